Source: an optimization exercise on an open RTL-to-GDS flow (aim: small area). Production flows keep margins and buffers that such runs may drop.
In this exercise RTL edits were held to simulation tests only and were not proved equivalent to the original.
The runs stand in the order in which they began. Some may have run side by side, so a run need not build on the results above it, and the first need not be the original design.
The series may have gaps, and a smaller design here may also do less where the tests do not look.
No activity file was given, so power comes from the tool's default toggle rates.

File: design/flow/run.sh
#!/bin/bash
# synth_recipe.tcl (not shown) runs the flow's synth.tcl, then flattens the netlist and writes it again
# the make line also repeats each setting of config.mk as NAME=value (left out here)
make -C /OpenROAD-flow-scripts/flow DESIGN_CONFIG=/design/flow/config.mk WORK_HOME=/design/flow/orfs CLKGATE_MAP_FILE= SYNTH_SCRIPT=/design/flow/synth_recipe.tcl finish
File: design/flow/config.mk
export PLATFORM = sky130hd
export DESIGN_NAME = pwm_top
export DESIGN_NICKNAME = pwm_top
export VERILOG_FILES = /design/flow/design.v
export SDC_FILE = /design/flow/constraint.sdc
export NUM_CORES = 4
export LEC_CHECK = 0
export CAP_MARGIN = 20
export CORE_MARGIN = 2
export CORE_UTILIZATION = 45
export SLEW_MARGIN = 20
File: design/flow/constraint.sdc
create_clock -name core_clock -period 10.0 [get_ports {clk_psc_i}]
set_input_delay 2.0000 -clock core_clock [delete_from_list [all_inputs] [get_ports {clk_psc_i}]]
set_output_delay 2.0000 -clock core_clock [all_outputs]
set_load 0.01 [all_outputs]
File: design/flow/design.v
module pwm_prescaler #(
    parameter integer PSC_WIDTH = 16
)(
    input  wire                 clk_psc_i,        
    input  wire                 rst_n_i,          
    input  wire                 cen_i,            
    input  wire [PSC_WIDTH-1:0] psc_preload_i,    
    output reg                  ck_cnt_o         
);
    reg [PSC_WIDTH-1:0] psc_counter_reg;
    reg [PSC_WIDTH-1:0] psc_shadow_reg;
    reg                  uev_o;             
    always @(posedge clk_psc_i or negedge rst_n_i) begin
        if (!rst_n_i) begin
            psc_shadow_reg <= {PSC_WIDTH{1'b0}};
            uev_o          <= 1'b0;
        end else begin
            if (psc_counter_reg >= psc_shadow_reg && cen_i) begin
                psc_shadow_reg <= psc_preload_i;
                uev_o          <= 1'b1;
            end else begin
                uev_o          <= 1'b0;
            end
        end
    end
    always @(posedge clk_psc_i or negedge rst_n_i) begin
        if (!rst_n_i) begin
            psc_counter_reg <= {PSC_WIDTH{1'b0}};
            ck_cnt_o        <= 1'b0;
        end else if (!cen_i) begin
            psc_counter_reg <= {PSC_WIDTH{1'b0}};
            ck_cnt_o        <= 1'b0;
        end else if (psc_preload_i == {PSC_WIDTH{1'b0}}) begin
            ck_cnt_o        <= 1'b1;
            psc_counter_reg <= {PSC_WIDTH{1'b0}};
        end else begin
            if (psc_counter_reg >= psc_shadow_reg) begin
                psc_counter_reg <= {PSC_WIDTH{1'b0}};
                ck_cnt_o        <= 1'b1;
            end else begin
                psc_counter_reg <= psc_counter_reg + 1'b1;
                ck_cnt_o        <= 1'b0;
            end
        end
    end
endmodule
module pwm_counter #(
    parameter integer CNT_WIDTH = 16
)(
    input  wire                 clk_psc_i,        
    input  wire                 rst_n_i,          
    input  wire                 ck_cnt_i,         
    input  wire                 cnt_en_i,         
    input  wire [CNT_WIDTH-1:0] arr_preload_i,    
    output reg  [CNT_WIDTH-1:0] cnt_o,            
    output reg                  overflow_o        
);
    reg [CNT_WIDTH-1:0] arr_shadow_reg;
    always @(posedge clk_psc_i or negedge rst_n_i) begin
        if (!rst_n_i) begin
            arr_shadow_reg <= {CNT_WIDTH{1'b0}};
        end else begin
            if (!cnt_en_i || overflow_o)
                arr_shadow_reg <= arr_preload_i;
        end
    end
    always @(posedge clk_psc_i or negedge rst_n_i) begin
        if (!rst_n_i) begin
            cnt_o       <= {CNT_WIDTH{1'b0}};
            overflow_o  <= 1'b0;
        end else if (!cnt_en_i) begin
            cnt_o       <= {CNT_WIDTH{1'b0}};
            overflow_o  <= 1'b0;
        end else if (ck_cnt_i) begin
            if (cnt_o >= arr_shadow_reg) begin
                cnt_o       <= {CNT_WIDTH{1'b0}};
                overflow_o  <= 1'b1;
            end else begin
                cnt_o       <= cnt_o + 1'b1;
                overflow_o  <= 1'b0;
            end
        end else begin
            overflow_o <= 1'b0;
        end
    end
endmodule
module pwm_comparator #(
    parameter integer WIDTH = 16
)(
    input  wire                     clk_psc_i,         
    input  wire                     rst_n_i,           
    input  wire [WIDTH-1:0]     cnt_i,             
    input  wire [WIDTH-1:0]     cmp_start_i,       
    input  wire [WIDTH-1:0]     cmp_end_i,         
    input  wire update_event_i,
    output reg                      cnt_eq_cmp_start_o,  
    output reg                      cnt_gt_cmp_start_o,  
    output reg                      cnt_eq_cmp_end_o,    
    output reg                      cnt_gt_cmp_end_o     
);
    reg [WIDTH-1:0] cmp_start_reg, cmp_end_reg;
    always @(posedge clk_psc_i or negedge rst_n_i) begin
        if (!rst_n_i) begin
            cmp_start_reg <= 0;
            cmp_end_reg   <= 0;
        end else begin
            if(update_event_i) begin
                cmp_start_reg <= cmp_start_i;
                cmp_end_reg   <= cmp_end_i;
            end
            else begin
                cmp_start_reg <= cmp_start_reg;
                cmp_end_reg   <= cmp_end_reg;
            end
        end
    end
    always @(posedge clk_psc_i or negedge rst_n_i) begin
        if (!rst_n_i) begin
            cnt_eq_cmp_start_o <= 1'b0;
            cnt_gt_cmp_start_o <= 1'b0;
            cnt_eq_cmp_end_o   <= 1'b0;
            cnt_gt_cmp_end_o   <= 1'b0;
        end else begin
            cnt_eq_cmp_start_o <= (cnt_i == cmp_start_reg);
            cnt_gt_cmp_start_o <= (cnt_i >  cmp_start_reg);
            cnt_eq_cmp_end_o   <= (cnt_i == cmp_end_reg);
            cnt_gt_cmp_end_o   <= (cnt_i >  cmp_end_reg);
        end
    end
endmodule
module pwm_oc_refgen (
    input  wire clk_psc_i,           
    input  wire rst_n_i,             
    input  wire cmp_start_eq_i,      
    input  wire cmp_start_gt_i,      
    input  wire cmp_end_eq_i,        
    input  wire cmp_end_gt_i,        
    input  wire mode_i,              
    output reg  oc_a_ref_o,          
    output reg  oc_b_ref_o           
);
    always @(posedge clk_psc_i or negedge rst_n_i) begin
        if (!rst_n_i) begin
            oc_a_ref_o <= 1'b0;
            oc_b_ref_o <= 1'b0;
        end 
        else begin
            if (mode_i) begin
                if (cmp_start_eq_i) begin
                    oc_a_ref_o <= 1'b1;
                    oc_b_ref_o <= 1'b0;
                end 
                else if (cmp_end_eq_i) begin
                    oc_a_ref_o <= 1'b0;
                    oc_b_ref_o <= 1'b1;
                end
            end
            else begin
                if (cmp_start_eq_i)
                    oc_a_ref_o <= 1'b0;
                else if (cmp_start_gt_i)
                    oc_a_ref_o <= oc_a_ref_o;  
                else
                    oc_a_ref_o <= 1'b1;
                if (cmp_end_eq_i)
                    oc_b_ref_o <= 1'b0;
                else if (cmp_end_gt_i)
                    oc_b_ref_o <= oc_b_ref_o;  
                else
                    oc_b_ref_o <= 1'b1;
            end
        end
    end
endmodule
module pwm_oc_deadtime #(
    parameter integer WIDTH = 8
)(
    input  wire              clk_psc_i,        
    input  wire              rst_n_i,          
    input  wire              update_event_i,   
    input  wire              pwm_in_i,         
    input  wire [WIDTH-1:0]  dtg_preload_i,    
    output wire              pwm_high_o,       
    output wire              pwm_low_o         
);
    reg [WIDTH-1:0] dtg_shadow_r;
    always @(posedge clk_psc_i or negedge rst_n_i) begin
        if (!rst_n_i)
            dtg_shadow_r <= {WIDTH{1'b0}};
        else if (update_event_i)
            dtg_shadow_r <= dtg_preload_i;
    end
    reg [WIDTH-1:0] dt_counter_r;
    reg              pwm_in_dly_r;
    always @(posedge clk_psc_i or negedge rst_n_i) begin
        if (!rst_n_i) begin
            dt_counter_r <= {WIDTH{1'b0}};
            pwm_in_dly_r <= 1'b0;
        end 
        else begin
            if (pwm_in_dly_r != pwm_in_i) begin
                if (dt_counter_r < dtg_shadow_r)
                    dt_counter_r <= dt_counter_r + 1'b1;
                else begin
                    dt_counter_r <= {WIDTH{1'b0}};
                    pwm_in_dly_r <= pwm_in_i;  
                end
            end 
            else begin
                dt_counter_r <= {WIDTH{1'b0}};
            end
        end
    end
    assign pwm_high_o =  pwm_in_dly_r &  pwm_in_i;   
    assign pwm_low_o  = ~(pwm_in_dly_r |  pwm_in_i);  
endmodule
module pwm_oc #(
    parameter integer DEADTIME_WIDTH = 8
)(
    input  wire clk_psc_i,            
    input  wire rst_n_i,              
    input  wire cmp_start_eq_i,       
    input  wire cmp_start_gt_i,       
    input  wire cmp_end_eq_i,         
    input  wire cmp_end_gt_i,         
    input  wire oc_mode_i,            
    input  wire dtg_src_sel_i,        
    input  wire update_event_i,       
    input  wire [DEADTIME_WIDTH-1:0] dtg_preload_i,  
    input  wire [1:0] oc_main_sel_i,  
    input  wire [1:0] oc_comp_sel_i,  
    input  wire oc_main_pol_i,        
    input  wire oc_comp_pol_i,        
    output wire oc_main_o,            
    output wire oc_comp_o             
);
    wire oc_ref_a_int;
    wire oc_ref_b_int;
    wire dtg_input_int;
    wire oc_main_dt_int;
    wire oc_comp_dt_int;
    pwm_oc_refgen u_oc_ref (
        .clk_psc_i       (clk_psc_i),
        .rst_n_i         (rst_n_i),
        .cmp_start_eq_i  (cmp_start_eq_i),
        .cmp_start_gt_i  (cmp_start_gt_i),
        .cmp_end_eq_i    (cmp_end_eq_i),
        .cmp_end_gt_i    (cmp_end_gt_i),
        .mode_i          (oc_mode_i),
        .oc_a_ref_o      (oc_ref_a_int),
        .oc_b_ref_o      (oc_ref_b_int)
    );
    assign dtg_input_int = (dtg_src_sel_i) ? oc_ref_a_int : oc_ref_b_int;
    pwm_oc_deadtime #(
        .WIDTH(DEADTIME_WIDTH)
    ) u_deadtime (
        .clk_psc_i    (clk_psc_i),
        .rst_n_i      (rst_n_i),
        .update_event_i(update_event_i),
        .pwm_in_i     (dtg_input_int),
        .dtg_preload_i(dtg_preload_i),
        .pwm_high_o   (oc_main_dt_int),
        .pwm_low_o    (oc_comp_dt_int)
    );
    reg oc_main_mux_int;
    reg oc_comp_mux_int;
    always @(*) begin
        case (oc_main_sel_i)
            2'b00: oc_main_mux_int = 1'b0;
            2'b01: oc_main_mux_int = oc_ref_a_int;
            2'b10: oc_main_mux_int = dtg_input_int;
            2'b11: oc_main_mux_int = oc_main_dt_int;
            default: oc_main_mux_int = 1'b0;
        endcase
        case (oc_comp_sel_i)
            2'b00: oc_comp_mux_int = 1'b0;
            2'b01: oc_comp_mux_int = oc_ref_b_int;
            2'b10: oc_comp_mux_int = dtg_input_int;
            2'b11: oc_comp_mux_int = oc_comp_dt_int;
            default: oc_comp_mux_int = 1'b0;
        endcase
    end
    assign oc_main_o = (oc_main_pol_i) ? ~oc_main_mux_int : oc_main_mux_int;
    assign oc_comp_o = (oc_comp_pol_i) ? ~oc_comp_mux_int : oc_comp_mux_int;
endmodule
module pwm_core #(
    parameter integer WIDTH = 16
)(
    input  wire                 clk_psc_i,
    input  wire                 rst_n_i,
    input  wire                 cnt_en_w,
    input  wire [WIDTH-1:0]     psc_preload_w,
    input  wire [WIDTH-1:0]     arr_preload_w,
    input  wire [WIDTH-1:0]     cmp_ch1_start_w,
    input  wire [WIDTH-1:0]     cmp_ch1_end_w,
    input  wire [WIDTH-1:0]     cmp_ch2_start_w,
    input  wire [WIDTH-1:0]     cmp_ch2_end_w,
    input  wire [7:0]           dtg_ch1_w,
    input  wire [7:0]           dtg_ch2_w,
    input  wire [WIDTH-1:0]     cfg_reg_ch1,
    input  wire [WIDTH-1:0]     cfg_reg_ch2,
    output wire                 pwm_ch1_a_o,
    output wire                 pwm_ch1_b_o,
    output wire                 pwm_ch2_a_o,
    output wire                 pwm_ch2_b_o
);
    wire ck_cnt_w;
    wire [WIDTH-1:0] cnt_val_w;
    wire overflow_w;
    pwm_prescaler #(
        .PSC_WIDTH(WIDTH)
    ) u_pwm_prescaler (
        .clk_psc_i(clk_psc_i),
        .rst_n_i(rst_n_i),
        .cen_i(cnt_en_w),
        .psc_preload_i(psc_preload_w),
        .ck_cnt_o(ck_cnt_w)
    );
    pwm_counter #(
        .CNT_WIDTH(WIDTH)
    ) u_pwm_counter (
        .clk_psc_i(clk_psc_i),
        .rst_n_i(rst_n_i),
        .ck_cnt_i(ck_cnt_w),
        .cnt_en_i(cnt_en_w),
        .arr_preload_i(arr_preload_w),
        .cnt_o(cnt_val_w),
        .overflow_o(overflow_w)
    );
    wire cnt_eq_cmp_ch1_start_w;
    wire cnt_gt_cmp_ch1_start_w;
    wire cnt_eq_cmp_ch1_end_w;
    wire cnt_gt_cmp_ch1_end_w;
    pwm_comparator #(.WIDTH(WIDTH)) u_pwm_comparator_ch1 (
        .clk_psc_i(clk_psc_i),
        .rst_n_i(rst_n_i),
        .update_event_i(overflow_w),
        .cnt_i(cnt_val_w),
        .cmp_start_i(cmp_ch1_start_w),
        .cmp_end_i(cmp_ch1_end_w),
        .cnt_eq_cmp_start_o(cnt_eq_cmp_ch1_start_w),
        .cnt_gt_cmp_start_o(cnt_gt_cmp_ch1_start_w),
        .cnt_eq_cmp_end_o(cnt_eq_cmp_ch1_end_w),
        .cnt_gt_cmp_end_o(cnt_gt_cmp_ch1_end_w)
    );
    wire oc_main_ch1_o;
    wire oc_comp_ch1_o;
    pwm_oc #(.DEADTIME_WIDTH(8)) u_pwm_oc_ch1 (
        .clk_psc_i(clk_psc_i),
        .rst_n_i(rst_n_i),
        .cmp_start_eq_i(cnt_eq_cmp_ch1_start_w),
        .cmp_start_gt_i(cnt_gt_cmp_ch1_start_w),
        .cmp_end_eq_i(cnt_eq_cmp_ch1_end_w),
        .cmp_end_gt_i(cnt_gt_cmp_ch1_end_w),
        .oc_mode_i(cfg_reg_ch1[0]),
        .dtg_src_sel_i(cfg_reg_ch1[1]),
        .update_event_i(overflow_w),
        .dtg_preload_i(dtg_ch1_w),
        .oc_main_sel_i(cfg_reg_ch1[3:2]),
        .oc_comp_sel_i(cfg_reg_ch1[5:4]),
        .oc_main_pol_i(cfg_reg_ch1[6]),
        .oc_comp_pol_i(cfg_reg_ch1[7]),
        .oc_main_o(oc_main_ch1_o),
        .oc_comp_o(oc_comp_ch1_o)
    );
    assign pwm_ch1_a_o = oc_main_ch1_o;
    assign pwm_ch1_b_o = oc_comp_ch1_o;
    wire cnt_eq_cmp_ch2_start_w;
    wire cnt_gt_cmp_ch2_start_w;
    wire cnt_eq_cmp_ch2_end_w;
    wire cnt_gt_cmp_ch2_end_w;
    pwm_comparator #(.WIDTH(16)) u_pwm_comparator_ch2 (
        .clk_psc_i(clk_psc_i),
        .rst_n_i(rst_n_i),
        .update_event_i(overflow_w),
        .cnt_i(cnt_val_w),
        .cmp_start_i(cmp_ch2_start_w),
        .cmp_end_i(cmp_ch2_end_w),
        .cnt_eq_cmp_start_o(cnt_eq_cmp_ch2_start_w),
        .cnt_gt_cmp_start_o(cnt_gt_cmp_ch2_start_w),
        .cnt_eq_cmp_end_o(cnt_eq_cmp_ch2_end_w),
        .cnt_gt_cmp_end_o(cnt_gt_cmp_ch2_end_w)
    );
    wire oc_main_ch2_o;
    wire oc_comp_ch2_o;
    pwm_oc #(.DEADTIME_WIDTH(8)) u_pwm_oc_ch2 (
        .clk_psc_i(clk_psc_i),
        .rst_n_i(rst_n_i),
        .cmp_start_eq_i(cnt_eq_cmp_ch2_start_w),
        .cmp_start_gt_i(cnt_gt_cmp_ch2_start_w),
        .cmp_end_eq_i(cnt_eq_cmp_ch2_end_w),
        .cmp_end_gt_i(cnt_gt_cmp_ch2_end_w),
        .oc_mode_i(cfg_reg_ch2[0]),
        .dtg_src_sel_i(cfg_reg_ch2[1]),
        .update_event_i(overflow_w),
        .dtg_preload_i(dtg_ch2_w),
        .oc_main_sel_i(cfg_reg_ch2[3:2]),
        .oc_comp_sel_i(cfg_reg_ch2[5:4]),
        .oc_main_pol_i(cfg_reg_ch2[6]),
        .oc_comp_pol_i(cfg_reg_ch2[7]),
        .oc_main_o(oc_main_ch2_o),
        .oc_comp_o(oc_comp_ch2_o)
    );
    assign pwm_ch2_a_o = oc_main_ch2_o;
    assign pwm_ch2_b_o = oc_comp_ch2_o;
endmodule
module pwm_register #(
    parameter integer WIDTH = 16
)(
    input  wire              clk_psc_i,
    input  wire              rst_n_i,
    input  wire              wr_en_i,
    input  wire              rd_en_i,
    input  wire [7:0]        addr_i,
    input  wire [WIDTH-1:0]  wr_data_i,
    output reg  [WIDTH-1:0]  rd_data_o,
    output reg               cen_1_o,
    output reg  [WIDTH-1:0]  arr_preload_1_o,
    output reg  [WIDTH-1:0]  psc_preload_1_o,
    output reg  [WIDTH-1:0]  cmp_ch1_start_o, cmp_ch1_end_o, cfg_reg_ch1,
    output reg  [7:0]        dtg_ch1_o,
    output reg  [WIDTH-1:0]  cmp_ch2_start_o, cmp_ch2_end_o, cfg_reg_ch2,
    output reg  [7:0]        dtg_ch2_o,
    output reg               cen_2_o,
    output reg  [WIDTH-1:0]  arr_preload_2_o,
    output reg  [WIDTH-1:0]  psc_preload_2_o,
    output reg  [WIDTH-1:0]  cmp_ch3_start_o, cmp_ch3_end_o, cfg_reg_ch3,
    output reg  [7:0]        dtg_ch3_o,
    output reg  [WIDTH-1:0]  cmp_ch4_start_o, cmp_ch4_end_o, cfg_reg_ch4,
    output reg  [7:0]        dtg_ch4_o,
    output reg               cen_3_o,
    output reg  [WIDTH-1:0]  arr_preload_3_o,
    output reg  [WIDTH-1:0]  psc_preload_3_o,
    output reg  [WIDTH-1:0]  cmp_ch5_start_o, cmp_ch5_end_o, cfg_reg_ch5,
    output reg  [7:0]        dtg_ch5_o,
    output reg  [WIDTH-1:0]  cmp_ch6_start_o, cmp_ch6_end_o, cfg_reg_ch6,
    output reg  [7:0]        dtg_ch6_o,
    output reg               cen_4_o,
    output reg  [WIDTH-1:0]  arr_preload_4_o,
    output reg  [WIDTH-1:0]  psc_preload_4_o,
    output reg  [WIDTH-1:0]  cmp_ch7_start_o, cmp_ch7_end_o, cfg_reg_ch7,
    output reg  [7:0]        dtg_ch7_o,
    output reg  [WIDTH-1:0]  cmp_ch8_start_o, cmp_ch8_end_o, cfg_reg_ch8,
    output reg  [7:0]        dtg_ch8_o
);
    always @(posedge clk_psc_i or negedge rst_n_i) begin
        if (!rst_n_i) begin
            cen_1_o <= 1'b0;
            cen_2_o <= 1'b0;
            cen_3_o <= 1'b0;
            cen_4_o <= 1'b0;
            arr_preload_1_o <= {WIDTH{1'b1}};
            arr_preload_2_o <= {WIDTH{1'b1}};
            arr_preload_3_o <= {WIDTH{1'b1}};
            arr_preload_4_o <= {WIDTH{1'b1}};
            psc_preload_1_o <= {WIDTH{1'b0}};
            psc_preload_2_o <= {WIDTH{1'b0}};
            psc_preload_3_o <= {WIDTH{1'b0}};
            psc_preload_4_o <= {WIDTH{1'b0}};
            cmp_ch1_start_o <= {WIDTH{1'b0}}; cmp_ch1_end_o <= {WIDTH{1'b0}}; cfg_reg_ch1 <= {WIDTH{1'b0}}; dtg_ch1_o <= 8'd1;
            cmp_ch2_start_o <= {WIDTH{1'b0}}; cmp_ch2_end_o <= {WIDTH{1'b0}}; cfg_reg_ch2 <= {WIDTH{1'b0}}; dtg_ch2_o <= 8'd1;
            cmp_ch3_start_o <= {WIDTH{1'b0}}; cmp_ch3_end_o <= {WIDTH{1'b0}}; cfg_reg_ch3 <= {WIDTH{1'b0}}; dtg_ch3_o <= 8'd1;
            cmp_ch4_start_o <= {WIDTH{1'b0}}; cmp_ch4_end_o <= {WIDTH{1'b0}}; cfg_reg_ch4 <= {WIDTH{1'b0}}; dtg_ch4_o <= 8'd1;
            cmp_ch5_start_o <= {WIDTH{1'b0}}; cmp_ch5_end_o <= {WIDTH{1'b0}}; cfg_reg_ch5 <= {WIDTH{1'b0}}; dtg_ch5_o <= 8'd1;
            cmp_ch6_start_o <= {WIDTH{1'b0}}; cmp_ch6_end_o <= {WIDTH{1'b0}}; cfg_reg_ch6 <= {WIDTH{1'b0}}; dtg_ch6_o <= 8'd1;
            cmp_ch7_start_o <= {WIDTH{1'b0}}; cmp_ch7_end_o <= {WIDTH{1'b0}}; cfg_reg_ch7 <= {WIDTH{1'b0}}; dtg_ch7_o <= 8'd1;
            cmp_ch8_start_o <= {WIDTH{1'b0}}; cmp_ch8_end_o <= {WIDTH{1'b0}}; cfg_reg_ch8 <= {WIDTH{1'b0}}; dtg_ch8_o <= 8'd1;
        end else if (wr_en_i) begin
            case (addr_i)
                8'd0: {cen_4_o, cen_3_o, cen_2_o, cen_1_o} <= wr_data_i[3:0];
                8'd1: psc_preload_1_o <= wr_data_i; 
                8'd2: arr_preload_1_o <= wr_data_i;
                8'd3: psc_preload_2_o <= wr_data_i; 
                8'd4: arr_preload_2_o <= wr_data_i;
                8'd5: psc_preload_3_o <= wr_data_i; 
                8'd6: arr_preload_3_o <= wr_data_i;
                8'd7: psc_preload_4_o <= wr_data_i;
                8'd8: arr_preload_4_o <= wr_data_i;
                8'd10: cmp_ch1_start_o <= wr_data_i; 
                8'd11: cmp_ch1_end_o <= wr_data_i;
                8'd12: dtg_ch1_o <= wr_data_i[7:0];
				8'd13: cfg_reg_ch1 <= wr_data_i;
                8'd14: cmp_ch2_start_o <= wr_data_i;
				8'd15: cmp_ch2_end_o <= wr_data_i;
                8'd16: dtg_ch2_o <= wr_data_i[7:0];
				8'd17: cfg_reg_ch2 <= wr_data_i;
                8'd18: cmp_ch3_start_o <= wr_data_i;
				8'd19: cmp_ch3_end_o <= wr_data_i;
                8'd20: dtg_ch3_o <= wr_data_i[7:0];
				8'd21: cfg_reg_ch3 <= wr_data_i;
                8'd22: cmp_ch4_start_o <= wr_data_i;
				8'd23: cmp_ch4_end_o <= wr_data_i;
                8'd24: dtg_ch4_o <= wr_data_i[7:0];
				8'd25: cfg_reg_ch4 <= wr_data_i;
                8'd26: cmp_ch5_start_o <= wr_data_i;
				8'd27: cmp_ch5_end_o <= wr_data_i;
                8'd28: dtg_ch5_o <= wr_data_i[7:0];
				8'd29: cfg_reg_ch5 <= wr_data_i;
                8'd30: cmp_ch6_start_o <= wr_data_i;
				8'd31: cmp_ch6_end_o <= wr_data_i;
                8'd32: dtg_ch6_o <= wr_data_i[7:0];
				8'd33: cfg_reg_ch6 <= wr_data_i;
                8'd34: cmp_ch7_start_o <= wr_data_i;
				8'd35: cmp_ch7_end_o <= wr_data_i;
                8'd36: dtg_ch7_o <= wr_data_i[7:0];
				8'd37: cfg_reg_ch7 <= wr_data_i;
                8'd38: cmp_ch8_start_o <= wr_data_i;
				8'd39: cmp_ch8_end_o <= wr_data_i;
                8'd40: dtg_ch8_o <= wr_data_i[7:0];
				8'd41: cfg_reg_ch8 <= wr_data_i;
                default: ; 
            endcase
        end
    end
    always @(*) begin
        if (rd_en_i) begin
            case (addr_i)
                8'd0: rd_data_o = {{(WIDTH-4){1'b0}}, cen_4_o, cen_3_o, cen_2_o, cen_1_o};
                8'd1: rd_data_o = psc_preload_1_o;
				8'd2: rd_data_o = arr_preload_1_o;
                8'd3: rd_data_o = psc_preload_2_o;
				8'd4: rd_data_o = arr_preload_2_o;
                8'd5: rd_data_o = psc_preload_3_o;
				8'd6: rd_data_o = arr_preload_3_o;
                8'd7: rd_data_o = psc_preload_4_o;
				8'd8: rd_data_o = arr_preload_4_o;
                8'd10: rd_data_o = cmp_ch1_start_o;
				8'd11: rd_data_o = cmp_ch1_end_o;
                8'd12: rd_data_o = {{(WIDTH-8){1'b0}}, dtg_ch1_o};
				8'd13: rd_data_o = cfg_reg_ch1;
                8'd14: rd_data_o = cmp_ch2_start_o;
				8'd15: rd_data_o = cmp_ch2_end_o;
                8'd16: rd_data_o = {{(WIDTH-8){1'b0}}, dtg_ch2_o};
				8'd17: rd_data_o = cfg_reg_ch2;
                8'd18: rd_data_o = cmp_ch3_start_o;
				8'd19: rd_data_o = cmp_ch3_end_o;
                8'd20: rd_data_o = {{(WIDTH-8){1'b0}}, dtg_ch3_o};
				8'd21: rd_data_o = cfg_reg_ch3;
                8'd22: rd_data_o = cmp_ch4_start_o;
				8'd23: rd_data_o = cmp_ch4_end_o;
                8'd24: rd_data_o = {{(WIDTH-8){1'b0}}, dtg_ch4_o};
				8'd25: rd_data_o = cfg_reg_ch4;
                8'd26: rd_data_o = cmp_ch5_start_o;
				8'd27: rd_data_o = cmp_ch5_end_o;
                8'd28: rd_data_o = {{(WIDTH-8){1'b0}}, dtg_ch5_o};
				8'd29: rd_data_o = cfg_reg_ch5;
                8'd30: rd_data_o = cmp_ch6_start_o;
				8'd31: rd_data_o = cmp_ch6_end_o;
                8'd32: rd_data_o = {{(WIDTH-8){1'b0}}, dtg_ch6_o};
				8'd33: rd_data_o = cfg_reg_ch6;
                8'd34: rd_data_o = cmp_ch7_start_o;
				8'd35: rd_data_o = cmp_ch7_end_o;
                8'd36: rd_data_o = {{(WIDTH-8){1'b0}}, dtg_ch7_o};
				8'd37: rd_data_o = cfg_reg_ch7;
                8'd38: rd_data_o = cmp_ch8_start_o;
				8'd39: rd_data_o = cmp_ch8_end_o;
                8'd40: rd_data_o = {{(WIDTH-8){1'b0}}, dtg_ch8_o};
				8'd41: rd_data_o = cfg_reg_ch8;
                default: rd_data_o = {WIDTH{1'b0}};
            endcase
        end else begin
            rd_data_o = {WIDTH{1'b0}};
        end
    end
endmodule
module pwm_top #(
    parameter integer WIDTH = 16
)(
    input  wire              clk_psc_i,      
    input  wire              rst_n_i,        
    input  wire [7:0]        addr_i,
    input  wire [15:0]       wdata_i,
    output wire [15:0]       rdata_o,
    input  wire              wr_en_i,
    input  wire              rd_en_i,
    output wire              pwm_ch1_a_o, pwm_ch1_b_o,
    output wire              pwm_ch2_a_o, pwm_ch2_b_o,
    output wire              pwm_ch3_a_o, pwm_ch3_b_o,
    output wire              pwm_ch4_a_o, pwm_ch4_b_o,
    output wire              pwm_ch5_a_o, pwm_ch5_b_o,
    output wire              pwm_ch6_a_o, pwm_ch6_b_o,
    output wire              pwm_ch7_a_o, pwm_ch7_b_o,
    output wire              pwm_ch8_a_o, pwm_ch8_b_o
);
    wire                cnt_en_1_w;
    wire [WIDTH-1:0]    psc_preload_1_w;
    wire [WIDTH-1:0]    arr_preload_1_w;
    wire [WIDTH-1:0]    cfg_reg_ch1;
    wire [WIDTH-1:0]    cmp_ch1_start_w, cmp_ch1_end_w;
    wire [7:0]          dtg_ch1_w;
    wire [WIDTH-1:0]    cfg_reg_ch2;
    wire [WIDTH-1:0]    cmp_ch2_start_w, cmp_ch2_end_w;
    wire [7:0]          dtg_ch2_w;
    wire                cnt_en_2_w;
    wire [WIDTH-1:0]    psc_preload_2_w;
    wire [WIDTH-1:0]    arr_preload_2_w;
    wire [WIDTH-1:0]    cfg_reg_ch3;
    wire [WIDTH-1:0]    cmp_ch3_start_w, cmp_ch3_end_w;
    wire [7:0]          dtg_ch3_w;
    wire [WIDTH-1:0]    cfg_reg_ch4;
    wire [WIDTH-1:0]    cmp_ch4_start_w, cmp_ch4_end_w;
    wire [7:0]          dtg_ch4_w;
    wire                cnt_en_3_w;
    wire [WIDTH-1:0]    psc_preload_3_w;
    wire [WIDTH-1:0]    arr_preload_3_w;
    wire [WIDTH-1:0]    cfg_reg_ch5;
    wire [WIDTH-1:0]    cmp_ch5_start_w, cmp_ch5_end_w;
    wire [7:0]          dtg_ch5_w;
    wire [WIDTH-1:0]    cfg_reg_ch6;
    wire [WIDTH-1:0]    cmp_ch6_start_w, cmp_ch6_end_w;
    wire [7:0]          dtg_ch6_w;
    wire                cnt_en_4_w;
    wire [WIDTH-1:0]    psc_preload_4_w;
    wire [WIDTH-1:0]    arr_preload_4_w;
    wire [WIDTH-1:0]    cfg_reg_ch7;
    wire [WIDTH-1:0]    cmp_ch7_start_w, cmp_ch7_end_w;
    wire [7:0]          dtg_ch7_w;
    wire [WIDTH-1:0]    cfg_reg_ch8;
    wire [WIDTH-1:0]    cmp_ch8_start_w, cmp_ch8_end_w;
    wire [7:0]          dtg_ch8_w;
    pwm_register #(
        .WIDTH(WIDTH)
    ) u_pwm_register (
        .clk_psc_i(clk_psc_i),
        .rst_n_i(rst_n_i),
        .wr_en_i(wr_en_i),
        .rd_en_i(rd_en_i),
        .addr_i(addr_i),
        .wr_data_i(wdata_i),
        .rd_data_o(rdata_o),
        .cen_1_o(cnt_en_1_w),
        .arr_preload_1_o(arr_preload_1_w),
        .psc_preload_1_o(psc_preload_1_w),
        .cmp_ch1_start_o(cmp_ch1_start_w),
        .cmp_ch1_end_o(cmp_ch1_end_w),
        .cfg_reg_ch1(cfg_reg_ch1),
        .dtg_ch1_o(dtg_ch1_w),
        .cmp_ch2_start_o(cmp_ch2_start_w),
        .cmp_ch2_end_o(cmp_ch2_end_w),
        .cfg_reg_ch2(cfg_reg_ch2),
        .dtg_ch2_o(dtg_ch2_w),
        .cen_2_o(cnt_en_2_w),
        .arr_preload_2_o(arr_preload_2_w),
        .psc_preload_2_o(psc_preload_2_w),
        .cmp_ch3_start_o(cmp_ch3_start_w),
        .cmp_ch3_end_o(cmp_ch3_end_w),
        .cfg_reg_ch3(cfg_reg_ch3),
        .dtg_ch3_o(dtg_ch3_w),
        .cmp_ch4_start_o(cmp_ch4_start_w),
        .cmp_ch4_end_o(cmp_ch4_end_w),
        .cfg_reg_ch4(cfg_reg_ch4),
        .dtg_ch4_o(dtg_ch4_w),
        .cen_3_o(cnt_en_3_w),
        .arr_preload_3_o(arr_preload_3_w),
        .psc_preload_3_o(psc_preload_3_w),
        .cmp_ch5_start_o(cmp_ch5_start_w),
        .cmp_ch5_end_o(cmp_ch5_end_w),
        .cfg_reg_ch5(cfg_reg_ch5),
        .dtg_ch5_o(dtg_ch5_w),
        .cmp_ch6_start_o(cmp_ch6_start_w),
        .cmp_ch6_end_o(cmp_ch6_end_w),
        .cfg_reg_ch6(cfg_reg_ch6),
        .dtg_ch6_o(dtg_ch6_w),
        .cen_4_o(cnt_en_4_w),
        .arr_preload_4_o(arr_preload_4_w),
        .psc_preload_4_o(psc_preload_4_w),
        .cmp_ch7_start_o(cmp_ch7_start_w),
        .cmp_ch7_end_o(cmp_ch7_end_w),
        .cfg_reg_ch7(cfg_reg_ch7),
        .dtg_ch7_o(dtg_ch7_w),
        .cmp_ch8_start_o(cmp_ch8_start_w),
        .cmp_ch8_end_o(cmp_ch8_end_w),
        .cfg_reg_ch8(cfg_reg_ch8),
        .dtg_ch8_o(dtg_ch8_w)
    );
    pwm_core u_pwm_core_1 (
        .clk_psc_i       (clk_psc_i),
        .rst_n_i         (rst_n_i),
        .cnt_en_w        (cnt_en_1_w),
        .psc_preload_w   (psc_preload_1_w),
        .arr_preload_w   (arr_preload_1_w),
        .cmp_ch1_start_w (cmp_ch1_start_w),
        .cmp_ch1_end_w   (cmp_ch1_end_w),
        .cmp_ch2_start_w (cmp_ch2_start_w),
        .cmp_ch2_end_w   (cmp_ch2_end_w),
        .dtg_ch1_w       (dtg_ch1_w),
        .dtg_ch2_w       (dtg_ch2_w),
        .cfg_reg_ch1     (cfg_reg_ch1),
        .cfg_reg_ch2     (cfg_reg_ch2),
        .pwm_ch1_a_o     (pwm_ch1_a_o),
        .pwm_ch1_b_o     (pwm_ch1_b_o),
        .pwm_ch2_a_o     (pwm_ch2_a_o),
        .pwm_ch2_b_o     (pwm_ch2_b_o)
    );
    pwm_core u_pwm_core_2 (
        .clk_psc_i       (clk_psc_i),
        .rst_n_i         (rst_n_i),
        .cnt_en_w        (cnt_en_2_w),
        .psc_preload_w   (psc_preload_2_w),
        .arr_preload_w   (arr_preload_2_w),
        .cmp_ch1_start_w (cmp_ch3_start_w),
        .cmp_ch1_end_w   (cmp_ch3_end_w),
        .cmp_ch2_start_w (cmp_ch4_start_w),
        .cmp_ch2_end_w   (cmp_ch4_end_w),
        .dtg_ch1_w       (dtg_ch3_w),
        .dtg_ch2_w       (dtg_ch4_w),
        .cfg_reg_ch1     (cfg_reg_ch3),
        .cfg_reg_ch2     (cfg_reg_ch4),
        .pwm_ch1_a_o     (pwm_ch3_a_o),
        .pwm_ch1_b_o     (pwm_ch3_b_o),
        .pwm_ch2_a_o     (pwm_ch4_a_o),
        .pwm_ch2_b_o     (pwm_ch4_b_o)
    );
    pwm_core u_pwm_core_3 (
        .clk_psc_i       (clk_psc_i),
        .rst_n_i         (rst_n_i),
        .cnt_en_w        (cnt_en_3_w),
        .psc_preload_w   (psc_preload_3_w),
        .arr_preload_w   (arr_preload_3_w),
        .cmp_ch1_start_w (cmp_ch5_start_w),
        .cmp_ch1_end_w   (cmp_ch5_end_w),
        .cmp_ch2_start_w (cmp_ch6_start_w),
        .cmp_ch2_end_w   (cmp_ch6_end_w),
        .dtg_ch1_w       (dtg_ch5_w),
        .dtg_ch2_w       (dtg_ch6_w),
        .cfg_reg_ch1     (cfg_reg_ch5),
        .cfg_reg_ch2     (cfg_reg_ch6),
        .pwm_ch1_a_o     (pwm_ch5_a_o),
        .pwm_ch1_b_o     (pwm_ch5_b_o),
        .pwm_ch2_a_o     (pwm_ch6_a_o),
        .pwm_ch2_b_o     (pwm_ch6_b_o)
    );
    pwm_core u_pwm_core_4 (
        .clk_psc_i       (clk_psc_i),
        .rst_n_i         (rst_n_i),
        .cnt_en_w        (cnt_en_4_w),
        .psc_preload_w   (psc_preload_4_w),
        .arr_preload_w   (arr_preload_4_w),
        .cmp_ch1_start_w (cmp_ch7_start_w),
        .cmp_ch1_end_w   (cmp_ch7_end_w),
        .cmp_ch2_start_w (cmp_ch8_start_w),
        .cmp_ch2_end_w   (cmp_ch8_end_w),
        .dtg_ch1_w       (dtg_ch7_w),
        .dtg_ch2_w       (dtg_ch8_w),
        .cfg_reg_ch1     (cfg_reg_ch7),
        .cfg_reg_ch2     (cfg_reg_ch8),
        .pwm_ch1_a_o     (pwm_ch7_a_o),
        .pwm_ch1_b_o     (pwm_ch7_b_o),
        .pwm_ch2_a_o     (pwm_ch8_a_o),
        .pwm_ch2_b_o     (pwm_ch8_b_o)
    );
endmodule
==> results.sh, run 1 <==
export IMPL_synth_ff_type="sky130_fd_sc_hd__dfrtp_1"
export IMPL_setup_viol_count_final=0
export IMPL_worstSetupStartpointType="input port"
export IMPL_top_signal_layer_used="met5"
export IMPL_fmax_mhz=115.9
export IMPL_buffer_ports_inserted=59
export IMPL_drt_drc_violations_left=0
export IMPL_cp_slowest_cell="sky130_fd_sc_hd__a2111oi_0"
export IMPL_wl_per_cell_um=29.05
export IMPL_worst_r2r_setup_slack_ns=6.76
export IMPL_post_place_cells=7964
export IMPL_die_area_mm2=0.1496
export IMPL_initial_antenna_violation_count=18
export IMPL_insertion_delay_ns=0.79
export IMPL_min_delay_path_class="register to register"
export IMPL_cts_resized_gates=0
export IMPL_detail_route_vias_per_cell=5.993
export IMPL_synth_seq_cells=1284
export IMPL_finalInstanceArea_mm2=0.07318
export IMPL_share_of_synthesized_area_occupied_by_flip_flops_and_latches_pct=48.86
export IMPL_p_leak_nw=33.72
export IMPL_dpl_cell_area_mm2=0.06825
export IMPL_setup_worst_path_class="input port to primary output"
export IMPL_grt_max_degree=186
export IMPL_cts_hold_buf=0
export IMPL_cp_data_required_time_ns=8.00
export IMPL_max_cap_violations=0
export IMPL_ir_drop_mv=0.1483
export IMPL_post_cts_setup_buffer_count=0
export IMPL_clock_power_share_pct=46.1
export IMPL_fin_crit_sh_pct=86.31
export IMPL_reg2regPathDepth=9
export IMPL_drt_initial_drc_count=4654
export IMPL_power_share_sequential_pct=47.6
export IMPL_area_growth_syn_to_layout_pct=10.95
export IMPL_number_of_global_route_vias_before_repair=47673
export IMPL_rsz0062_at_grt="no"
export IMPL_final_max_slew_viol_count=0
export IMPL_post_route_cells_drive_above_1_share_pct=18.50
export IMPL_routabilityCongestion=1.025
export IMPL_global_router_s_overall_resource_usage_pct=31.86
export IMPL_r2r_start="u_pwm_core_3.u_pwm_counter.cnt_o[0]$_DFFE_PN0P_"
export IMPL_tns_ns=0
export IMPL_synthArstFlopShare_pct=100.0
export IMPL_postSynthNetCount=6719
export IMPL_routed_wl_um=239200
export IMPL_rr_endpoint="u_pwm_core_3.u_pwm_counter.cnt_o[9]$_DFFE_PN0P_"
export IMPL_power_share_combinational_pct=6.3
export IMPL_run_status="finished clean"
export IMPL_ant_nets=0
export IMPL_post_cts_clock_slew_at_the_launch_and_capture_registers_of_the_worst_setup_and_hold_paths_ns=0.06
export IMPL_cts_max_level=4
export IMPL_number_of_flops_mapped_to_enable_cells_by_yosys=0
export IMPL_layoutNonFillerInstCount=8236
export IMPL_start_util_pct=45.31
export IMPL_worst_setup_path_endpoint="rdata_o[15]"
export IMPL_finalCriticalPeriod_ns=8.631
export IMPL_grt_pass1_wl_um=347800
export IMPL_route_met3_wl_um=16160
export IMPL_num_nets_final=6713
export IMPL_crit_chain="buf_2 > buf_4 > nand2b_1 > nor3_1 > a2111oi_0 > o21ai_0 > a2111oi_0 > a41oi_1 > clkdlybuf4s50_1"
export IMPL_crit_fanout=39
export IMPL_worst_hold_path_num_cells=1
export IMPL_num_fill_cells=13132
export IMPL_cp_end_kind="primary output"
export IMPL_cts_num_sinks=1284
export IMPL_clock_buffer_count_from_cts=145
export IMPL_cts_buffer_depth=3
export IMPL_ports=60
export IMPL_max_slew_margin_pct=20.84
export IMPL_core_area_mm2=0.1456
export IMPL_global_route_overflow=0
export IMPL_drt_met1_wl_um=106900
export IMPL_maximum_cell_stage_delay_along_the_critical_path_ns=1.01
export IMPL_crit_path_frequent_cell="sky130_fd_sc_hd__a2111oi_0"
export IMPL_total_power_mw=11.80
export IMPL_die_w_um=386.8
export IMPL_postSynthAreaPerCell_um2=10.63
export IMPL_dieHeight_um=386.8
export IMPL_utilization_pct=50.27
export IMPL_post_dp_hpwl_um=173300
export IMPL_detailroute_via_count=49359
export IMPL_finalHoldViolCount=0
export IMPL_sw_share_pct=25.70
export IMPL_drt_pass1_iter_count=6
export IMPL_p_per_area_mw_per_mm2=161.3
export IMPL_clock_tree_root_cell="sky130_fd_sc_hd__clkbuf_16"
export IMPL_crit_path_from="addr_i[2]"
export IMPL_tritoncts="done"
export IMPL_synth_cell_area_mm2=0.06595
export IMPL_worst_ep_arrival_time_ns=6.63
export IMPL_netlist_instances=6203
export IMPL_synth_warning_count=7
export IMPL_cellInternalPower_mw=8.768
export IMPL_skew_ns=0.02874
export IMPL_met2_wire_length_um=105900
export IMPL_psw_mw=3.033
export IMPL_tightest_slew_ns=1.157
export IMPL_num_rows=140
export IMPL_yosysUniqueCellTypes=77
==> metrics by stage <==
stage / setup slack [ns] / hold WS, ns
6_report: 1.369 / 0.5028
5_1_grt: 1.462 / 0.5168
4_1_cts: 1.643 / 0.5017
3_5_place_dp: 1.654 / 0.4869
3_3_place_gp: 1.675 / 0.4818
2_1_floorplan: 4.288 / 0.4590
==> routing by layer <==
layer | GRT usage [%] | up-vias
met1 | 45.57 | 25419
met4 | 12.11 | 10
li1 | - | 21868
met3 | 5.421 | 373
met5 | 0 | -
met2 | 48.35 | 1689
==> power groups by stage <==
stage	Clock, mW	Combinational (mW)	Sequential, mW
after CTS	5.52	0.741	5.61
final	5.44	0.744	5.62
after detailed placement	0	0.737	5.70
after floorplan	0	0.406	5.53
after global placement	0	0.724	5.70
after global routing	5.74	0.806	5.62
==> how the worst min path moves through the flow <==
stage                     slack (ns)                                                         from                                                           to
after floorplan                 0.46                      u_pwm_register.dtg_ch1_o[2]$_DFFE_PN0P_                                                     register
after global placement          0.48                   u_pwm_register.cfg_reg_ch3[13]$_DFFE_PN0P_                   u_pwm_register.cfg_reg_ch3[13]$_DFFE_PN0P_
after detailed placement        0.49                   u_pwm_register.cfg_reg_ch3[13]$_DFFE_PN0P_                   u_pwm_register.cfg_reg_ch3[13]$_DFFE_PN0P_
after CTS                       0.50                   u_pwm_register.cfg_reg_ch3[13]$_DFFE_PN0P_                   u_pwm_register.cfg_reg_ch3[13]$_DFFE_PN0P_
after global routing            0.52  u_pwm_core_2.u_pwm_prescaler.psc_shadow_reg[12]$_DFFE_PN0P_  u_pwm_core_2.u_pwm_prescaler.psc_shadow_reg[12]$_DFFE_PN0P_
final                           0.50                   u_pwm_register.cfg_reg_ch3[13]$_DFFE_PN0P_                   u_pwm_register.cfg_reg_ch3[13]$_DFFE_PN0P_
==> area by class of cell <==
cell class | instances | area (um^2) | share of cell area, %
antenna | 4 | 10.01 | 0.01368
clock buffer | 219 | 4257 | 5.817
clock inverter | 46 | 594.3 | 0.8122
inverter | 509 | 1911 | 2.611
multi-input combinational | 4116 | 30540 | 41.73
sequential | 1284 | 32240 | 44.05
tap | 1917 | 2399 | 3.278
timing repair buffer | 141 | 1230 | 1.681
==> cells in the mapped netlist (all sizes together) (9+ instances only) <==
| library cell | number | share of area (%) |
|---|---|---|
| a31oi | 29 | 0.28 |
| o22ai | 30 | 0.28 |
| nand2b | 61 | 0.58 |
| o311ai | 30 | 0.40 |
| a211oi | 17 | 0.19 |
| and4 | 11 | 0.15 |
| and3 | 51 | 0.48 |
| o21ai | 528 | 4.0 |
| mux2i | 73 | 1.1 |
| buf | 111 | 0.94 |
| a22oi | 94 | 1.1 |
| a32oi | 10 | 0.13 |
| nor2b | 67 | 0.64 |
| nor3 | 52 | 0.39 |
| a21o | 78 | 0.89 |
| a22o | 26 | 0.35 |
| dfstp | 72 | 2.9 |
| nor4 | 35 | 0.35 |
| nand2 | 602 | 3.5 |
| xnor2 | 41 | 0.54 |
| xor2 | 83 | 1.1 |
| nand4 | 85 | 0.81 |
| a41oi | 17 | 0.23 |
| clkbuf | 183 | 1.0 |
| nor2 | 301 | 1.8 |
| dfrtp | 1212 | 46 |
| a21oi | 215 | 1.6 |
| o211ai | 33 | 0.38 |
| mux2 | 694 | 12 |
| o22a | 10 | 0.13 |
| and2 | 11 | 0.10 |
| ha | 488 | 9.3 |
| o21a | 26 | 0.30 |
| or2 | 16 | 0.15 |
| a221oi | 25 | 0.33 |
| nand3 | 181 | 1.4 |
| a222oi | 9 | 0.14 |
| inv | 509 | 2.9 |
| o31ai | 13 | 0.15 |
| a2111oi | 11 | 0.15 |
==> placed cells by master, fill, tap and decap left out, types with 13 or more instances in the layout <==
| cell type | n |
|---|---|
| sky130_fd_sc_hd__a31oi_1 | 29 |
| sky130_fd_sc_hd__clkbuf_1 | 39 |
| sky130_fd_sc_hd__a211oi_1 | 17 |
| sky130_fd_sc_hd__xor2_1 | 83 |
| sky130_fd_sc_hd__mux2_2 | 691 |
| sky130_fd_sc_hd__a41oi_1 | 17 |
| sky130_fd_sc_hd__nand4_1 | 85 |
| sky130_fd_sc_hd__clkdlybuf4s50_1 | 38 |
| sky130_fd_sc_hd__o22ai_1 | 30 |
| sky130_fd_sc_hd__a21oi_1 | 214 |
| sky130_fd_sc_hd__mux2i_1 | 73 |
| sky130_fd_sc_hd__a21o_1 | 78 |
| sky130_fd_sc_hd__nor2_1 | 284 |
| sky130_fd_sc_hd__o211ai_1 | 33 |
| sky130_fd_sc_hd__clkinv_2 | 18 |
| sky130_fd_sc_hd__nand2_1 | 582 |
| sky130_fd_sc_hd__xnor2_1 | 41 |
| sky130_fd_sc_hd__and3_1 | 51 |
| sky130_fd_sc_hd__nand2_2 | 20 |
| sky130_fd_sc_hd__buf_4 | 84 |
| sky130_fd_sc_hd__clkbuf_8 | 35 |
| sky130_fd_sc_hd__ha_1 | 488 |
| sky130_fd_sc_hd__a22o_1 | 26 |
| sky130_fd_sc_hd__o21a_1 | 26 |
| sky130_fd_sc_hd__nor4_1 | 34 |
| sky130_fd_sc_hd__nor3_1 | 52 |
| sky130_fd_sc_hd__o21ai_0 | 524 |
| sky130_fd_sc_hd__clkbuf_16 | 145 |
| sky130_fd_sc_hd__o311ai_0 | 29 |
| sky130_fd_sc_hd__dfrtp_1 | 1208 |
| sky130_fd_sc_hd__a221oi_1 | 25 |
| sky130_fd_sc_hd__a22oi_1 | 94 |
| sky130_fd_sc_hd__dfstp_2 | 72 |
| sky130_fd_sc_hd__or2_2 | 15 |
| sky130_fd_sc_hd__nor2b_1 | 63 |
| sky130_fd_sc_hd__inv_1 | 509 |
| sky130_fd_sc_hd__o31ai_1 | 13 |
| sky130_fd_sc_hd__nand2b_1 | 60 |
| sky130_fd_sc_hd__nand3_1 | 178 |
==> cell families after synthesis <==
kind of cell             count (synthesis)  share of synthesized area [%]
AO/OA/AOI/OAI                         1244                          11.62
multiplexers                           772                          13.13
adder cells (fa/ha/maj)                488                          9.258
XOR/XNOR                               124                          1.647
flip-flops                            1284                          48.86
buffers and inverters                  803                          4.883
AND/OR/NAND/NOR                       1488                          10.61
==> critical path, delay by kind of cell <==
family,cells,cell delay [ns]
buf+inv,3,1.50
compound gates,4,2.55
simple gates,2,0.52
==> run 2, diff against run 1 <==
--- a/design/flow/design.v
+++ b/design/flow/design.v
@@ -3,7 +3,7 @@
 )(
-    input  wire                 clk_psc_i,        
-    input  wire                 rst_n_i,          
-    input  wire                 cen_i,            
-    input  wire [PSC_WIDTH-1:0] psc_preload_i,    
-    output reg                  ck_cnt_o         
+    input  wire                 clk_psc_i,
+    input  wire                 rst_n_i,
+    input  wire                 cen_i,
+    input  wire [PSC_WIDTH-1:0] psc_preload_i,
+    output reg                  ck_cnt_o
 );
@@ -11,35 +11,16 @@
     reg [PSC_WIDTH-1:0] psc_shadow_reg;
-    reg                  uev_o;             
+    wire psc_hit_w  = (psc_counter_reg == psc_shadow_reg);
+    wire psc_zero_w = (psc_preload_i == {PSC_WIDTH{1'b0}});
     always @(posedge clk_psc_i or negedge rst_n_i) begin
-        if (!rst_n_i) begin
+        if (!rst_n_i)
             psc_shadow_reg <= {PSC_WIDTH{1'b0}};
-            uev_o          <= 1'b0;
-        end else begin
-            if (psc_counter_reg >= psc_shadow_reg && cen_i) begin
-                psc_shadow_reg <= psc_preload_i;
-                uev_o          <= 1'b1;
-            end else begin
-                uev_o          <= 1'b0;
-            end
-        end
+        else if (psc_hit_w && cen_i)
+            psc_shadow_reg <= psc_preload_i;
     end
-    always @(posedge clk_psc_i or negedge rst_n_i) begin
-        if (!rst_n_i) begin
-            psc_counter_reg <= {PSC_WIDTH{1'b0}};
-            ck_cnt_o        <= 1'b0;
-        end else if (!cen_i) begin
-            psc_counter_reg <= {PSC_WIDTH{1'b0}};
-            ck_cnt_o        <= 1'b0;
-        end else if (psc_preload_i == {PSC_WIDTH{1'b0}}) begin
-            ck_cnt_o        <= 1'b1;
+    always @(posedge clk_psc_i) begin
+        if (!cen_i || psc_zero_w || psc_hit_w)
             psc_counter_reg <= {PSC_WIDTH{1'b0}};
-        end else begin
-            if (psc_counter_reg >= psc_shadow_reg) begin
-                psc_counter_reg <= {PSC_WIDTH{1'b0}};
-                ck_cnt_o        <= 1'b1;
-            end else begin
-                psc_counter_reg <= psc_counter_reg + 1'b1;
-                ck_cnt_o        <= 1'b0;
-            end
-        end
+        else
+            psc_counter_reg <= psc_counter_reg + 1'b1;
+        ck_cnt_o <= cen_i & (psc_zero_w | psc_hit_w);
     end
@@ -49,11 +30,16 @@
 )(
-    input  wire                 clk_psc_i,        
-    input  wire                 rst_n_i,          
-    input  wire                 ck_cnt_i,         
-    input  wire                 cnt_en_i,         
-    input  wire [CNT_WIDTH-1:0] arr_preload_i,    
-    output reg  [CNT_WIDTH-1:0] cnt_o,            
-    output reg                  overflow_o        
+    input  wire                 clk_psc_i,
+    input  wire                 rst_n_i,
+    input  wire                 ck_cnt_i,
+    input  wire                 cnt_en_i,
+    input  wire [CNT_WIDTH-1:0] arr_preload_i,
+    output reg  [CNT_WIDTH-1:0] cnt_o,
+    output reg                  overflow_o,
+    output reg                  inc_o,         
+    output wire                 cnt_hi_zero_o  
 );
     reg [CNT_WIDTH-1:0] arr_shadow_reg;
+    wire wrap_w = (cnt_o[CNT_WIDTH-1:1] == arr_shadow_reg[CNT_WIDTH-1:1]) &
+                  (cnt_o[0] | ~arr_shadow_reg[0]);
+    assign cnt_hi_zero_o = (cnt_o[CNT_WIDTH-1:1] == {(CNT_WIDTH-1){1'b0}});
     always @(posedge clk_psc_i or negedge rst_n_i) begin
@@ -74,3 +60,3 @@
         end else if (ck_cnt_i) begin
-            if (cnt_o >= arr_shadow_reg) begin
+            if (wrap_w) begin
                 cnt_o       <= {CNT_WIDTH{1'b0}};
@@ -85,44 +71,36 @@
     end
+    always @(posedge clk_psc_i)
+        inc_o <= cnt_en_i & ck_cnt_i & ~wrap_w;
 endmodule
-module pwm_comparator #(
+module pwm_cmp_one #(
     parameter integer WIDTH = 16
 )(
-    input  wire                     clk_psc_i,         
-    input  wire                     rst_n_i,           
-    input  wire [WIDTH-1:0]     cnt_i,             
-    input  wire [WIDTH-1:0]     cmp_start_i,       
-    input  wire [WIDTH-1:0]     cmp_end_i,         
-    input  wire update_event_i,
-    output reg                      cnt_eq_cmp_start_o,  
-    output reg                      cnt_gt_cmp_start_o,  
-    output reg                      cnt_eq_cmp_end_o,    
-    output reg                      cnt_gt_cmp_end_o     
+    input  wire             clk_psc_i,
+    input  wire             rst_n_i,
+    input  wire [WIDTH-1:0] cnt_i,
+    input  wire             cnt_hi_zero_i,
+    input  wire             inc_i,
+    input  wire [WIDTH-1:0] cmp_i,
+    input  wire             update_event_i,
+    output reg              eq_o,
+    output reg              gt_o
 );
-    reg [WIDTH-1:0] cmp_start_reg, cmp_end_reg;
+    reg [WIDTH-1:0] cmp_reg;
     always @(posedge clk_psc_i or negedge rst_n_i) begin
-        if (!rst_n_i) begin
-            cmp_start_reg <= 0;
-            cmp_end_reg   <= 0;
-        end else begin
-            if(update_event_i) begin
-                cmp_start_reg <= cmp_start_i;
-                cmp_end_reg   <= cmp_end_i;
-            end
-            else begin
-                cmp_start_reg <= cmp_start_reg;
-                cmp_end_reg   <= cmp_end_reg;
-            end
-        end
+        if (!rst_n_i)
+            cmp_reg <= {WIDTH{1'b0}};
+        else if (update_event_i)
+            cmp_reg <= cmp_i;
     end
+    wire hi_eq_w = (cnt_i[WIDTH-1:1] == cmp_reg[WIDTH-1:1]);
+    wire eq_w    = hi_eq_w & (cnt_i[0] == cmp_reg[0]);
+    wire gt_w    = cnt_hi_zero_i ? (cnt_i[0] & hi_eq_w & ~cmp_reg[0])
+                                 : (gt_o | (inc_i & eq_o));
     always @(posedge clk_psc_i or negedge rst_n_i) begin
         if (!rst_n_i) begin
-            cnt_eq_cmp_start_o <= 1'b0;
-            cnt_gt_cmp_start_o <= 1'b0;
-            cnt_eq_cmp_end_o   <= 1'b0;
-            cnt_gt_cmp_end_o   <= 1'b0;
+            eq_o <= 1'b0;
+            gt_o <= 1'b0;
         end else begin
-            cnt_eq_cmp_start_o <= (cnt_i == cmp_start_reg);
-            cnt_gt_cmp_start_o <= (cnt_i >  cmp_start_reg);
-            cnt_eq_cmp_end_o   <= (cnt_i == cmp_end_reg);
-            cnt_gt_cmp_end_o   <= (cnt_i >  cmp_end_reg);
+            eq_o <= eq_w;
+            gt_o <= gt_w;
         end
@@ -130,2 +108,31 @@
 endmodule
+module pwm_comparator #(
+    parameter integer WIDTH = 16
+)(
+    input  wire                 clk_psc_i,
+    input  wire                 rst_n_i,
+    input  wire [WIDTH-1:0]     cnt_i,
+    input  wire                 cnt_hi_zero_i,
+    input  wire                 inc_i,
+    input  wire [WIDTH-1:0]     cmp_start_i,
+    input  wire [WIDTH-1:0]     cmp_end_i,
+    input  wire                 update_event_i,
+    output wire                 cnt_eq_cmp_start_o,
+    output wire                 cnt_gt_cmp_start_o,
+    output wire                 cnt_eq_cmp_end_o,
+    output wire                 cnt_gt_cmp_end_o
+);
+    pwm_cmp_one #(.WIDTH(WIDTH)) u_start (
+        .clk_psc_i(clk_psc_i), .rst_n_i(rst_n_i),
+        .cnt_i(cnt_i), .cnt_hi_zero_i(cnt_hi_zero_i), .inc_i(inc_i),
+        .cmp_i(cmp_start_i), .update_event_i(update_event_i),
+        .eq_o(cnt_eq_cmp_start_o), .gt_o(cnt_gt_cmp_start_o)
+    );
+    pwm_cmp_one #(.WIDTH(WIDTH)) u_end (
+        .clk_psc_i(clk_psc_i), .rst_n_i(rst_n_i),
+        .cnt_i(cnt_i), .cnt_hi_zero_i(cnt_hi_zero_i), .inc_i(inc_i),
+        .cmp_i(cmp_end_i), .update_event_i(update_event_i),
+        .eq_o(cnt_eq_cmp_end_o), .gt_o(cnt_gt_cmp_end_o)
+    );
+endmodule
 module pwm_oc_refgen (
@@ -177,9 +184,9 @@
 )(
-    input  wire              clk_psc_i,        
-    input  wire              rst_n_i,          
-    input  wire              update_event_i,   
-    input  wire              pwm_in_i,         
-    input  wire [WIDTH-1:0]  dtg_preload_i,    
-    output wire              pwm_high_o,       
-    output wire              pwm_low_o         
+    input  wire              clk_psc_i,
+    input  wire              rst_n_i,
+    input  wire              update_event_i,
+    input  wire              pwm_in_i,
+    input  wire [WIDTH-1:0]  dtg_preload_i,
+    output wire              pwm_high_o,
+    output wire              pwm_low_o
 );
@@ -193,24 +200,19 @@
     reg [WIDTH-1:0] dt_counter_r;
-    reg              pwm_in_dly_r;
-    always @(posedge clk_psc_i or negedge rst_n_i) begin
-        if (!rst_n_i) begin
+    reg             pwm_in_dly_r;
+    wire edge_w = (pwm_in_dly_r != pwm_in_i);
+    wire more_w = (dt_counter_r < dtg_shadow_r);
+    always @(posedge clk_psc_i) begin
+        if (edge_w && more_w)
+            dt_counter_r <= dt_counter_r + 1'b1;
+        else
             dt_counter_r <= {WIDTH{1'b0}};
+    end
+    always @(posedge clk_psc_i or negedge rst_n_i) begin
+        if (!rst_n_i)
             pwm_in_dly_r <= 1'b0;
-        end 
-        else begin
-            if (pwm_in_dly_r != pwm_in_i) begin
-                if (dt_counter_r < dtg_shadow_r)
-                    dt_counter_r <= dt_counter_r + 1'b1;
-                else begin
-                    dt_counter_r <= {WIDTH{1'b0}};
-                    pwm_in_dly_r <= pwm_in_i;  
-                end
-            end 
-            else begin
-                dt_counter_r <= {WIDTH{1'b0}};
-            end
-        end
+        else if (edge_w && !more_w)
+            pwm_in_dly_r <= pwm_in_i;
     end
-    assign pwm_high_o =  pwm_in_dly_r &  pwm_in_i;   
-    assign pwm_low_o  = ~(pwm_in_dly_r |  pwm_in_i);  
+    assign pwm_high_o =  pwm_in_dly_r &  pwm_in_i;
+    assign pwm_low_o  = ~(pwm_in_dly_r |  pwm_in_i);
 endmodule
@@ -309,2 +311,4 @@
     wire overflow_w;
+    wire inc_w;
+    wire cnt_hi_zero_w;
     pwm_prescaler #(
@@ -327,3 +331,5 @@
         .cnt_o(cnt_val_w),
-        .overflow_o(overflow_w)
+        .overflow_o(overflow_w),
+        .inc_o(inc_w),
+        .cnt_hi_zero_o(cnt_hi_zero_w)
     );
@@ -338,2 +344,4 @@
         .cnt_i(cnt_val_w),
+        .cnt_hi_zero_i(cnt_hi_zero_w),
+        .inc_i(inc_w),
         .cmp_start_i(cmp_ch1_start_w),
@@ -376,2 +384,4 @@
         .cnt_i(cnt_val_w),
+        .cnt_hi_zero_i(cnt_hi_zero_w),
+        .inc_i(inc_w),
         .cmp_start_i(cmp_ch2_start_w),
==> run 2 against run 1 <==
Highest routed layer unchanged. Largest cell class unchanged. Total power decreased by 0.93%. Register-to-register slack got worse by 0.19 ns. Hold slack got worse by 0.041 ns. Clock skew increased by 0.0060 ns. Maximum frequency increased by 2.9%. Critical path type unchanged. Design area decreased by 6.5%.
==> results.sh, run 2 <==
export IMPL_num_nets_final=5273
export IMPL_final_max_slew_viol_count=0
export IMPL_cp_end_kind="primary output"
export IMPL_maximum_cell_stage_delay_along_the_critical_path_ns=0.94
export IMPL_fin_crit_sh_pct=83.91
export IMPL_cts_buffer_depth=3
export IMPL_share_of_synthesized_area_occupied_by_flip_flops_and_latches_pct=51.23
export IMPL_post_cts_clock_slew_at_the_launch_and_capture_registers_of_the_worst_setup_and_hold_paths_ns=0.06
export IMPL_ant_nets=0
export IMPL_sw_share_pct=25.45
export IMPL_power_share_sequential_pct=48.0
export IMPL_num_rows=135
export IMPL_worst_ep_arrival_time_ns=6.39
export IMPL_p_per_area_mw_per_mm2=170.8
export IMPL_fmax_mhz=119.2
export IMPL_final_seq_area_mm2=0.03166
export IMPL_detailroute_via_count=43454
export IMPL_synth_area_leader_cell="sky130_fd_sc_hd__dfrtp_1"
export IMPL_min_delay_path_class="register to register"
export IMPL_power_share_combinational_pct=6.1
export IMPL_die_w_um=374.5
export IMPL_post_dp_hpwl_um=158600
export IMPL_p_leak_nw=32.58
export IMPL_finalHoldViolCount=0
export IMPL_rr_endpoint="u_pwm_core_2.u_pwm_counter.cnt_o[1]$_DFFE_PN0P_"
export IMPL_cts_num_sinks=1288
export IMPL_worst_r2r_setup_slack_ns=6.57
export IMPL_crit_chain="clkdlybuf4s50_1 > or4b_1 > nor2_4 > nand3_1 > a21boi_0 > a2111oi_0 > a41oi_1 > clkdlybuf4s50_1"
export IMPL_timing_final_ws_setup_ns=1.609
export IMPL_setup_viol_count_final=0
export IMPL_reg2regPathDepth=6
export IMPL_routabilityCongestion=1.057
export IMPL_finalInstanceArea_mm2=0.06844
export IMPL_drt_drc_violations_left=0
export IMPL_finalCriticalPeriod_ns=8.391
export IMPL_crit_fanout=31
export IMPL_tritoncts="done"
export IMPL_drt_pass1_iter_count=9
export IMPL_postSynthAreaPerCell_um2=11.84
export IMPL_cts_resized_gates=0
export IMPL_post_route_cells_drive_above_1_share_pct=27.61
export IMPL_cts_max_level=4
export IMPL_worstSetupStartpointType="input port"
export IMPL_grt_max_degree=176
export IMPL_max_slew_margin_pct=21.01
export IMPL_cp_slowest_cell="sky130_fd_sc_hd__or4b_1"
export IMPL_worst_hold_path_num_cells=1
export IMPL_number_of_flops_mapped_to_enable_cells_by_yosys=0
export IMPL_core_area_mm2=0.1358
export IMPL_start_util_pct=45.47
export IMPL_buffer_ports_inserted=59
export IMPL_post_cts_setup_buffer_count=0
export IMPL_area_growth_syn_to_layout_pct=10.82
export IMPL_synthArstFlopShare_pct=89.44
export IMPL_cp_data_required_time_ns=8.00
export IMPL_rsz0062_at_grt="no"
export IMPL_dieHeight_um=374.5
export IMPL_post_synth_most_frequent_cells="sky130_fd_sc_hd__dfrtp_1 (1080), sky130_fd_sc_hd__mux2_2 (990), sky130_fd_sc_hd__xor2_1 (344), sky130_fd_sc_hd__nand2_1 (227), sky130_fd_sc_hd__nor2_1 (226)"
export IMPL_gate_family_responsible_for_the_most_delay_along_the_worst_path="simple AND/OR/NAND/NOR gates"
export IMPL_number_of_global_route_vias_before_repair=41976
export IMPL_die_area_mm2=0.1402
export IMPL_synth_ff_type="sky130_fd_sc_hd__dfrtp_1"
export IMPL_detail_route_vias_per_cell=6.158
export IMPL_global_router_s_overall_resource_usage_pct=31.92
export IMPL_global_route_overflow=0
export IMPL_insertion_delay_ns=0.81
export IMPL_psw_mw=2.976
export IMPL_netlist_instances=5216
export IMPL_drt_initial_drc_count=4817
export IMPL_dpl_cell_area_mm2=0.06360
export IMPL_synth_top_cell_area_share_pct=43.76
export IMPL_initial_antenna_violation_count=18
export IMPL_tns_ns=0
export IMPL_yosys_cell_count_top_type="sky130_fd_sc_hd__dfrtp_1"
export IMPL_ports=60
export IMPL_clock_tree_root_cell="sky130_fd_sc_hd__clkbuf_16"
export IMPL_clock_buffer_count_from_cts=145
export IMPL_detailedPlace_worstSlack_ns=1.798
export IMPL_crit_path_frequent_cell="sky130_fd_sc_hd__clkdlybuf4s50_1"
export IMPL_synth_seq_cells=1288
export IMPL_setup_worst_path_class="input port to primary output"
export IMPL_synth_cell_area_mm2=0.06176
export IMPL_grt_pass1_wl_um=321400
export IMPL_max_cap_violations=0
export IMPL_ir_drop_mv=0.1498
export IMPL_skew_ns=0.03473
export IMPL_cts_hold_buf=0
export IMPL_critical_path_n_buffers_inverters=2
export IMPL_synth_area_leaders="sky130_fd_sc_hd__dfrtp_1 (44%), sky130_fd_sc_hd__mux2_2 (18%), sky130_fd_sc_hd__xor2_1 (4.9%), sky130_fd_sc_hd__dfxtp_1 (4.4%), sky130_fd_sc_hd__dfstp_2 (3.1%)"
export IMPL_cellInternalPower_mw=8.715
export IMPL_clock_power_share_pct=45.8
export IMPL_synth_warning_count=7
export IMPL_multi_input_gate_area_mm2=0.02810
export IMPL_tightest_slew_ns=1.185
export IMPL_r2r_start="u_pwm_core_2.u_pwm_counter.cnt_o[9]$_DFFE_PN0P_"
export IMPL_wl_per_cell_um=31.79
export IMPL_postSynthNetCount=5340
export IMPL_layout_cells_most_common_list="sky130_fd_sc_hd__dfrtp_1 (1076), sky130_fd_sc_hd__mux2_2 (990), sky130_fd_sc_hd__xor2_1 (344), sky130_fd_sc_hd__nand2_1 (227), sky130_fd_sc_hd__nor2_1 (222)"
export IMPL_routed_wl_um=224300
export IMPL_layout_cells_most_common="sky130_fd_sc_hd__dfrtp_1"
export IMPL_yosysUniqueCellTypes=84
export IMPL_num_fill_cells=12129
export IMPL_run_status="finished clean"
-- run 2: layer usage --
metal  vias to the layer above  part of all wire, %  GRT usage (%)
li1                      18520                    -              -
met1                     22697                   43          44.53
met2                      1755                   44          47.46
met3                       474                  8.0          7.176
met4                         8                  4.9          14.20
met5                         -                0.019              0
-- run 2: worst max-delay path by stage --
stage	slack, ns	to	cells after the start	startpoint
6_report	1.61	rdata_o[7]	8	addr_i[7]
5_1_grt	1.64	rdata_o[14]	8	addr_i[7]
4_1_cts	1.77	rdata_o[14]	8	addr_i[7]
3_5_place_dp	1.80	rdata_o[14]	8	addr_i[7]
3_3_place_gp	1.81	rdata_o[14]	8	addr_i[7]
2_1_floorplan	4.32	rdata_o[3]	8	addr_i[7]
-- run 2: metrics by stage --
step | instances | total power [mW] | util, % | hold slack [ns]
2_1_floorplan | 5216 | 5.941 | - | 0.4252
5_1_grt | 7054 | 12.06 | 50.39 | 0.4897
3_3_place_gp | 6782 | 6.402 | 46.83 | 0.4455
6_report | 7056 | 11.69 | 50.39 | 0.4621
4_1_cts | 7053 | 11.77 | 50.37 | 0.4649
3_5_place_dp | 6782 | 6.410 | 46.84 | 0.4537
-- run 2: power groups by stage --
stage | Clock [mW] | Combinational [mW] | Sequential [mW]
final | 5.36 | 0.718 | 5.62
after global routing | 5.67 | 0.765 | 5.62
after CTS | 5.45 | 0.712 | 5.61
after detailed placement | 0 | 0.710 | 5.70
after global placement | 0 | 0.702 | 5.70
after floorplan | 0 | 0.397 | 5.54
-- run 2: area by class of cell --
| type | count | share of cell area, % |
|---|---|---|
| clock inverters | 51 | 0.8867 |
| diodes | 2 | 0.007313 |
| well taps | 1781 | 3.256 |
| multi-input cells | 3450 | 41.06 |
| flip-flops and latches | 1288 | 46.25 |
| inverters | 133 | 0.7295 |
| repair buffers | 131 | 1.682 |
| clock buffers | 220 | 6.125 |
-- run 2: logic make-up (layout without fill, tap and decap cells) --
| kind of cell | Yosys count | in the layout | share of synthesized area [%] |
|---|---|---|---|
| buffers and inverters | 478 | 535 | 3.357 |
| AOI/OAI and AO/OA | 687 | 687 | 7.512 |
| and+or+nand+nor | 1082 | 1082 | 9.077 |
| DFF | 1288 | 1288 | 51.23 |
| other | 0 | 2 | 0 |
| adders and majority gates | 96 | 96 | 1.945 |
| xor gates and xnor gates | 500 | 500 | 7.091 |
| muxes | 1085 | 1085 | 19.78 |
==> run 3, diff against run 2 <==
--- a/design/flow/config.mk
+++ b/design/flow/config.mk
@@ -10,2 +10,5 @@
 export CORE_UTILIZATION = 45
+export CTS_BUF_LIST = sky130_fd_sc_hd__clkbuf_16
+export CTS_CLUSTER_DIAMETER = 80
+export CTS_CLUSTER_SIZE = 24
 export SLEW_MARGIN = 20
==> run 3 against run 2 <==
Global-route usage is 0.33 points lower. Synthesized cell count stayed put. Via count is 1.4% lower. Total power is 16% lower. Die area stayed put. First-iteration DRC count is 2.3% lower. Critical endpoint is now rdata_o[3]. Largest cell class unchanged. Largest power group unchanged.
==> results.sh, run 3 <==
export IMPL_rsz0062_at_grt="no"
export IMPL_cts_resized_gates=0
export IMPL_cp_slowest_cell="sky130_fd_sc_hd__or4b_1"
export IMPL_psw_mw=2.683
export IMPL_number_of_global_route_vias_before_repair=41118
export IMPL_routabilityCongestion=1.057
export IMPL_worstSetupStartpointType="input port"
export IMPL_post_dp_hpwl_um=158600
export IMPL_routed_wl_um=223000
export IMPL_max_slew_margin_pct=18.69
export IMPL_worst_ep_arrival_time_ns=6.38
export IMPL_synth_area_leader_cell="sky130_fd_sc_hd__dfrtp_1"
export IMPL_synth_cell_area_mm2=0.06176
export IMPL_finalHoldViolCount=0
export IMPL_layout_cells_most_common="sky130_fd_sc_hd__dfrtp_1"
export IMPL_ant_nets=0
export IMPL_grt_pass1_wl_um=318400
export IMPL_skew_ns=0.04684
export IMPL_rr_endpoint="u_pwm_core_2.u_pwm_counter.cnt_o[1]$_DFFE_PN0P_"
export IMPL_drt_pass1_iter_count=8
export IMPL_cp_data_required_time_ns=8.00
export IMPL_num_nets_final=5202
export IMPL_cellInternalPower_mw=7.129
export IMPL_drt_drc_violations_left=0
export IMPL_tritoncts="done"
export IMPL_detailroute_via_count=42846
export IMPL_wl_per_cell_um=32.20
export IMPL_buffer_ports_inserted=59
export IMPL_setup_worst_path_class="input port to primary output"
export IMPL_clock_buffer_count_from_cts=75
export IMPL_finalCriticalPeriod_ns=8.382
export IMPL_yosys_cell_count_top_type="sky130_fd_sc_hd__dfrtp_1"
export IMPL_cts_num_sinks=1288
export IMPL_crit_path_frequent_cell="sky130_fd_sc_hd__clkdlybuf4s50_1"
export IMPL_insertion_delay_ns=0.74
export IMPL_crit_fanout=31
export IMPL_dieHeight_um=374.5
export IMPL_post_route_cells_drive_above_1_share_pct=26.16
export IMPL_final_max_slew_viol_count=0
export IMPL_total_power_mw=9.812
export IMPL_cp_end_kind="primary output"
export IMPL_die_area_mm2=0.1402
export IMPL_tightest_slew_ns=1.220
export IMPL_share_of_synthesized_area_occupied_by_flip_flops_and_latches_pct=51.23
export IMPL_number_of_flops_mapped_to_enable_cells_by_yosys=0
export IMPL_grt_max_degree=176
export IMPL_r2r_start="u_pwm_core_2.u_pwm_counter.cnt_o[9]$_DFFE_PN0P_"
export IMPL_netlist_instances=5216
export IMPL_setup_viol_count_final=0
export IMPL_synth_area_leaders="sky130_fd_sc_hd__dfrtp_1 (44%), sky130_fd_sc_hd__mux2_2 (18%), sky130_fd_sc_hd__xor2_1 (4.9%), sky130_fd_sc_hd__dfxtp_1 (4.4%), sky130_fd_sc_hd__dfstp_2 (3.1%)"
export IMPL_cts_buffer_depth=3
export IMPL_synth_warning_count=7
export IMPL_initial_antenna_violation_count=22
export IMPL_synth_ff_type="sky130_fd_sc_hd__dfrtp_1"
export IMPL_crit_path_from="addr_i[7]"
export IMPL_synth_top_cell_area_share_pct=43.76
export IMPL_postSynthAreaPerCell_um2=11.84
export IMPL_cts_max_level=3
export IMPL_max_cap_violations=0
export IMPL_global_router_s_overall_resource_usage_pct=31.59
export IMPL_area_growth_syn_to_layout_pct=7.024
export IMPL_ir_drop_mv=0.1673
export IMPL_maximum_cell_stage_delay_along_the_critical_path_ns=0.93
export IMPL_ports=60
export IMPL_tns_ns=0
export IMPL_p_per_area_mw_per_mm2=148.5
export IMPL_post_cts_setup_buffer_count=0
export IMPL_global_route_overflow=0
export IMPL_layout_cells_most_common_list="sky130_fd_sc_hd__dfrtp_1 (1076), sky130_fd_sc_hd__mux2_2 (990), sky130_fd_sc_hd__xor2_1 (344), sky130_fd_sc_hd__nand2_1 (227), sky130_fd_sc_hd__nor2_1 (222)"
export IMPL_post_cts_clock_slew_at_the_launch_and_capture_registers_of_the_worst_setup_and_hold_paths_ns=0.09
export IMPL_synthArstFlopShare_pct=89.44
export IMPL_num_rows=135
export IMPL_die_w_um=374.5
export IMPL_p_leak_nw=31.51
export IMPL_run_status="finished clean"
export IMPL_reg2regPathDepth=6
export IMPL_fin_crit_sh_pct=83.82
export IMPL_drt_initial_drc_count=4705
export IMPL_crit_chain="clkdlybuf4s50_1 > or4b_1 > nor2_4 > a32oi_1 > a31o_1 > a41oi_1 > clkdlybuf4s50_1"
export IMPL_worst_r2r_setup_slack_ns=6.62
export IMPL_start_util_pct=45.47
export IMPL_power_share_sequential_pct=57.1
export IMPL_detail_route_vias_per_cell=6.186
export IMPL_post_synth_most_frequent_cells="sky130_fd_sc_hd__dfrtp_1 (1080), sky130_fd_sc_hd__mux2_2 (990), sky130_fd_sc_hd__xor2_1 (344), sky130_fd_sc_hd__nand2_1 (227), sky130_fd_sc_hd__nor2_1 (226)"
export IMPL_core_area_mm2=0.1358
export IMPL_fmax_mhz=119.3
export IMPL_yosysUniqueCellTypes=84
export IMPL_postSynthNetCount=5340
export IMPL_min_delay_path_class="register to register"
export IMPL_clock_tree_root_cell="sky130_fd_sc_hd__clkbuf_16"
export IMPL_sw_share_pct=27.34
export IMPL_synth_seq_cells=1288
export IMPL_worst_setup_path_endpoint="rdata_o[3]"
export IMPL_clock_power_share_pct=35.6
export IMPL_cts_hold_buf=0
export IMPL_power_share_combinational_pct=7.3
run 3: cell counts after synthesis:
No cell type changed its count.
run 3: how the worst min path moves through the flow:
stage / depth (start not counted) / to / slack [ns] / startpoint
5_1_grt: 1 / register / 0.49 / register
4_1_cts: 1 / register / 0.47 / register
3_3_place_gp: 1 / register / 0.45 / register
3_5_place_dp: 1 / register / 0.45 / register
6_report: 1 / register / 0.48 / register
2_1_floorplan: 1 / register / 0.43 / register
run 3: cell type report:
cell class,count,area (um^2)
fillers,12356,69710
multi-input cells,3450,28100
clock buffers,77,1927
inverters,133,499.2
well taps,1781,2228
repair buffers,130,1124
flip-flops and latches,1288,31660
clock inverters,63,550.5
diodes,4,10.01
run 3: worst max-delay path, delay by kind of cell:
kind / cells / cell delay [ns]
buffers and inverters: 2 / 1.34
AND/OR/NAND/NOR: 2 / 1.84
AO/OA/AOI/OAI: 3 / 1.15
run 3: layer usage:
| layer | vias to the layer above | part of all wire (%) | global-route usage, % | wire, um |
|---|---|---|---|---|
| li1 | 18294 | - | - | - |
| met3 | 441 | 7.5 | 6.192 | 16760 |
| met1 | 22432 | 44 | 44.46 | 97390 |
| met4 | 14 | 5.3 | 14.84 | 11860 |
| met5 | - | 0.035 | 0 | 79 |
| met2 | 1665 | 43 | 46.85 | 96930 |
run 3: per-stage QoR:
step	hold slack (ns)	util [%]	cells	worst slack, ns	area, um^2
finish	0.4755	48.67	6926	1.618	66090
global route	0.4948	48.66	6922	1.639	66080
CTS	0.4724	48.66	6922	1.765	66080
detailed placement	0.4537	46.84	6782	1.798	63600
global placement	0.4455	46.83	6782	1.805	63590
floorplan	0.4252	-	5216	4.322	61760
run 3: power by group through the flow:
stage	Combinational [mW]	Clock (mW)	Sequential (mW)
finish	0.716	3.49	5.61
global route	0.763	3.75	5.61
CTS	0.712	3.56	5.60
detailed placement	0.710	0	5.70
global placement	0.702	0	5.70
floorplan	0.397	0	5.54
run 3: cell families after synthesis:
logic type	count (synthesis)	synth area share (%)
xor gates and xnor gates	500	7.091
adders and majority gates	96	1.945
AOI/OAI and AO/OA	687	7.512
DFF	1288	51.23
muxes	1085	19.78
and+or+nand+nor	1082	9.077
buffers and inverters	478	3.357
==> run 4, diff against run 3 <==
--- a/design/flow/design.v
+++ b/design/flow/design.v
@@ -11,9 +11,14 @@
     reg [PSC_WIDTH-1:0] psc_shadow_reg;
-    wire psc_hit_w  = (psc_counter_reg == psc_shadow_reg);
+    reg                 psc_loaded_reg;   
+    wire psc_hit_w  = ~psc_loaded_reg | (psc_counter_reg == psc_shadow_reg);
     wire psc_zero_w = (psc_preload_i == {PSC_WIDTH{1'b0}});
+    always @(posedge clk_psc_i) begin
+        if (psc_hit_w && cen_i)
+            psc_shadow_reg <= psc_preload_i;
+    end
     always @(posedge clk_psc_i or negedge rst_n_i) begin
         if (!rst_n_i)
-            psc_shadow_reg <= {PSC_WIDTH{1'b0}};
-        else if (psc_hit_w && cen_i)
-            psc_shadow_reg <= psc_preload_i;
+            psc_loaded_reg <= 1'b0;
+        else if (cen_i)
+            psc_loaded_reg <= 1'b1;
     end
@@ -38,3 +43,4 @@
     output reg                  inc_o,         
-    output wire                 cnt_hi_zero_o  
+    output wire                 cnt_hi_zero_o,  
+    output reg                  updated_o       
 );
@@ -44,9 +50,5 @@
     assign cnt_hi_zero_o = (cnt_o[CNT_WIDTH-1:1] == {(CNT_WIDTH-1){1'b0}});
-    always @(posedge clk_psc_i or negedge rst_n_i) begin
-        if (!rst_n_i) begin
-            arr_shadow_reg <= {CNT_WIDTH{1'b0}};
-        end else begin
-            if (!cnt_en_i || overflow_o)
-                arr_shadow_reg <= arr_preload_i;
-        end
+    always @(posedge clk_psc_i) begin
+        if (!cnt_en_i || overflow_o)
+            arr_shadow_reg <= arr_preload_i;
     end
@@ -71,2 +73,8 @@
     end
+    always @(posedge clk_psc_i or negedge rst_n_i) begin
+        if (!rst_n_i)
+            updated_o <= 1'b0;
+        else if (overflow_o)
+            updated_o <= 1'b1;
+    end
     always @(posedge clk_psc_i)
@@ -82,2 +90,3 @@
     input  wire             inc_i,
+    input  wire             updated_i,
     input  wire [WIDTH-1:0] cmp_i,
@@ -88,12 +97,11 @@
     reg [WIDTH-1:0] cmp_reg;
-    always @(posedge clk_psc_i or negedge rst_n_i) begin
-        if (!rst_n_i)
-            cmp_reg <= {WIDTH{1'b0}};
-        else if (update_event_i)
+    always @(posedge clk_psc_i) begin
+        if (update_event_i)
             cmp_reg <= cmp_i;
     end
-    wire hi_eq_w = (cnt_i[WIDTH-1:1] == cmp_reg[WIDTH-1:1]);
-    wire eq_w    = hi_eq_w & (cnt_i[0] == cmp_reg[0]);
-    wire gt_w    = cnt_hi_zero_i ? (cnt_i[0] & hi_eq_w & ~cmp_reg[0])
-                                 : (gt_o | (inc_i & eq_o));
+    wire hi_eq_w  = updated_i ? (cnt_i[WIDTH-1:1] == cmp_reg[WIDTH-1:1]) : cnt_hi_zero_i;
+    wire lo_eq_w  = ~updated_i ? ~cnt_i[0] : (cnt_i[0] == cmp_reg[0]);
+    wire eq_w     = hi_eq_w & lo_eq_w;
+    wire gt_w     = cnt_hi_zero_i ? (cnt_i[0] & hi_eq_w)
+                                  : (gt_o | (inc_i & eq_o));
     always @(posedge clk_psc_i or negedge rst_n_i) begin
@@ -116,2 +124,3 @@
     input  wire                 inc_i,
+    input  wire                 updated_i,
     input  wire [WIDTH-1:0]     cmp_start_i,
@@ -126,3 +135,3 @@
         .clk_psc_i(clk_psc_i), .rst_n_i(rst_n_i),
-        .cnt_i(cnt_i), .cnt_hi_zero_i(cnt_hi_zero_i), .inc_i(inc_i),
+        .cnt_i(cnt_i), .cnt_hi_zero_i(cnt_hi_zero_i), .inc_i(inc_i), .updated_i(updated_i),
         .cmp_i(cmp_start_i), .update_event_i(update_event_i),
@@ -132,3 +141,3 @@
         .clk_psc_i(clk_psc_i), .rst_n_i(rst_n_i),
-        .cnt_i(cnt_i), .cnt_hi_zero_i(cnt_hi_zero_i), .inc_i(inc_i),
+        .cnt_i(cnt_i), .cnt_hi_zero_i(cnt_hi_zero_i), .inc_i(inc_i), .updated_i(updated_i),
         .cmp_i(cmp_end_i), .update_event_i(update_event_i),
@@ -187,2 +196,3 @@
     input  wire              update_event_i,
+    input  wire              updated_i,        
     input  wire              pwm_in_i,
@@ -193,6 +203,4 @@
     reg [WIDTH-1:0] dtg_shadow_r;
-    always @(posedge clk_psc_i or negedge rst_n_i) begin
-        if (!rst_n_i)
-            dtg_shadow_r <= {WIDTH{1'b0}};
-        else if (update_event_i)
+    always @(posedge clk_psc_i) begin
+        if (update_event_i)
             dtg_shadow_r <= dtg_preload_i;
@@ -202,3 +210,3 @@
     wire edge_w = (pwm_in_dly_r != pwm_in_i);
-    wire more_w = (dt_counter_r < dtg_shadow_r);
+    wire more_w = updated_i & (dt_counter_r < dtg_shadow_r);
     always @(posedge clk_psc_i) begin
@@ -230,2 +238,3 @@
     input  wire update_event_i,       
+    input  wire updated_i,            
     input  wire [DEADTIME_WIDTH-1:0] dtg_preload_i,  
@@ -261,2 +270,3 @@
         .update_event_i(update_event_i),
+        .updated_i    (updated_i),
         .pwm_in_i     (dtg_input_int),
@@ -313,2 +323,3 @@
     wire cnt_hi_zero_w;
+    wire updated_w;
     pwm_prescaler #(
@@ -333,3 +344,4 @@
         .inc_o(inc_w),
-        .cnt_hi_zero_o(cnt_hi_zero_w)
+        .cnt_hi_zero_o(cnt_hi_zero_w),
+        .updated_o(updated_w)
     );
@@ -346,2 +358,3 @@
         .inc_i(inc_w),
+        .updated_i(updated_w),
         .cmp_start_i(cmp_ch1_start_w),
@@ -365,2 +378,3 @@
         .update_event_i(overflow_w),
+        .updated_i(updated_w),
         .dtg_preload_i(dtg_ch1_w),
@@ -386,2 +400,3 @@
         .inc_i(inc_w),
+        .updated_i(updated_w),
         .cmp_start_i(cmp_ch2_start_w),
@@ -405,2 +420,3 @@
         .update_event_i(overflow_w),
+        .updated_i(updated_w),
         .dtg_preload_i(dtg_ch2_w),
==> run 4 against run 3 <==
Non-clock buffer count decreased by 6. Combinational power fell by 12%. Sequential share of layout area increased by 5.8 points. Via count down 7.5%. Clock skew fell by 0.011 ns. Synthesized cell count decreased by 9.3%. Flip-flop and latch count grew 8. Clock-buffer cell count down 5. Wire length down 7.7%. Critical path type unchanged. Highest routed layer unchanged.
==> results.sh, run 4 <==
export IMPL_wl_per_cell_um=31.92
export IMPL_drt_drc_violations_left=0
export IMPL_postSynthAreaPerCell_um2=12.51
export IMPL_clock_tree_root_cell="sky130_fd_sc_hd__clkbuf_16"
export IMPL_cts_hold_buf=0
export IMPL_cts_max_level=3
export IMPL_cp_end_kind="primary output"
export IMPL_synthArstFlopShare_pct=54.94
export IMPL_yosysUniqueCellTypes=82
export IMPL_core_area_mm2=0.1310
export IMPL_fmax_mhz=115.1
export IMPL_drt_pass1_iter_count=6
export IMPL_dpl_cell_area_mm2=0.06110
export IMPL_post_synth_most_frequent_cells="sky130_fd_sc_hd__dfrtp_1 (640), sky130_fd_sc_hd__mux2_2 (517), sky130_fd_sc_hd__edfxtp_1 (448), sky130_fd_sc_hd__xnor2_1 (416), sky130_fd_sc_hd__nor2_1 (276)"
export IMPL_routabilityCongestion=1.001
export IMPL_post_dp_hpwl_um=145900
export IMPL_tns_ns=0
export IMPL_rsz0062_at_grt="no"
export IMPL_skew_ns=0.03591
export IMPL_setup_viol_count_final=0
export IMPL_ir_drop_mv=0.1503
export IMPL_insertion_delay_ns=0.75
export IMPL_final_max_slew_viol_count=0
export IMPL_worstSetupStartpointType="input port"
export IMPL_cts_num_sinks=1296
export IMPL_cts_buffer_depth=3
export IMPL_synth_warning_count=7
export IMPL_drt_initial_drc_count=4653
export IMPL_post_cts_clock_slew_at_the_launch_and_capture_registers_of_the_worst_setup_and_hold_paths_ns=0.08
export IMPL_synth_ff_type="sky130_fd_sc_hd__dfrtp_1"
export IMPL_tightest_slew_ns=1.183
export IMPL_synth_cell_area_mm2=0.05917
export IMPL_utilization_pct=48.48
export IMPL_buffer_ports_inserted=59
export IMPL_yosys_cell_count_top_type="sky130_fd_sc_hd__dfrtp_1"
export IMPL_p_leak_nw=25.48
export IMPL_detailroute_via_count=39616
export IMPL_finalCriticalPeriod_ns=8.685
export IMPL_die_w_um=366.6
export IMPL_global_route_overflow=0
export IMPL_die_area_mm2=0.1344
export IMPL_min_delay_path_class="register to register"
export IMPL_setup_worst_path_class="input port to primary output"
export IMPL_cp_data_required_time_ns=8.00
export IMPL_run_status="finished clean"
export IMPL_detail_route_vias_per_cell=6.142
export IMPL_post_cts_setup_buffer_count=0
export IMPL_multi_input_gate_area_mm2=0.02333
export IMPL_clock_buffer_count_from_cts=72
export IMPL_number_of_flops_mapped_to_enable_cells_by_yosys=448
export IMPL_max_cap_violations=0
export IMPL_share_of_synthesized_area_occupied_by_flip_flops_and_latches_pct=57.60
export IMPL_finalHoldViolCount=0
export IMPL_layout_cells_most_common="sky130_fd_sc_hd__dfrtp_1"
export IMPL_grt_max_degree=141
export IMPL_tritoncts="done"
export IMPL_ant_nets=0
export IMPL_synth_area_leader_cell="sky130_fd_sc_hd__dfrtp_1"
export IMPL_grt_pass1_wl_um=291900
export IMPL_num_fill_cells=11871
export IMPL_fin_crit_sh_pct=86.85
export IMPL_layout_cells_most_common_list="sky130_fd_sc_hd__dfrtp_1 (636), sky130_fd_sc_hd__mux2_2 (517), sky130_fd_sc_hd__edfxtp_1 (448), sky130_fd_sc_hd__xnor2_1 (416), sky130_fd_sc_hd__nor2_1 (272)"
export IMPL_num_nets_final=4756
export IMPL_area_growth_syn_to_layout_pct=7.301
export IMPL_worst_ep_arrival_time_ns=6.69
export IMPL_routed_wl_um=205900
export IMPL_number_of_global_route_vias_before_repair=37676
export IMPL_final_seq_area_mm2=0.03410
export IMPL_initial_antenna_violation_count=16
export IMPL_synth_seq_cells=1296
export IMPL_cts_resized_gates=0
export IMPL_num_rows=133
export IMPL_netlist_instances=4729
export IMPL_synth_area_leaders="sky130_fd_sc_hd__dfrtp_1 (27%), sky130_fd_sc_hd__edfxtp_1 (23%), sky130_fd_sc_hd__mux2_2 (9.8%), sky130_fd_sc_hd__xnor2_1 (6.2%), sky130_fd_sc_hd__dfxtp_1 (4.6%)"
export IMPL_ports=60
export IMPL_synth_top_cell_area_share_pct=27.07
export IMPL_start_util_pct=45.18
export IMPL_dieHeight_um=366.6
export IMPL_p_per_area_mw_per_mm2=155.0
export IMPL_finalInstanceArea_mm2=0.06349
export IMPL_postSynthNetCount=4853
export IMPL_global_router_s_overall_resource_usage_pct=30.33
export IMPL_max_slew_margin_pct=21.04
export IMPL_post_route_cells_drive_above_1_share_pct=17.90
export IMPL_crit_fanout=14
## run 4: cell types whose count changed in the layout (fill, tap and decap cells not counted), sizes merged, moves of 41 or more
cell / delta
xor2: -260
xnor2: +260
nor2: +54
dfrtp: -440
nor4: -41
o21ai: -64
mux2: -402
nand2: -42
edfxtp: +448
## run 4: logic make-up after synthesis
family	synth area share, %
compound gates	7.418
flops	57.60
buf+inv	3.043
mux	13.27
simple gates	9.238
fa+ha+maj	2.030
xor+xnor	7.401
## run 4: worst paths after layout
path                                                                  from                                              end  slack (ns)  cells past startpoint
setup / recovery                                                 addr_i[5]                                       rdata_o[6]        1.31                     10
hold / removal                                                    register                                         register        0.46                      1
setup reg to reg           u_pwm_core_3.u_pwm_counter.cnt_o[2]$_DFFE_PN0P_  u_pwm_core_3.u_pwm_counter.cnt_o[1]$_DFFE_PN0P_        6.86                      6
hold reg to reg                                                   register                                         register        0.46                      1
max in group asynchronous                                          rst_n_i  u_pwm_core_3.u_pwm_counter.cnt_o[9]$_DFFE_PN0P_        6.54                      3
min in group asynchronous                                          rst_n_i          u_pwm_register.dtg_ch6_o[1]$_DFFE_PN0P_        1.29                      1
## run 4: critical path, stage by stage
cell	delay (ns)
sky130_fd_sc_hd__clkdlybuf4s50_1	0.82
sky130_fd_sc_hd__or4_1	0.95
sky130_fd_sc_hd__buf_4	0.32
sky130_fd_sc_hd__nor2_2	0.55
sky130_fd_sc_hd__o21ai_1	0.15
sky130_fd_sc_hd__a21oi_2	0.21
sky130_fd_sc_hd__o41ai_4	0.16
sky130_fd_sc_hd__buf_4	0.24
sky130_fd_sc_hd__a41oi_1	0.56
sky130_fd_sc_hd__clkdlybuf4s50_1	0.68
## run 4: power breakdown
part | internal [mW] | switching [mW] | total, mW
Sequential | 5.65 | 0.219 | 5.87
Combinational | 0.215 | 0.412 | 0.627
Clock | 1.43 | 1.91 | 3.34
## run 4: area by class of cell
class	instances	area share (%)
Antenna cell	3	0.01182
Clock buffer	72	2.838
Clock inverter	62	0.8040
Inverter	122	0.7212
Multi-Input combinational cell	3016	36.74
Sequential cell	1296	53.70
Tap cell	1755	3.458
Timing Repair Buffer	124	1.724
## run 4: through the flow
stage / hold WS [ns] / setup WS (ns) / total power, mW / cells
finish: 0.4618 / 1.315 / 9.839 / 6450
global route: 0.4901 / 1.266 / 10.12 / 6448
CTS: 0.4675 / 1.488 / 9.881 / 6444
detailed placement: 0.4466 / 1.505 / 6.592 / 6310
global placement: 0.4437 / 1.574 / 6.581 / 6309
floorplan: 0.4208 / 4.273 / 6.187 / 4729
## run 4: routing by layer
metal,wire [um],GRT usage (%),vias to the layer above,share of wire (%)
met1,89530,43.44,20626,43
met5,83,0,-,0.040
met3,15630,5.468,405,7.6
met2,90360,45.18,1664,44
li1,-,-,16909,-
met4,10260,13.07,12,5.0
==> run 5, diff against run 4 <==
==> design/flow/flow/run.sh (new file) <==
#!/bin/bash
# Own layout flow: the standard flow (standard.sh) with two changes:
#  1. synthesis maps the logic with an area-oriented ABC script (flow/abc_area.script)
#     instead of ORFS's; everything before ABC (including the flip-flop mapping) and
#     after it is ORFS's synthesis as synth_recipe.tcl runs it.
#  2. CTS runs without dummy loads.
# Each tool's full output goes to a log file in this folder (run_*.log) and ORFS's logs.
set -euo pipefail
cd "$(dirname "$0")/.."
WORK=$PWD
mkdir -p "$WORK/myflow"

# synth.tcl with the ABC script swapped for ours
sed 's#^source $::env(SCRIPTS_DIR)/synth_preamble.tcl#source $::env(SCRIPTS_DIR)/synth_preamble.tcl\nset abc_args [lreplace $abc_args 1 1 '"$WORK"'/flow/abc_area.script]#' \
  "$FLOW_HOME/scripts/synth.tcl" > "$WORK/myflow/synth.tcl"
grep -q "flow/abc_area.script" "$WORK/myflow/synth.tcl"
sed 's#source $::env(SCRIPTS_DIR)/synth.tcl#source '"$WORK"'/myflow/synth.tcl#' \
  "$WORK/synth_recipe.tcl" > "$WORK/myflow/synth_recipe.tcl"
grep -q "myflow/synth.tcl" "$WORK/myflow/synth_recipe.tcl"

# standard.sh with our synthesis script and CTS arguments
CTS_ARGS="-sink_clustering_enable -repair_clock_nets -dont_use_dummy_load -sink_clustering_size 24 -sink_clustering_max_diameter 80 -buf_list sky130_fd_sc_hd__clkbuf_16"
sed -e "s#SYNTH_SCRIPT=[^ ]*synth_recipe.tcl#SYNTH_SCRIPT=$WORK/myflow/synth_recipe.tcl 'CTS_ARGS=$CTS_ARGS'#" \
  "$WORK/standard.sh" > "$WORK/myflow/standard.sh"
grep -q "myflow/synth_recipe.tcl" "$WORK/myflow/standard.sh"

bash "$WORK/myflow/standard.sh" > "$WORK/run_standard.log" 2>&1
==> design/flow/flow/abc_area.script (new file) <==
strash
dch -f
amap
strash
dch -f
amap
==> design/flow/standard.sh (new file) <==
#!/bin/bash
# synth_recipe.tcl (not shown) runs the flow's synth.tcl, then flattens the netlist and writes it again
# the make line also repeats each setting of config.mk as NAME=value (left out here)
make -C /OpenROAD-flow-scripts/flow DESIGN_CONFIG=/design/flow/config.mk WORK_HOME=/design/flow/orfs CLKGATE_MAP_FILE= SYNTH_SCRIPT=/design/flow/synth_recipe.tcl "${@:-finish}"
removed: design/flow/run.sh
==> run 5 against run 4 <==
Sequential power is 4.3% higher. Non-clock buffer count is 37 higher. Clock skew is 0.016 ns higher. Largest power group unchanged. Sequential share of layout area is 3.0 points higher. Wire length is 1.2% higher. Combinational power is 110% higher. Synthesized area is 7.3% lower.
==> results.sh, run 5 <==
export IMPL_final_max_slew_viol_count=0
export IMPL_max_slew_margin_pct=24.25
export IMPL_r2r_start="u_pwm_core_4.u_pwm_counter.cnt_o[2]$_DFFE_PN0P_"
export IMPL_run_status="finished clean"
export IMPL_cts_resized_gates=0
export IMPL_min_delay_path_class="register to register"
export IMPL_post_synth_most_frequent_cells="sky130_fd_sc_hd__clkinv_1 (906), sky130_fd_sc_hd__o22ai_1 (833), sky130_fd_sc_hd__dfrtp_1 (640), sky130_fd_sc_hd__nor2_1 (619), sky130_fd_sc_hd__edfxtp_1 (448)"
export IMPL_number_of_flops_mapped_to_enable_cells_by_yosys=448
export IMPL_synth_ff_type="sky130_fd_sc_hd__dfrtp_1"
export IMPL_setup_viol_count_final=0
export IMPL_routed_wl_um=208300
export IMPL_finalCriticalPeriod_ns=8.864
export IMPL_ports=60
export IMPL_worst_r2r_setup_slack_ns=6.52
export IMPL_netlist_instances=5185
export IMPL_post_cts_setup_buffer_count=0
export IMPL_worst_hold_path_num_cells=0
export IMPL_cts_max_level=3
export IMPL_cp_end_kind="primary output"
export IMPL_die_area_mm2=0.1247
export IMPL_rsz0062_at_grt="no"
export IMPL_detail_route_vias_per_cell=6.271
export IMPL_layout_cells_most_common_list="sky130_fd_sc_hd__clkinv_1 (897), sky130_fd_sc_hd__o22ai_1 (833), sky130_fd_sc_hd__dfrtp_1 (636), sky130_fd_sc_hd__nor2_1 (612), sky130_fd_sc_hd__edfxtp_1 (448)"
export IMPL_reg2regPathDepth=14
export IMPL_insertion_delay_ns=0.69
export IMPL_num_rows=128
export IMPL_initial_antenna_violation_count=13
export IMPL_skew_ns=0.05213
export IMPL_fin_crit_sh_pct=88.64
export IMPL_detailedPlace_worstSlack_ns=1.443
export IMPL_start_util_pct=45.19
export IMPL_grt_pass1_wl_um=297400
export IMPL_buffer_ports_inserted=59
export IMPL_num_nets_final=5542
export IMPL_worst_setup_path_endpoint="rdata_o[8]"
export IMPL_synthArstFlopShare_pct=54.94
export IMPL_setup_worst_path_class="input port to primary output"
export IMPL_share_of_synthesized_area_occupied_by_flip_flops_and_latches_pct=62.13
export IMPL_crit_fanout=10
export IMPL_drt_initial_drc_count=6075
export IMPL_p_leak_nw=21.36
export IMPL_ir_drop_mv=0.1159
export IMPL_clock_tree_root_cell="sky130_fd_sc_hd__clkbuf_16"
export IMPL_core_area_mm2=0.1214
export IMPL_post_cts_clock_slew_at_the_launch_and_capture_registers_of_the_worst_setup_and_hold_paths_ns=0.10
export IMPL_drt_drc_violations_left=0
export IMPL_worst_ep_arrival_time_ns=6.86
export IMPL_clock_buffer_count_from_cts=70
export IMPL_yosysUniqueCellTypes=51
export IMPL_synth_top_cell_area_share_pct=29.19
export IMPL_finalInstanceArea_mm2=0.06011
export IMPL_rr_endpoint="u_pwm_core_4.u_pwm_counter.cnt_o[15]$_DFFE_PN0P_"
export IMPL_cp_slowest_cell="sky130_fd_sc_hd__clkdlybuf4s50_1"
export IMPL_grt_max_degree=130
export IMPL_die_w_um=353.2
export IMPL_layout_cells_most_common="sky130_fd_sc_hd__clkinv_1"
export IMPL_synth_warning_count=7
export IMPL_global_route_overflow=0
export IMPL_tns_ns=0
export IMPL_postSynthNetCount=5309
export IMPL_maximum_cell_stage_delay_along_the_critical_path_ns=0.85
export IMPL_ant_nets=0
export IMPL_routabilityCongestion=1.081
export IMPL_detailroute_via_count=44184
export IMPL_global_router_s_overall_resource_usage_pct=32.92
export IMPL_p_per_area_mw_per_mm2=173.1
export IMPL_post_dp_hpwl_um=150700
export IMPL_postSynthAreaPerCell_um2=10.58
export IMPL_yosys_cell_count_top_type="sky130_fd_sc_hd__clkinv_1"
export IMPL_tightest_slew_ns=1.132
export IMPL_synth_cell_area_mm2=0.05486
export IMPL_cts_hold_buf=0
export IMPL_crit_path_from="addr_i[3]"
export IMPL_tritoncts="done"
export IMPL_area_growth_syn_to_layout_pct=9.563
export IMPL_wl_per_cell_um=29.56
export IMPL_cts_buffer_depth=3
export IMPL_worstSetupStartpointType="input port"
export IMPL_max_cap_violations=0
export IMPL_finalHoldViolCount=0
export IMPL_cp_data_required_time_ns=8.00
export IMPL_number_of_global_route_vias_before_repair=40757
export IMPL_dieHeight_um=353.2
export IMPL_timing_final_ws_setup_ns=1.136
export IMPL_drt_pass1_iter_count=8
export IMPL_cts_num_sinks=1296
export IMPL_synth_seq_cells=1296
export IMPL_synth_area_leaders="sky130_fd_sc_hd__dfrtp_1 (29%), sky130_fd_sc_hd__edfxtp_1 (25%), sky130_fd_sc_hd__o22ai_1 (9.5%), sky130_fd_sc_hd__clkinv_1 (6.2%), sky130_fd_sc_hd__dfxtp_1 (5.0%)"
export IMPL_fmax_mhz=112.8
export IMPL_synth_area_leader_cell="sky130_fd_sc_hd__dfrtp_1"
export IMPL_crit_chain="clkdlybuf4s50_1 > clkinv_1 > nand4_1 > or2_0 > buf_4 > o22ai_1 > nor4_1 > o2111ai_1 > nor4_1 > a31oi_1 > clkdlybuf4s50_1"
export IMPL_dpl_cell_area_mm2=0.05831
export IMPL_post_route_cells_drive_above_1_share_pct=4.893
[run 5: power breakdown]
part           switching (mW)  internal (mW)
Sequential              0.267           5.86
Combinational           0.921          0.415
Clock                    1.69           1.25
[run 5: cell type report]
class | instances | area, um^2
diodes | 5 | 12.51
clock buffers | 70 | 1752
fillers | 11228 | 61290
inverters | 906 | 3411
multi-input cells | 2983 | 17390
flip-flops and latches | 1296 | 34100
well taps | 1625 | 2033
repair buffers | 161 | 1406
[run 5: worst min-delay path by stage]
stage | from | endpoint | slack [ns]
finish | u_pwm_register.cmp_ch2_start_o[5]$_DFFE_PN0P_ | register | 0.42
global route | u_pwm_register.cmp_ch7_end_o[10]$_DFFE_PN0P_ | register | 0.41
CTS | u_pwm_register.cmp_ch7_end_o[10]$_DFFE_PN0P_ | register | 0.41
detailed placement | u_pwm_register.cmp_ch7_end_o[12]$_DFFE_PN0P_ | register | 0.44
global placement | u_pwm_register.cmp_ch5_start_o[11]$_DFFE_PN0P_ | register | 0.43
floorplan | register | register | 0.43
[run 5: stage by stage]
step | util (%) | power [mW] | hold slack [ns] | cells
after floorplan | - | 6.853 | 0.4299 | 5185
after global placement | 48.02 | 7.514 | 0.4337 | 6970
after detailed placement | 48.03 | 7.535 | 0.4365 | 6970
after CTS | 49.47 | 10.44 | 0.4105 | 7040
after global routing | 49.50 | 10.79 | 0.4148 | 7042
final | 49.51 | 10.41 | 0.4197 | 7046
[run 5: critical path, delay by kind of cell]
family | cells | cell delay [ns]
buffers and inverters | 4 | 2.12
and+or+nand+nor | 4 | 1.80
AOI/OAI and AO/OA | 3 | 0.93
[run 5: cell families after synthesis]
group	after synthesis	synth area share, %
xor gates and xnor gates	7	0.1118
AOI/OAI and AO/OA	1611	19.07
adders and majority gates	96	2.190
buffers and inverters	906	6.199
and+or+nand+nor	1269	10.30
DFF	1296	62.13
[run 5: layer usage]
layer / vias to the layer above / share of wire [%] / GRT usage, %
met5: - / 0.053 / 0
met4: 16 / 4.8 / 13.23
met3: 427 / 11 / 8.429
met2: 2413 / 42 / 47.44
met1: 21781 / 42 / 47.45
li1: 19547 / - / -
==> run 6, diff against run 5 <==
==> design/flow/flow/abc_area.script (replaced) <==
strash
dch -f
amap
strash
dch -f
amap
strash
dch -f
amap
topo
stime -c
buffer -c
upsize -c
dnsize -c
--- a/design/flow/config.mk
+++ b/design/flow/config.mk
@@ -9,3 +9,3 @@
 export CORE_MARGIN = 2
-export CORE_UTILIZATION = 45
+export CORE_UTILIZATION = 70
 export CTS_BUF_LIST = sky130_fd_sc_hd__clkbuf_16
==> run 6 against run 5 <==
Highest routed layer unchanged. Still clean. Total power is 0.12% higher. Clock-buffer cell count is 10 lower. Global-route usage grew 17 points. Critical path type unchanged. Largest power group unchanged. Wire length fell by 2.3%. Final cell count decreased by 17%.
==> results.sh, run 6 <==
export IMPL_run_status="finished clean"
export IMPL_num_rows=102
export IMPL_core_area_mm2=0.07772
export IMPL_synth_top_family_by_area="compound AO/OA/AOI/OAI gates"
export IMPL_post_cts_clock_slew_at_the_launch_and_capture_registers_of_the_worst_setup_and_hold_paths_ns=0.10
export IMPL_max_cap_violations=0
export IMPL_psw_mw=2.957
export IMPL_wl_per_cell_um=34.80
export IMPL_fin_worst_hold_slack_ns=0.4569
export IMPL_clock_power_share_pct=25.6
export IMPL_min_delay_path_class="register to register"
export IMPL_grt_pass1_wl_um=291600
export IMPL_worst_hold_startpoint="u_pwm_register.cmp_ch7_start_o[11]$_DFFE_PN0P_"
export IMPL_rsz0062_at_grt="no"
export IMPL_worst_ep_arrival_time_ns=6.82
export IMPL_global_route_overflow=0
export IMPL_post_synth_mux_area_share_pct=0
export IMPL_cellInternalPower_mw=7.462
export IMPL_worst_r2r_setup_slack_ns=6.33
export IMPL_synth_ff_type="sky130_fd_sc_hd__dfrtp_1"
export IMPL_post_cts_setup_buffer_count=0
export IMPL_setup_worst_path_class="input port to primary output"
export IMPL_detail_route_vias_per_cell=7.694
export IMPL_setup_viol_count_final=0
export IMPL_postSynthNetCount=4986
export IMPL_clock_tree_root_cell="sky130_fd_sc_hd__clkbuf_16"
export IMPL_layout_cells_most_common="sky130_fd_sc_hd__dfrtp_1"
export IMPL_number_of_global_route_vias_before_repair=42373
export IMPL_die_area_mm2=0.08108
export IMPL_drt_drc_violations_left=0
export IMPL_post_synth_most_frequent_cells="sky130_fd_sc_hd__dfrtp_1 (640), sky130_fd_sc_hd__nor2_1 (551), sky130_fd_sc_hd__o22a_1 (487), sky130_fd_sc_hd__edfxtp_1 (448), sky130_fd_sc_hd__inv_1 (395)"
export IMPL_worst_hold_path_num_cells=0
export IMPL_post_route_cells_drive_above_1_share_pct=5.333
export IMPL_cts_max_level=2
export IMPL_crit_fanout=15
export IMPL_tightest_slew_ns=1.253
export IMPL_power_share_sequential_pct=61.5
export IMPL_die_w_um=284.7
export IMPL_synth_top_cell_area_share_pct=29.03
export IMPL_routabilityCongestion=1.081
export IMPL_dieHeight_um=284.7
export IMPL_skew_ns=0.02446
export IMPL_p_leak_nw=23.27
export IMPL_power_share_combinational_pct=12.9
export IMPL_synth_area_leaders="sky130_fd_sc_hd__dfrtp_1 (29%), sky130_fd_sc_hd__edfxtp_1 (24%), sky130_fd_sc_hd__o22a_1 (7.7%), sky130_fd_sc_hd__dfxtp_1 (4.9%), sky130_fd_sc_hd__nor2_1 (3.7%)"
export IMPL_detailedPlace_worstSlack_ns=1.559
export IMPL_cts_resized_gates=0
export IMPL_timing_final_ws_setup_ns=1.183
export IMPL_final_max_slew_viol_count=0
export IMPL_yosysUniqueCellTypes=64
export IMPL_share_of_synthesized_area_occupied_by_flip_flops_and_latches_pct=61.77
export IMPL_ports=60
export IMPL_r2r_start="u_pwm_core_2.u_pwm_counter.cnt_o[15]$_DFFE_PN0P_"
export IMPL_area_growth_syn_to_layout_pct=5.461
export IMPL_rr_endpoint="u_pwm_core_2.u_pwm_counter.cnt_o[14]$_DFFE_PN0P_"
export IMPL_sw_share_pct=28.38
export IMPL_tns_ns=0
export IMPL_ant_nets=0
export IMPL_cp_data_required_time_ns=8.00
export IMPL_ir_drop_mv=0.1999
export IMPL_cts_buffer_depth=3
export IMPL_layout_cells_most_common_list="sky130_fd_sc_hd__dfrtp_1 (636), sky130_fd_sc_hd__nor2_1 (550), sky130_fd_sc_hd__o22a_1 (487), sky130_fd_sc_hd__edfxtp_1 (448), sky130_fd_sc_hd__inv_1 (395)"
export IMPL_drt_initial_drc_count=8821
export IMPL_compound_gate_fraction_of_synth_area_pct=22.52
export IMPL_synthArstFlopShare_pct=54.94
export IMPL_clock_buffer_count_from_cts=60
export IMPL_start_util_pct=70.99
export IMPL_post_synth_fa_ha_maj_area_fraction_pct=2.177
export IMPL_worstSetupStartpointType="input port"
export IMPL_cts_num_sinks=1296
export IMPL_utilization_pct=74.86
export IMPL_drt_pass1_iter_count=15
export IMPL_synth_cell_area_mm2=0.05517
export IMPL_grt_max_degree=185
export IMPL_fmax_mhz=113.4
export IMPL_p_per_area_mw_per_mm2=179.1
export IMPL_number_of_flops_mapped_to_enable_cells_by_yosys=448
export IMPL_synth_area_leader_cell="sky130_fd_sc_hd__dfrtp_1"
export IMPL_buffer_ports_inserted=59
export IMPL_post_dp_hpwl_um=143300
export IMPL_global_router_s_overall_resource_usage_pct=49.92
export IMPL_synth_warning_count=7
export IMPL_detailroute_via_count=44989
export IMPL_initial_antenna_violation_count=21
export IMPL_synth_simple_area_share_pct=8.847
export IMPL_num_nets_final=4926
export IMPL_yosys_cell_count_top_type="sky130_fd_sc_hd__dfrtp_1"
export IMPL_finalCriticalPeriod_ns=8.817
export IMPL_cts_hold_buf=0
export IMPL_fraction_of_synthesized_cell_area_in_xor_and_xnor_cells_pct=0.06350
export IMPL_netlist_instances=4862
export IMPL_reg2regPathDepth=11
export IMPL_num_fill_cells=4739
export IMPL_post_place_cells=5779
export IMPL_tritoncts="done"
export IMPL_synth_seq_cells=1296
export IMPL_fin_crit_sh_pct=88.17
export IMPL_layoutNonFillerInstCount=5847
export IMPL_insertion_delay_ns=0.68
export IMPL_finalHoldViolCount=0
export IMPL_max_slew_margin_pct=16.48
export IMPL_postSynthAreaPerCell_um2=11.35
export IMPL_routed_wl_um=203500
export IMPL_cp_end_kind="primary output"
==> run 6: per-layer routing <==
| layer | vias up | global-route usage, % | wire, um |
|---|---|---|---|
| li1 | 18145 | - | - |
| met1 | 21628 | 64.85 | 69320 |
| met2 | 4181 | 71.60 | 85020 |
| met3 | 1009 | 19.40 | 32860 |
| met4 | 26 | 29.82 | 16130 |
| met5 | - | 0 | 153 |
==> run 6: power groups by stage <==
| stage | clock network, mW | logic (mW) | registers [mW] |
|---|---|---|---|
| after floorplan | 0 | 0.850 | 6.18 |
| after global placement | 0 | 1.22 | 6.45 |
| after detailed placement | 0 | 1.29 | 6.46 |
| after CTS | 2.63 | 1.31 | 6.35 |
| after global routing | 2.81 | 1.46 | 6.40 |
| final | 2.67 | 1.35 | 6.40 |
==> run 6: worst max-delay path by stage <==
stage / cells after the start / startpoint / to
final: 11 / addr_i[7] / rdata_o[15]
after global placement: 17 / addr_i[6] / rdata_o[5]
after detailed placement: 17 / addr_i[7] / rdata_o[5]
after CTS: 17 / addr_i[7] / rdata_o[5]
after floorplan: 13 / addr_i[7] / rdata_o[1]
after global routing: 11 / addr_i[7] / rdata_o[15]
==> run 6: worst max-delay path: stages <==
cell and delay, ns:
sky130_fd_sc_hd__clkdlybuf4s50_1 0.45, sky130_fd_sc_hd__or2_2 0.13, sky130_fd_sc_hd__or3_1 0.50, sky130_fd_sc_hd__nor2_1 0.43, sky130_fd_sc_hd__inv_1 0.26, sky130_fd_sc_hd__nor2b_1 0.07, sky130_fd_sc_hd__a2111oi_0 0.83, sky130_fd_sc_hd__o211ai_1 0.24
sky130_fd_sc_hd__a2111oi_0 0.86, sky130_fd_sc_hd__a31oi_1 0.44, sky130_fd_sc_hd__clkdlybuf4s50_1 0.60
==> run 6: stage by stage <==
stage	total power, mW	instance area, um^2
floorplan	7.035	55170
global placement	7.671	56620
detailed placement	7.752	56630
CTS	10.30	58140
global route	10.67	58170
finish	10.42	58190
==> run 6: cell type report <==
cell class,instances,area (um^2),share of cell area (%)
flip-flops and latches,1296,34100,58.60
multi-input cells,2889,18560,31.89
inverters,426,1599,2.748
clock buffers,60,1501,2.580
well taps,1040,1301,2.236
repair buffers,129,1114,1.914
diodes,7,17.52,0.03010
==> run 6: cell families after synthesis <==
| family | Yosys count |
|---|---|
| AOI/OAI and AO/OA | 1670 |
| DFF | 1296 |
| and+or+nand+nor | 1119 |
| buffers and inverters | 677 |
| adders and majority gates | 96 |
| xor gates and xnor gates | 4 |
==> run 7, diff against run 6 <==
--- a/design/flow/design.v
+++ b/design/flow/design.v
@@ -54,2 +54,3 @@
     end
+    wire clr_w = ~cnt_en_i | (ck_cnt_i & wrap_w);
     always @(posedge clk_psc_i or negedge rst_n_i) begin
@@ -58,15 +59,5 @@
             overflow_o  <= 1'b0;
-        end else if (!cnt_en_i) begin
-            cnt_o       <= {CNT_WIDTH{1'b0}};
-            overflow_o  <= 1'b0;
-        end else if (ck_cnt_i) begin
-            if (wrap_w) begin
-                cnt_o       <= {CNT_WIDTH{1'b0}};
-                overflow_o  <= 1'b1;
-            end else begin
-                cnt_o       <= cnt_o + 1'b1;
-                overflow_o  <= 1'b0;
-            end
         end else begin
-            overflow_o <= 1'b0;
+            cnt_o       <= clr_w ? {CNT_WIDTH{1'b0}} : cnt_o + {{(CNT_WIDTH-1){1'b0}}, ck_cnt_i};
+            overflow_o  <= cnt_en_i & ck_cnt_i & wrap_w;
         end
@@ -210,3 +201,10 @@
     wire edge_w = (pwm_in_dly_r != pwm_in_i);
-    wire more_w = updated_i & (dt_counter_r < dtg_shadow_r);
+    reg lt_r;
+    integer k;
+    always @(*) begin
+        lt_r = 1'b0;
+        for (k = 0; k < WIDTH; k = k + 1)
+            lt_r = dt_counter_r[k] ? (dtg_shadow_r[k] & lt_r) : (dtg_shadow_r[k] | lt_r);
+    end
+    wire more_w = updated_i & lt_r;
     always @(posedge clk_psc_i) begin
--- a/design/flow/flow/run.sh
+++ b/design/flow/flow/run.sh
@@ -1,7 +1,8 @@
 #!/bin/bash
-# Own layout flow: the standard flow (standard.sh) with two changes:
+# Own layout flow: the standard flow (standard.sh) with these changes:
 #  1. synthesis maps the logic with an area-oriented ABC script (flow/abc_area.script)
 #     instead of ORFS's; everything before ABC (including the flip-flop mapping) and
-#     after it is ORFS's synthesis as synth_recipe.tcl runs it.
-#  2. CTS runs without dummy loads.
+#     after it is ORFS's synthesis as synth_recipe.tcl runs it;
+#  2. CTS runs without dummy loads;
+#  3. the port buffers are buf_1 cells.
 # Each tool's full output goes to a log file in this folder (run_*.log) and ORFS's logs.
@@ -20,5 +21,6 @@
 
-# standard.sh with our synthesis script and CTS arguments
+# standard.sh with our synthesis script, CTS arguments and port buffer cell
 CTS_ARGS="-sink_clustering_enable -repair_clock_nets -dont_use_dummy_load -sink_clustering_size 24 -sink_clustering_max_diameter 80 -buf_list sky130_fd_sc_hd__clkbuf_16"
-sed -e "s#SYNTH_SCRIPT=[^ ]*synth_recipe.tcl#SYNTH_SCRIPT=$WORK/myflow/synth_recipe.tcl 'CTS_ARGS=$CTS_ARGS'#" \
+BPA="-buffer_cell sky130_fd_sc_hd__buf_1"
+sed -e "s#SYNTH_SCRIPT=[^ ]*synth_recipe.tcl#SYNTH_SCRIPT=$WORK/myflow/synth_recipe.tcl 'CTS_ARGS=$CTS_ARGS' 'BUFFER_PORTS_ARGS=$BPA'#" \
   "$WORK/standard.sh" > "$WORK/myflow/standard.sh"
==> run 7 against run 6 <==
Still clean on timing, DRC and antenna. Wire length shrank 6.1%. Final cell count grew 0.82%. Synthesized area shrank 1.4%. Clock power is essentially flat. Design area shrank 1.6%. Sequential power is essentially flat.
==> results.sh, run 7 <==
export IMPL_tightest_slew_ns=1.161
export IMPL_dieHeight_um=282.8
export IMPL_synth_warning_count=7
export IMPL_share_of_synthesized_area_occupied_by_flip_flops_and_latches_pct=62.66
export IMPL_global_router_s_overall_resource_usage_pct=48.00
export IMPL_p_per_area_mw_per_mm2=179.2
export IMPL_buffer_ports_inserted=59
export IMPL_tritoncts="done"
export IMPL_insertion_delay_ns=0.70
export IMPL_post_cts_clock_slew_at_the_launch_and_capture_registers_of_the_worst_setup_and_hold_paths_ns=0.09
export IMPL_cellInternalPower_mw=7.393
export IMPL_cp_data_required_time_ns=8.00
export IMPL_max_slew_margin_pct=22.58
export IMPL_worst_ep_arrival_time_ns=5.96
export IMPL_total_power_mw=10.26
export IMPL_yosys_cell_count_top_type="sky130_fd_sc_hd__nor2_1"
export IMPL_start_util_pct=70.45
export IMPL_synth_seq_cells=1296
export IMPL_run_status="finished clean"
export IMPL_postSynthNetCount=4954
export IMPL_cts_num_sinks=1296
export IMPL_finalCriticalPeriod_ns=7.961
export IMPL_cts_hold_buf=0
export IMPL_post_cts_setup_buffer_count=0
export IMPL_layout_cells_most_common_list="sky130_fd_sc_hd__nor2_1 (641), sky130_fd_sc_hd__dfrtp_1 (636), sky130_fd_sc_hd__edfxtp_1 (448), sky130_fd_sc_hd__a21oi_1 (390), sky130_fd_sc_hd__inv_1 (384)"
export IMPL_grt_max_degree=165
export IMPL_synth_cell_area_mm2=0.05440
export IMPL_synthArstFlopShare_pct=54.94
export IMPL_routabilityCongestion=1.125
export IMPL_post_synth_most_frequent_cells="sky130_fd_sc_hd__nor2_1 (642), sky130_fd_sc_hd__dfrtp_1 (640), sky130_fd_sc_hd__edfxtp_1 (448), sky130_fd_sc_hd__a21oi_1 (390), sky130_fd_sc_hd__inv_1 (387)"
export IMPL_layout_cells_most_common="sky130_fd_sc_hd__nor2_1"
export IMPL_routed_wl_um=191200
export IMPL_worstSetupStartpointType="input port"
export IMPL_drt_pass1_iter_count=12
export IMPL_sw_share_pct=27.97
export IMPL_dpl_cell_area_mm2=0.05570
export IMPL_ir_drop_mv=0.1948
export IMPL_number_of_flops_mapped_to_enable_cells_by_yosys=448
export IMPL_netlist_instances=4882
export IMPL_timing_final_ws_setup_ns=2.039
export IMPL_initial_antenna_violation_count=12
export IMPL_maximum_cell_stage_delay_along_the_critical_path_ns=0.80
export IMPL_detailedPlace_worstSlack_ns=2.323
export IMPL_area_growth_syn_to_layout_pct=5.256
export IMPL_post_dp_hpwl_um=135800
export IMPL_setup_viol_count_final=0
export IMPL_num_fill_cells=5065
export IMPL_power_share_sequential_pct=62.0
export IMPL_finalInstanceArea_mm2=0.05725
export IMPL_max_cap_violations=0
export IMPL_cts_max_level=2
export IMPL_grt_pass1_wl_um=272500
export IMPL_final_max_slew_viol_count=0
export IMPL_drt_initial_drc_count=7680
export IMPL_skew_ns=0.04386
export IMPL_ports=60
export IMPL_final_seq_area_mm2=0.03410
export IMPL_clock_buffer_count_from_cts=61
export IMPL_synth_ff_type="sky130_fd_sc_hd__dfrtp_1"
export IMPL_tns_ns=0
export IMPL_synth_top_cell_area_share_pct=29.44
export IMPL_min_delay_path_class="register to register"
export IMPL_drt_drc_violations_left=0
export IMPL_rsz0062_at_grt="no"
export IMPL_synth_area_leader_cell="sky130_fd_sc_hd__dfrtp_1"
export IMPL_global_route_overflow=0
export IMPL_fin_crit_sh_pct=79.61
export IMPL_cp_slowest_cell="sky130_fd_sc_hd__a2111oi_0"
export IMPL_detail_route_vias_per_cell=7.412
export IMPL_crit_fanout=17
export IMPL_psw_mw=2.870
export IMPL_postSynthAreaPerCell_um2=11.14
export IMPL_multi_input_gate_area_mm2=0.01785
export IMPL_cts_buffer_depth=3
export IMPL_p_leak_nw=22.59
export IMPL_setup_worst_path_class="input port to primary output"
export IMPL_yosysUniqueCellTypes=73
export IMPL_core_area_mm2=0.07721
export IMPL_detailroute_via_count=43693
export IMPL_number_of_global_route_vias_before_repair=40359
export IMPL_post_route_cells_drive_above_1_share_pct=6.000
export IMPL_power_share_combinational_pct=11.9
export IMPL_ant_nets=0
export IMPL_synth_area_leaders="sky130_fd_sc_hd__dfrtp_1 (29%), sky130_fd_sc_hd__edfxtp_1 (25%), sky130_fd_sc_hd__o22a_1 (5.8%), sky130_fd_sc_hd__dfxtp_1 (5.0%), sky130_fd_sc_hd__nor2_1 (4.4%)"
export IMPL_die_area_mm2=0.07995
export IMPL_wl_per_cell_um=32.43
export IMPL_finalHoldViolCount=0
export IMPL_num_rows=102
export IMPL_cts_resized_gates=0
export IMPL_clock_tree_root_cell="sky130_fd_sc_hd__clkbuf_16"
export IMPL_crit_chain="buf_1 > inv_1 > nand4_1 > nor2_1 > buf_4 > a222oi_1 > o2111ai_1 > a2111oi_0 > o2111ai_1 > a2111oi_0 > a21oi_1 > buf_1"
export IMPL_cp_end_kind="primary output"
export IMPL_fmax_mhz=125.6
export IMPL_clock_power_share_pct=26.1
export IMPL_die_w_um=282.8
export IMPL_num_nets_final=4924
==> run 7: changes by cell type in the layout (fill, tap and decap cells not counted), sizes merged, moves of 42 or more <==
cell,change
ha,-52
buf,+46
o22a,-126
a21oi,+101
nor2,+101
clkdlybuf4s50,-42
==> run 7: layout make-up <==
cell class / count / area share [%]
inverter: 417 / 2.736
clock buffer: 61 / 2.666
antenna: 5 / 0.02185
sequential: 1296 / 59.55
tap: 1040 / 2.273
multi-input combinational: 2934 / 31.17
timing repair buffer: 142 / 1.576
==> run 7: worst paths after layout <==
check | start | end | slack [ns] | cells after the start
max | addr_i[2] | rdata_o[4] | 2.04 | 12
min | u_pwm_register.cmp_ch4_start_o[13]$_DFFE_PN0P_ | register | 0.44 | 0
max reg2reg | u_pwm_core_2.u_pwm_counter.cnt_o[14]$_DFF_PN0_ | u_pwm_core_2.u_pwm_comparator_ch1.u_start.eq_o$_DFF_PN0_ | 6.69 | 10
min reg2reg | u_pwm_register.cmp_ch4_start_o[13]$_DFFE_PN0P_ | register | 0.44 | 0
max in group asynchronous | rst_n_i | u_pwm_core_1.u_pwm_counter.overflow_o$_DFF_PN0_ | 6.80 | 3
min in group asynchronous | rst_n_i | u_pwm_register.psc_preload_4_o[2]$_DFFE_PN0P_ | 1.18 | 1
==> run 7: per-stage QoR <==
step                      cells  util (%)  hold WS (ns)
after floorplan            4882         -        0.4173
after global placement     5829     72.14        0.4267
after detailed placement   5829     72.14        0.4319
after CTS                  5890     74.12        0.4356
after global routing       5891     74.14        0.4468
final                      5895     74.15        0.4385
==> run 7: power groups by stage <==
stage	Combinational [mW]	Sequential, mW	Clock (mW)
after floorplan	0.793	6.17	0
after global routing	1.32	6.37	2.85
after CTS	1.19	6.33	2.66
after global placement	1.12	6.43	0
after detailed placement	1.18	6.43	0
final	1.22	6.37	2.68
==> run 7: cells by family after synthesis <==
logic type / share of synthesized area [%]
xor gates and xnor gates: 0.04831
adders and majority gates: 1.012
DFF: 62.66
and+or+nand+nor: 10.05
buffers and inverters: 4.552
AOI/OAI and AO/OA: 21.68
==> run 7: critical path, delay by kind of cell <==
family / cells / cell delay (ns)
compound gates: 6 / 2.63
buf+inv: 4 / 1.10
simple gates: 2 / 0.22
==> run 7: per-layer routing <==
metal	track usage, %	wire length, um	up-vias
met5	0	94	-
met4	33.25	16910	12
met3	15.77	27670	919
met2	69.48	81230	3519
met1	61.80	65260	21112
li1	-	-	18131
==> run 8, diff against run 7 <==
--- a/design/flow/config.mk
+++ b/design/flow/config.mk
@@ -9,3 +9,3 @@
 export CORE_MARGIN = 2
-export CORE_UTILIZATION = 70
+export CORE_UTILIZATION = 62
 export CTS_BUF_LIST = sky130_fd_sc_hd__clkbuf_16
==> run 8 against run 7 <==
Flip-flop and latch count did not move. Maximum frequency rose by 0.28%. Final cell count increased by 2.0%. Register-to-register slack improved by 0.04 ns. Clock power is 5% higher. Clock skew grew 0.020 ns. First-iteration DRC count is 7.6% lower. Via count decreased by 2.9%. Combinational power hardly changed. Design area increased by 0.48%. Sequential share of layout area decreased by 0.28 points. Critical path depth up 1. Largest cell class unchanged. Largest power group unchanged.
==> results.sh, run 8 <==
export IMPL_fin_worst_hold_slack_ns=0.4306
export IMPL_post_dp_hpwl_um=139800
export IMPL_global_router_s_overall_resource_usage_pct=43.40
export IMPL_area_growth_syn_to_layout_pct=5.757
export IMPL_initial_antenna_violation_count=14
export IMPL_cp_data_required_time_ns=8.00
export IMPL_yosys_cell_count_top_type="sky130_fd_sc_hd__nor2_1"
export IMPL_buffer_ports_inserted=59
export IMPL_power_share_sequential_pct=61.3
export IMPL_synth_seq_cells=1296
export IMPL_detail_route_vias_per_cell=7.058
export IMPL_grt_max_degree=167
export IMPL_detailedPlace_worstSlack_ns=2.266
export IMPL_synth_top_cell_area_share_pct=29.44
export IMPL_synth_warning_count=7
export IMPL_grt_pass1_wl_um=278700
export IMPL_post_place_cells=5942
export IMPL_final_max_slew_viol_count=0
export IMPL_ir_drop_mv=0.1648
export IMPL_run_status="finished clean"
export IMPL_synth_ff_type="sky130_fd_sc_hd__dfrtp_1"
export IMPL_drt_drc_violations_left=0
export IMPL_globalRouteMet3Util_pct=13.23
export IMPL_postSynthAreaPerCell_um2=11.14
export IMPL_gate_family_responsible_for_the_most_delay_along_the_worst_path="compound AO/OA/AOI/OAI gates"
export IMPL_fmax_mhz=126.0
export IMPL_postSynthNetCount=4954
export IMPL_global_route_overflow=0
export IMPL_clock_buffer_count_from_cts=66
export IMPL_p_per_area_mw_per_mm2=180.8
export IMPL_psw_mw=2.906
export IMPL_routabilityCongestion=1.104
export IMPL_post_route_cells_drive_above_1_share_pct=6.077
export IMPL_num_fill_cells=6585
export IMPL_dieHeight_um=300.2
export IMPL_netlist_instances=4882
export IMPL_min_delay_path_class="register to register"
export IMPL_tritoncts="done"
export IMPL_max_cap_violations=0
export IMPL_number_of_flops_mapped_to_enable_cells_by_yosys=448
export IMPL_rsz0062_at_grt="no"
export IMPL_synth_area_leaders="sky130_fd_sc_hd__dfrtp_1 (29%), sky130_fd_sc_hd__edfxtp_1 (25%), sky130_fd_sc_hd__o22a_1 (5.8%), sky130_fd_sc_hd__dfxtp_1 (5.0%), sky130_fd_sc_hd__nor2_1 (4.4%)"
export IMPL_num_nets_final=4928
export IMPL_cp_slowest_cell="sky130_fd_sc_hd__a2111oi_0"
export IMPL_cts_hold_buf=0
export IMPL_detailroute_via_count=42434
export IMPL_cts_resized_gates=0
export IMPL_cp_end_kind="primary output"
export IMPL_worstSetupStartpointType="input port"
export IMPL_insertion_delay_ns=0.65
export IMPL_drt_initial_drc_count=7097
export IMPL_fin_crit_sh_pct=79.39
export IMPL_crit_fanout=16
export IMPL_wl_per_cell_um=32.56
export IMPL_clock_tree_root_cell="sky130_fd_sc_hd__clkbuf_16"
export IMPL_start_util_pct=62.60
export IMPL_tns_ns=0
export IMPL_routed_wl_um=195700
export IMPL_ports=60
export IMPL_post_cts_clock_slew_at_the_launch_and_capture_registers_of_the_worst_setup_and_hold_paths_ns=0.10
export IMPL_setup_worst_path_class="input port to primary output"
export IMPL_synth_cell_area_mm2=0.05440
export IMPL_global_route_usage_met1_pct=57.95
export IMPL_layout_cells_most_common="sky130_fd_sc_hd__nor2_1"
export IMPL_finalHoldViolCount=0
export IMPL_use_met2_pct=63.19
export IMPL_critical_path_n_buffers_inverters=3
export IMPL_num_rows=108
export IMPL_crit_chain="buf_1 > or2_2 > nor2_1 > nand2_1 > nor2_1 > buf_4 > a222oi_1 > o2111ai_1 > a2111oi_0 > o2111ai_1 > a2111oi_0 > a21oi_1 > buf_1"
export IMPL_cellInternalPower_mw=7.496
export IMPL_number_of_global_route_vias_before_repair=39072
export IMPL_timing_final_ws_setup_ns=2.061
export IMPL_yosysUniqueCellTypes=73
export IMPL_post_cts_setup_buffer_count=0
export IMPL_post_synth_most_frequent_cells="sky130_fd_sc_hd__nor2_1 (642), sky130_fd_sc_hd__dfrtp_1 (640), sky130_fd_sc_hd__edfxtp_1 (448), sky130_fd_sc_hd__a21oi_1 (390), sky130_fd_sc_hd__inv_1 (387)"
export IMPL_die_w_um=300.2
export IMPL_finalCriticalPeriod_ns=7.939
export IMPL_tightest_slew_ns=1.149
export IMPL_p_leak_nw=22.65
export IMPL_sw_share_pct=27.94
export IMPL_skew_ns=0.06358
export IMPL_worst_ep_arrival_time_ns=5.94
export IMPL_max_slew_margin_pct=23.40
export IMPL_drt_pass1_iter_count=13
export IMPL_synthArstFlopShare_pct=54.94
export IMPL_die_area_mm2=0.09012
export IMPL_setup_viol_count_final=0
export IMPL_cts_buffer_depth=3
export IMPL_share_of_synthesized_area_occupied_by_flip_flops_and_latches_pct=62.66
export IMPL_final_seq_area_mm2=0.03410
export IMPL_maximum_cell_stage_delay_along_the_critical_path_ns=0.73
export IMPL_cts_max_level=3
export IMPL_layoutNonFillerInstCount=6012
export IMPL_multi_input_gate_area_mm2=0.01785
export IMPL_core_area_mm2=0.08689
export IMPL_global_route_hottest_layer="met2"
export IMPL_clock_power_share_pct=27.1
export IMPL_layout_cells_most_common_list="sky130_fd_sc_hd__nor2_1 (641), sky130_fd_sc_hd__dfrtp_1 (636), sky130_fd_sc_hd__edfxtp_1 (448), sky130_fd_sc_hd__a21oi_1 (390), sky130_fd_sc_hd__inv_1 (384)"
export IMPL_ant_nets=0
export IMPL_synth_area_leader_cell="sky130_fd_sc_hd__dfrtp_1"
export IMPL_cts_num_sinks=1296
export IMPL_power_share_combinational_pct=11.6
run 8: cell count changes in the layout (fill, tap and decap cells not counted), sizes merged:
cell,previous run,this run
clkbuf,70,74
diode,5,3
clkinv,27,28
inv,390,389
run 8: cell families after synthesis:
family | count (synthesis) | share of synthesized area [%]
and+or+nand+nor | 1260 | 10.05
adders and majority gates | 44 | 1.012
AOI/OAI and AO/OA | 1627 | 21.68
DFF | 1296 | 62.66
buffers and inverters | 652 | 4.552
xor gates and xnor gates | 3 | 0.04831
run 8: power groups by stage:
stage / clock [mW] / combinational (mW) / sequential, mW
final: 2.82 / 1.21 / 6.37
after global routing: 3.00 / 1.34 / 6.39
after CTS: 2.83 / 1.19 / 6.34
after detailed placement: 0 / 1.19 / 6.45
after global placement: 0 / 1.15 / 6.45
after floorplan: 0 / 0.793 / 6.17
run 8: worst paths after layout:
path                       depth (start not counted)                                                        to  slack (ns)                                           start
max                                               13                                                rdata_o[4]        2.06                                       addr_i[7]
min in group asynchronous                          1             u_pwm_register.psc_preload_4_o[2]$_DFFE_PN0P_        1.45                                         rst_n_i
max in group asynchronous                          3             u_pwm_register.cmp_ch8_start_o[9]$_DFFE_PN0P_        6.44                                         rst_n_i
max reg2reg                                       10  u_pwm_core_2.u_pwm_comparator_ch1.u_start.eq_o$_DFF_PN0_        6.73  u_pwm_core_2.u_pwm_counter.cnt_o[14]$_DFF_PN0_
min                                                0                                                  register        0.43         u_pwm_register.dtg_ch4_o[7]$_DFFE_PN0P_
min reg2reg                                        0                                                  register        0.43         u_pwm_register.dtg_ch4_o[7]$_DFFE_PN0P_
run 8: area by class of cell:
cell class                      instances  share of cell area [%]
Sequential cell                      1296                   59.27
Tap cell                             1155                   2.512
Inverter                              417                   2.725
Timing Repair Buffer                  141                   1.581
Antenna cell                            3                 0.01305
Clock buffer                           66                   2.871
Multi-Input combinational cell       2934                   31.03
run 8: per-stage QoR:
| stage | total power [mW] | utilization [%] | area, um^2 |
|---|---|---|---|
| final | 10.40 | 66.21 | 57530 |
| after global routing | 10.73 | 66.20 | 57520 |
| after CTS | 10.36 | 66.16 | 57480 |
| after detailed placement | 7.640 | 64.26 | 55830 |
| after global placement | 7.599 | 64.25 | 55830 |
| after floorplan | 6.967 | - | 54400 |
run 8: metal layers:
layer	part of all wire [%]	wire length, um	vias up
met4	7.7	14990	22
met5	0.066	129	-
met2	42	82860	2768
met3	13	25040	668
li1	-	-	18155
met1	37	72710	20821

==> what the ideal ports hide <==
The results above use ideal ports. As a check the final layouts listed here were re-extracted and re-timed, cells and wires unchanged.
Step 1: set_driving_cell puts a clkbuf_16 on clk_psc_i and a buf_2 on each other input, an assumption about the parent block.
Step 2 also shifts input and output timing later by t, the mid clock arrival at the registers, as if the neighbouring blocks saw the same clock.
Three values: ideal ports, drivers, drivers and shift; two values: the first two.
run | shift t [ns] | slack for setup (ns) | latest minus earliest clock arrival (ns) | worst register clock-pin slew, ns | pins driven straight from the clock port
run 1 | 0.858 | 1.369 / 1.286 / 1.286 | 0.031 / 0.032 | 0.07 / 0.07 | 1
run 2 | 0.875 | 1.609 / 1.530 / 1.530 | 0.044 / 0.043 | 0.07 / 0.07 | 1
run 3 | 0.801 | 1.618 / 1.542 / 1.542 | 0.051 / 0.051 | 0.10 / 0.10 | 1
run 4 | 0.794 | 1.315 / 1.274 / 1.274 | 0.058 / 0.059 | 0.10 / 0.10 | 1
run 5 | 0.754 | 1.136 / 1.053 / 1.053 | 0.063 / 0.063 | 0.10 / 0.10 | 1
run 6 | 0.744 | 1.183 / 1.160 / 1.160 | 0.031 / 0.031 | 0.10 / 0.10 | 1
run 7 | 0.745 | 2.039 / 1.988 / 1.988 | 0.062 / 0.062 | 0.11 / 0.11 | 1
run 8 | 0.703 | 2.061 / 2.039 / 2.039 | 0.073 / 0.072 | 0.10 / 0.10 | 1
After both steps setup and hold are still met in every run listed.
